Context: an optimization exercise on an open-source flow, tuned for small area. The choices shown serve that exercise and are no tape-out recipe.
Function was checked by simulation only, so behaviour that the tests miss may differ from the original.
The runs stand in the order in which they began. Some may have run side by side, so a run need not build on the results above it, and the first need not be the original design.
Some runs may be left out. An edit can pass the tests and still lose a function that they never use. The flow treats the clock pin as an ideal source, which a real chip does not have.

[flow/run.sh]
#!/bin/bash
# synth_recipe.tcl (not shown) runs the flow's synth.tcl, then flattens the netlist and writes it again
# the make line also repeats each setting of config.mk as NAME=value (left out here)
make -C /OpenROAD-flow-scripts/flow DESIGN_CONFIG=/design/flow/config.mk WORK_HOME=/design/flow/orfs CLKGATE_MAP_FILE= SYNTH_SCRIPT=/design/flow/synth_recipe.tcl finish
[flow/config.mk]
export PLATFORM = sky130hd
export DESIGN_NAME = router_top
export DESIGN_NICKNAME = router_top
export VERILOG_FILES = /design/flow/design.v
export SDC_FILE = /design/flow/constraint.sdc
export NUM_CORES = 4
export LEC_CHECK = 0
export CAP_MARGIN = 20
export CORE_MARGIN = 2
export CORE_UTILIZATION = 40
export SLEW_MARGIN = 20
[flow/constraint.sdc]
create_clock -name core_clock -period 5.0 [get_ports {clk}]
set_input_delay 1.0000 -clock core_clock [delete_from_list [all_inputs] [get_ports {clk}]]
set_output_delay 1.0000 -clock core_clock [all_outputs]
set_load 0.01 [all_outputs]
[flow/design.v]
module router_fifo(clk,resetn,soft_reset,write_enb,read_enb,lfd_state,data_in,data_out,full,empty);
input clk,resetn,soft_reset,write_enb,read_enb,lfd_state;
input [7:0]data_in;
output reg [7:0]data_out;
output full,empty;
reg [8:0]mem[15:0];
reg [4:0]wr_pt,rd_pt;
reg [6:0]counter;
reg lfd_state_s;
integer i;
always@(posedge clk)
	begin
		if(!resetn)
			lfd_state_s<=0;
		else
			lfd_state_s<=lfd_state;
	end
always@(posedge clk)
begin
   if(!resetn)
   counter<=0;
   else if(soft_reset)
   counter<=0;
   else if(read_enb && !empty)
	begin
		if(mem[rd_pt[3:0]][8]==1'b1)
			counter<=mem[rd_pt[3:0]] [7:2]+1'b1;
	else if(counter!=0)
			counter<=counter-1'b1;
   end
end	
always@(posedge clk)
begin
   if(!resetn)
   data_out<=8'd0;
   else if(soft_reset)
   data_out<=8'd0;  
   else
   begin
     if(counter==7'd0 && data_out!=8'd0)
	 data_out<=8'd0;  
	 else if(read_enb && !empty)
	 data_out<=mem[rd_pt[3:0]][7:0];
	end
end	
always@(posedge clk)
begin
  if(!resetn)
  begin
  for(i=0;i<16;i=i+1)
  mem[i]<=0;
  end
   else if(soft_reset)
   begin
   for(i=0;i<16;i=i+1)
   mem[i]<=0;
   end
   else
   begin
    if(write_enb && !full)
	mem[wr_pt[3:0]]<={lfd_state_s,data_in};
   end
end
always@(posedge clk)
begin
 if(!resetn)
 begin
   wr_pt<=5'd0;
   rd_pt<=5'd0;
 end
  else if(soft_reset)
  begin
   wr_pt<=5'd0;
   rd_pt<=5'd0;
  end
  else
  begin
   if(!full && write_enb)
		wr_pt<=wr_pt+1'b1;
   else
		wr_pt<=wr_pt;
   if(!empty && read_enb)
		rd_pt<=rd_pt+	'b1;
   else
		rd_pt<=rd_pt;
   end
end
assign full=(wr_pt=={~rd_pt[4],rd_pt[3:0]}) ? 1'b1:1'b0;
assign empty=(wr_pt==rd_pt) ? 1'b1:1'b0;
endmodule
module router_sync(clk,reset_in,detect_add,write_en_reg,read_en_0,read_en_1,read_en_2,empty_0,empty_1,empty_2,
full_0,full_1,full_2,data_in,write_en,soft_rst_0,soft_rst_1,soft_rst_2,fifo_full,valid_out_0,valid_out_1,valid_out_2);
input clk,reset_in,detect_add,write_en_reg,read_en_0,read_en_1,read_en_2,empty_0,empty_1,empty_2,full_0,full_1,full_2;
input [1:0]data_in;
output reg [2:0]write_en;
output reg soft_rst_0,soft_rst_1,soft_rst_2;
output reg fifo_full;
output valid_out_0,valid_out_1,valid_out_2;
reg [1:0]temp_reg;  
reg [4:0]timer_0,timer_1,timer_2;  
always@(posedge clk)
	begin
		if(!reset_in)
			temp_reg<=2'b00;
		else if(detect_add)
				temp_reg<=data_in;
	end
always@(*)
	begin
		if(write_en_reg)
			begin
				case(temp_reg)
				2'b00:write_en=3'b001;
				2'b01:write_en=3'b010;
				2'b10:write_en=3'b100;
				default:write_en=3'b000;
				endcase
			end
		else
			write_en=3'b000;
	end
always@(*)
	begin
		case(temp_reg)
		2'b00:fifo_full=full_0;
		2'b01:fifo_full=full_1;
		2'b10:fifo_full=full_2;
		default:fifo_full=1'b0;
		endcase
	end
always@(posedge clk)
	begin
		soft_rst_0<=1'b0;
		timer_0<=5'd0;
		if(!reset_in)
			begin
				soft_rst_0<=1'b0;
				timer_0<=5'd0;
			end
		else if(valid_out_0)
				begin
					if(!read_en_0)
						begin
							if(timer_0==5'd29)
							begin
								soft_rst_0<=1'b1;
								timer_0<=5'd0;
							end
								else
									begin
										soft_rst_0<=1'b0;
										timer_0<=timer_0+5'd1;
									end
						end
				end
	end
always@(posedge clk)
	begin
		soft_rst_1<=1'b0;
		timer_1<=5'd0;
		if(!reset_in)
			begin
				soft_rst_1<=1'b0;
				timer_1<=5'd0;
			end
		else if(valid_out_1)
				begin
					if(!read_en_1)
						begin
							if(timer_1==5'd29)
							begin
								soft_rst_1<=1'b1;
								timer_1<=5'd0;
							end
								else
									begin
										soft_rst_1<=1'b0;
										timer_1<=timer_1+5'd1;
									end
						end
				end
	end
always@(posedge clk)
	begin
		soft_rst_2<=1'b0;
		timer_2<=5'd0;
		if(!reset_in)
			begin
				soft_rst_2<=1'b0;
				timer_2<=5'd0;
			end
		else if(valid_out_2)
				begin
					if(!read_en_2)
						begin
							if(timer_2==5'd29)
							begin
								soft_rst_2<=1'b1;
								timer_2<=5'd0;
							end
								else
									begin
										soft_rst_2<=1'b0;
										timer_2<=timer_2+5'd1;
									end
						end
				end
	end
assign valid_out_0=~empty_0;
assign valid_out_1=~empty_1;
assign valid_out_2=~empty_2;
endmodule						
module router_fsm(clk,resetn,data_in,pkt_valid,parity_done,soft_reset_0,soft_reset_1,soft_reset_2,
fifo_full,low_pkt_valid,fifo_empty_0,fifo_empty_1,fifo_empty_2,detect_add,ld_state,laf_state,full_state,
write_enb_reg,rst_int_reg,lfd_state,busy);
input clk,resetn,pkt_valid,parity_done,soft_reset_0,soft_reset_1,soft_reset_2,fifo_full,low_pkt_valid,
fifo_empty_0,fifo_empty_1,fifo_empty_2;
input [1:0]data_in;
output  busy,detect_add,ld_state,laf_state,full_state,write_enb_reg,rst_int_reg,lfd_state;
reg [1:0]addr;
parameter Decode_address=3'b000,
		  Load_first_data=3'b001,
		  Load_data=3'b010,
		  Fifo_full_state=3'b011,
		  Load_after_full=3'b100,
		  Load_parity=3'b101,
		  Check_parity_error=3'b110,
		  Wait_till_empty=3'b111;
reg [2:0]present_state,next_state;
always@(posedge clk)
	begin
		if(!resetn)
			present_state<=Decode_address;
		else
		begin
			if((soft_reset_0&&(data_in==2'b00))||(soft_reset_1&&(data_in==2'b01))||(soft_reset_2&&(data_in==2'b10)))
				present_state<=Decode_address;
			else
				present_state<=next_state;
		end
	end
always@(posedge clk)
	begin
		if(!resetn)
			addr<=2'b00;
		else
			begin
			if((soft_reset_0&&(data_in==2'b00))||
			   (soft_reset_1&&(data_in==2'b01))||
			   (soft_reset_2&&(data_in==2'b10)))
			     addr<=2'b00;
			else if(detect_add)
					addr<=data_in;
			end
    end
always@(*)
	begin
		next_state=present_state;
			begin
				case(present_state)
					Decode_address : begin
									if(((pkt_valid)&&(data_in==2'b00)&&fifo_empty_0)||
										((pkt_valid)&&(data_in==2'b01)&&fifo_empty_1)||
										((pkt_valid)&&(data_in==2'b10)&&fifo_empty_2))
										next_state=Load_first_data;
									else if(((pkt_valid)&&(data_in==2'b00)&&(~fifo_empty_0))||
										((pkt_valid)&&(data_in==2'b01)&&(~fifo_empty_1))||
										((pkt_valid)&&(data_in==2'b10)&&(~fifo_empty_2)))
											next_state=Wait_till_empty;
									else
										next_state=Decode_address;
									end
					Load_first_data:next_state=Load_data;
					Load_data      :begin
									if(fifo_full)
										next_state=Fifo_full_state;
									else if((!fifo_full)&&!pkt_valid)
										next_state=Load_parity;
									else
										next_state=Load_data;
									end
					Fifo_full_state:begin
									if(!fifo_full)
										next_state=Load_after_full;
									else
										next_state=Fifo_full_state;
									end
					Load_after_full:begin
									if((!parity_done)&&(!low_pkt_valid))
										next_state=Load_data;
									else if((!parity_done)&&(low_pkt_valid))
										next_state=Load_parity;
									else if(parity_done)
										next_state=Decode_address;
									end
					Wait_till_empty:begin
									if((fifo_empty_0 && addr==2'b00 )||
									   (fifo_empty_1 && addr==2'b01 )||
										(fifo_empty_2 && addr==2'b10 ))
										 next_state=Load_first_data;
									else
										next_state=Wait_till_empty;
									end
					Load_parity: next_state=Check_parity_error;
					Check_parity_error:begin
										if(!fifo_full)
										  next_state=Decode_address;
										else
										  next_state=Fifo_full_state;
										 end
					default: next_state=Decode_address;
				endcase
			end
	end
assign detect_add=(present_state==Decode_address)?1'b1:1'b0;
assign lfd_state=(present_state==Load_first_data)?1'b1:1'b0;
assign ld_state=(present_state==Load_data)?1'b1:1'b0;
assign full_state=(present_state==Fifo_full_state)?1'b1:1'b0;
assign laf_state=(present_state==Load_after_full)?1'b1:1'b0;
assign rst_int_reg=(present_state==Check_parity_error)?1'b1:1'b0;
assign write_enb_reg=((present_state==Load_data)||
					(present_state==Load_after_full)||
					(present_state==Load_parity))?1'b1:1'b0;
assign busy=((present_state==Load_first_data)||
			(present_state==Fifo_full_state)||
			(present_state==Load_after_full)||
			(present_state==Load_parity)||
			(present_state==Check_parity_error)||
			(present_state==Wait_till_empty))?1'b1:1'b0;
endmodule
module router_reg(clk,resetn,pkt_valid,data_in,fifo_full,rst_in_reg,detect_add,
ld_state,laf_state,full_state,lfd_state,parity_done,low_pkt_valid,err,d_out);
input clk,resetn,pkt_valid,fifo_full,rst_in_reg,detect_add,ld_state,laf_state,full_state,lfd_state;
input [7:0]data_in;
output reg parity_done,low_pkt_valid,err;
output reg [7:0]d_out;
reg [7:0]Internal_parity,Packet_parity,Header_byte,fifo_full_state_byte;
always@(posedge clk)
	begin
		if(!resetn)
			d_out<=8'd0;
		else if(lfd_state)
			d_out<=Header_byte;
		else if(ld_state && ~fifo_full)
			d_out<=data_in;
		else if(laf_state)
			d_out<=fifo_full_state_byte;
		else
			d_out<=d_out;
	end
always@(posedge clk)
	begin
		if(!resetn)
			{Header_byte,fifo_full_state_byte}<=16'b0;
		else
			begin
				if(pkt_valid && detect_add)
					Header_byte<=data_in;
				else if(ld_state && fifo_full)
					fifo_full_state_byte<=data_in;
			end
	end
always@(posedge clk)
	begin
		if(!resetn)
			Internal_parity<=0;
		else if(detect_add)
			Internal_parity<=0;
		else if(lfd_state)
			Internal_parity<=Header_byte;
		else if(ld_state && pkt_valid && !full_state)
			Internal_parity<=Internal_parity^data_in;
		else if(!pkt_valid && rst_in_reg)
			Internal_parity<=0;
	end
always@(posedge clk)
	begin
		if(!resetn)
			parity_done<=0;
		else begin
			if(ld_state && !pkt_valid && !fifo_full)
				parity_done<=1'b1;
			else if(laf_state && !parity_done && low_pkt_valid)
				parity_done<=1;
			else
				begin
					if(detect_add)
						parity_done<=0;
				end
			end
	end
always@(posedge clk)
	begin
		if(!resetn)
			low_pkt_valid<=0;
		else
			begin
				if(rst_in_reg)
					low_pkt_valid<=0;
				else if(!pkt_valid && ld_state)
					low_pkt_valid<=1'b1;
			end
	end
always@(posedge clk)
	begin
		if(!resetn)
			Packet_parity<=0;
		else if((ld_state && !pkt_valid && !fifo_full)||
				(laf_state && low_pkt_valid && !parity_done))
				Packet_parity<=data_in;
		else if(!pkt_valid && rst_in_reg)
				Packet_parity<=0;
		else
			begin
				if(detect_add)
					Packet_parity<=0;
			end
	end
always@(posedge clk)
	begin
		if(!resetn)
			err<=0;
		else
			begin
				if(parity_done==1'b1 && (Internal_parity != Packet_parity))
					err<=1'b1;
				else
					err<=0;
			end
	end
endmodule
module router_top(
input clk,resetn,read_enb_0,read_enb_1,read_enb_2,pkt_valid,
input [7:0]data_in,
output valid_out_0,valid_out_1,valid_out_2,error,busy,
output [7:0]data_out_0,data_out_1,data_out_2
);
wire w,w1,w2,w3,w4,w5,w6,w7,w8,w9,w10,w11,w12,w13,w14,w15;
wire [2:0]full;
wire [2:0]write_enb;
wire [7:0]data;
router_fsm	fsm1(.clk(clk) ,.resetn(resetn) ,.data_in(data_in[1:0]) ,.pkt_valid(pkt_valid) ,.parity_done(w1) ,.soft_reset_0(w2) ,.soft_reset_1(w3) ,.soft_reset_2(w4)
,.fifo_full(w5) ,.low_pkt_valid(w6) ,.fifo_empty_0(w7) ,.fifo_empty_1(w8) ,.fifo_empty_2(w9) ,.detect_add(w10) ,.ld_state(w11) ,.laf_state(w12) ,.full_state(w13)
,.write_enb_reg(w) ,.rst_int_reg(w14) ,.lfd_state(w15) ,.busy(busy));
router_sync	sync1(.clk(clk) ,.reset_in(resetn) ,.detect_add(w10) ,.write_en_reg(w) ,.read_en_0(read_enb_0) ,.read_en_1(read_enb_1) ,.read_en_2(read_enb_2)
 ,.empty_0(w7) ,.empty_1(w8) ,.empty_2(w9) ,.full_0(full[0]) ,.full_1(full[1]) ,.full_2(full[2]) ,.data_in(data_in[1:0]) ,.write_en(write_enb),
 .soft_rst_0(w2) ,.soft_rst_1(w3) ,.soft_rst_2(w4) ,.fifo_full(w5) ,.valid_out_0(valid_out_0) ,.valid_out_1(valid_out_1) ,.valid_out_2(valid_out_2));
 router_reg	register(.clk(clk) ,.resetn(resetn) ,.pkt_valid(pkt_valid) ,.data_in(data_in) ,.fifo_full(w5) ,.rst_in_reg(w14) ,
 .detect_add(w10) ,.ld_state(w11) ,.laf_state(w12) ,.full_state(w13) ,.lfd_state(w15) ,.parity_done(w1) ,.low_pkt_valid(w6) ,.err(error) ,.d_out(data));
 router_fifo	fifo1(.clk(clk) ,.resetn(resetn) ,.soft_reset(w2) ,.write_enb(write_enb[0]) ,.read_enb(read_enb_0) ,.lfd_state(w15) ,.data_in(data) ,.data_out(data_out_0) ,
 .full(full[0]) ,.empty(w7));
 router_fifo	fifo2(.clk(clk) ,.resetn(resetn) ,.soft_reset(w3) ,.write_enb(write_enb[1]) ,.read_enb(read_enb_1) ,.lfd_state(w15) ,.data_in(data) ,.data_out(data_out_1) ,
 .full(full[1]) ,.empty(w8));
 router_fifo	fifo3(.clk(clk) ,.resetn(resetn) ,.soft_reset(w4) ,.write_enb(write_enb[2]) ,.read_enb(read_enb_2) ,.lfd_state(w15) ,.data_in(data) ,.data_out(data_out_2) ,
 .full(full[2]) ,.empty(w9));
 endmodule
==> results of run 1 <==
[worst max path at each step]
stage / from / end / slack (ps) / depth (start not counted)
after global placement: resetn / fifo1.mem[3][8] / 1510 / 5
after CTS: fifo2.wr_pt[3] / valid_out_1 / 1110 / 4
after global routing: fsm1.present_state[1] / fifo1.mem[3][5] / 930 / 7
after detailed placement: resetn / fifo1.mem[3][4] / 1310 / 5
after floorplan: resetn / fifo1.mem[11][0] / 2100 / 4
final: fifo2.wr_pt[3] / valid_out_1 / 1210 / 4
[per-layer routing]
metal | wire length [um] | GRT usage (%) | vias up
met1 | 28800 | 25.9 | 8506
met4 | 1830 | 6.20 | 0
met5 | 0 | 0 | -
met3 | 3470 | 2.95 | 112
met2 | 31400 | 30.6 | 496
li1 | - | - | 7900
[logic make-up (layout without fill, tap and decap cells)]
family                   count (synthesis)  count (layout)  synth area share, %
AND/OR/NAND/NOR                        906             906                 18.1
flip-flops                             588             588                 59.0
AO/OA/AOI/OAI                          218             218                 5.16
buffers and inverters                  179             254                 2.93
multiplexers                           155             155                 11.4
XOR/XNOR                                65              65                 2.09
adder cells (fa/ha/maj)                 30              30                 1.38
[through the flow]
step                      cell area (um^2)  hold slack (ps)  std cells  util (%)
after global placement               28600              448       2967      42.5
after detailed placement             28600              462       2967      42.5
after CTS                            30900              471       3089      45.8
after global routing                 30900              492       3089      45.8
after floorplan                      27300              433       2141         -
final                                30900              468       3089      45.8
[area by class of cell]
class,count,area [um^2],share of cell area [%]
sequential,588,16100,52.2
multi-input combinational,1374,10400,33.7
clock buffer,92,1930,6.26
tap,873,1090,3.54
timing repair buffer,109,931,3.02
clock inverter,30,312,1.01
inverter,23,86.3,0.280
[cells in the mapped netlist (all sizes together), types with 7 or more instances]
cell type	count
a21boi	15
a21oi	48
a221oi	8
a22oi	30
a31oi	14
and2	295
and3	150
buf	36
clkbuf	118
dfxtp	156
edfxtp	432
ha	30
inv	23
mux2i	31
mux4	123
nand2	169
nand2b	21
nand3	35
nand4	12
nor2	135
nor2b	19
nor3	24
o211ai	10
o21ai	62
or3	9
or4	7
xnor2	15
xor2	50
[worst min-delay path, stage by stage, from the launching register on]
cell and delay (ps):
sky130_fd_sc_hd__dfxtp_1 310, sky130_fd_sc_hd__nand2_1 60, sky130_fd_sc_hd__mux2i_1 50
==> summary.md, run 1 <==
The number of instances in the synthesized netlist was 2141. The HPWL after detailed placement is 42.6 mm. For the pin with the worst max-slew slack, the measured transition is 1120 ps.

The tightest min-delay check is of the reg -> reg type. The number of synthesis warnings came out at 4. The first routing iteration left 1381 violations. Dividing the synthesized area by the synthesized cell count gives 12.7 um^2. The tool flagged a number of max-cap violations equal to 0. OpenSTA, run right after detailed placement, puts the worst setup slack at 1310 ps.

For the first-pass GRT wire length, the log shows 101 mm. The path with the worst hold slack has its endpoint at register.Packet_parity[0]. For this run, design rule violations remaining after detail routing come to 0. The worst setup path is captured at a primary output. Setup violations remaining at the end of the flow were counted as 0. Input and output buffers added on the ports amount to 42. The first detailed-routing pass ran for 5 iterations. The floorplan die height is 265 um, and the register bit total from synthesis is 588.

The tree built by TritonCTS fans out to 588 sinks. Once the clock tree was built, the resizer swapped 0 gates to a different size. Summed over all layers, the global routing overflow is 0. For the count of pins on the block boundary, the log shows 43. The most used flip-flop cell after synthesis is sky130_fd_sc_hd__edfxtp_1. The worst hold path cell count was 2; the routed via count divided by cell count was 5.51. The period utilization works out to 75.7%.

The flow ran to the end and the layout has no timing, DRC or antenna violations. Critical path class: reg -> out. The tools report the initial antenna violation count as 0. The initial standard-cell utilization of the core was 40.5%. Endpoint of the most critical register-to-register path: fifo1.mem[3][4].

The startpoint identified for the worst hold timing path is register.Packet_parity[0]. The buffers plus inverters on the worst setup path works out to 1. The total inserted antenna cells came out at 0. For this design, the CTS-stage hold fixing added 0 buffers. Measured in cells, the most critical reg-to-reg path has a length of 7.

The biggest area contributor in the post-synthesis netlist is sky130_fd_sc_hd__edfxtp_1. The logs give 70300 um^2 for the die area and 95 for the floorplan row count. The tree is rooted in a sky130_fd_sc_hd__clkbuf_16. For the number of global-route vias before repair, the log shows 17000. The logs give 25.5% for the worst slew margin relative to its limit and 2207 for the number of nets in the layout. The floorplan step defined a core boundary enclosing 67400 um^2. The critical path goes through xor2_1 > nor4_2 > nand2_1 > clkdlybuf4s50_1. In this run the cell area of the synthesized design comes to 27300 um^2. In the synthesized netlist the async set-or-reset flop fraction comes to 0%. The post-route netlist has 13.9% of its cells at a drive strength greater than 1. For the number of hold-slack violations in the final timing report, the log shows 0. The synthesized design devotes to its leading area cell type 47.5% of total area. After clock tree synthesis, the clock-pin slew on the worst setup and hold paths is 50 ps. Data on the critical path is required at its endpoint by 4000 ps.

The pin count of the biggest net entering global routing is 49. In this run the critical register-to-register path is launched from fsm1.present_state[1]. Among all stages on the critical path, the largest delay is contributed by sky130_fd_sc_hd__nor4_2. In this run the post-CTS setup repair buffer count came out at 0. Yosys mapped a number of flops with a built-in enable equal to 432. The clock latency on the worst-skew pair was 620 ps; the final worst clock skew was 29.4 ps.

The count of nets left with antenna violations once routing finished came out at 0. For the finished layout, the period the worst path requires is 3790 ps. From left edge to right edge, the die measures 265 um. Relative to the synthesized area, the layout overhead comes to 13.1%.

Leading cell type in the layout, fill and taps excluded: sky130_fd_sc_hd__edfxtp_1. The number of max-slew violations in the final report is 0, and the setup TNS after final layout is 0 ps. The data arrival time at the worst-slack endpoint was 2790 ps. Type of element launching the critical path: a flop. The largest single stage delay on the critical path is 710 ps. Counting the fill cells in the layout gives 5926. In the final layout, the registers with the most flip-flops are fifo1.mem x144, fifo2.mem x144, fifo3.mem x144. The routed wirelength normalized by instance count was 21.2 um.

Yosys attributes the largest share of cell area to sky130_fd_sc_hd__edfxtp_1 (48%), sky130_fd_sc_hd__dfxtp_1 (11%), sky130_fd_sc_hd__mux4_2 (9.7%). The number of different library cells used by synthesis comes to 74. The library cells used most frequently in the layout, excluding fill and tap cells, are sky130_fd_sc_hd__edfxtp_1 (432), sky130_fd_sc_hd__and2_1 (295), sky130_fd_sc_hd__nand2_1 (169).

The gate family responsible for the most delay along the worst path was simple AND/OR/NAND/NOR gates. When the netlist entered floorplanning its net count stood at 2185. After synthesis, flip-flops and latches occupy 59.0% of the total area. TritonCTS built the clock tree. The minimum setup slack among reg-to-reg paths is 1290 ps.

Setup repair after global routing left no endpoint under its margin. The run gives 1210 ps as the slack of the critical path. Buffers inserted during clock tree synthesis total 67. Across all layers, the routed design uses 17000 vias. Along the worst path, the maximum fanout reaches 9. Routability-driven placement finished with a final weighted congestion of 0.832.

The tools report the total track usage as 18.8%. The tools report the overall routed net length as 65.4 mm. The clock passes through at most 3 buffers.

Timing would allow up to 264 MHz. The clock tree synthesis step divided the H-tree into 3 levels.
Power of run 1 is not shown: the default activity estimate is doubtful for this run.
==> inputs of run 2 (changes only) <==
==> flow/design.v (replaced) <==
module router_fifo(clk,resetn,read_enb,write_enb,hdr_load,data_in,data_out,full,empty,soft_reset);
input clk,resetn,read_enb,write_enb,hdr_load;
input [7:0]data_in;
output reg [7:0]data_out;
output full,empty;
output soft_reset;
reg [7:0]mem[15:0];
reg [4:0]last;
reg [6:0]counter;
reg hdr;           
reg [4:0]timer;    
integer i;
assign empty = last[4];
assign full  = (last == 5'd15);
wire rd = read_enb && !empty;
wire wr = write_enb && !full;
wire [7:0] m1[7:0], m2[3:0], m3[1:0];
genvar g;
generate
	for(g=0;g<8;g=g+1) begin : l1
		assign m1[g] = last[0] ? mem[2*g+1] : mem[2*g];
	end
	for(g=0;g<4;g=g+1) begin : l2
		assign m2[g] = last[1] ? m1[2*g+1] : m1[2*g];
	end
	for(g=0;g<2;g=g+1) begin : l3
		assign m3[g] = last[2] ? m2[2*g+1] : m2[2*g];
	end
endgenerate
wire [7:0] head = last[3] ? m3[1] : m3[0];
assign soft_reset = (timer == 5'd30);
always@(posedge clk)
	if(!resetn || empty || read_enb)
		timer <= 5'd0;
	else if(timer == 5'd29)
		timer <= 5'd30;
	else if(timer == 5'd30)
		timer <= 5'd1;
	else
		timer <= timer + 5'd1;
always@(posedge clk)
	if(wr) begin
		mem[0] <= data_in;
		for(i=1;i<16;i=i+1)
			mem[i] <= mem[i-1];
	end
always@(posedge clk)
	if(!resetn || soft_reset) begin
		last <= 5'h1f;
		counter <= 7'd0;
		data_out <= 8'd0;
	end else begin
		if(wr && !rd)
			last <= last + 5'd1;
		else if(rd && !wr)
			last <= last - 5'd1;
		if(rd) begin
			if(hdr)
				counter <= head[7:2] + 7'd1;
			else if(counter != 7'd0)
				counter <= counter - 7'd1;
		end
		if(counter == 7'd0 && data_out != 8'd0)
			data_out <= 8'd0;
		else if(rd)
			data_out <= head;
	end
always@(posedge clk)
	if(!resetn)
		hdr <= 1'b0;
	else if(hdr_load)
		hdr <= 1'b1;
	else if(soft_reset || rd)
		hdr <= 1'b0;
endmodule
module router_fsm(clk,resetn,pkt_valid,data_in,empty,full,soft_rst,write_en,hdr_load,busy,err,d_out);
input clk,resetn,pkt_valid;
input [7:0]data_in;
input [2:0]empty,full,soft_rst;
output [2:0]write_en;
output [2:0]hdr_load;
output busy;
output reg err;
output reg [7:0]d_out;
localparam Decode_address=3'b000,
		  Load_first_data=3'b001,
		  Load_data=3'b010,
		  Fifo_full_state=3'b011,
		  Load_after_full=3'b100,
		  Load_parity=3'b101,
		  Check_parity_error=3'b110,
		  Wait_till_empty=3'b111;
reg [2:0]state,next_state;
reg [1:0]addr;
reg [7:0]full_byte;      
reg [7:0]parity_diff;    
reg parity_done,low_pkt_valid;
wire da  = (state==Decode_address);
wire lfd = (state==Load_first_data);
wire ld  = (state==Load_data);
wire laf = (state==Load_after_full);
wire cpe = (state==Check_parity_error);
wire [2:0] din_dec = {data_in[1:0]==2'd2, data_in[1:0]==2'd1, data_in[1:0]==2'd0};
wire [2:0] addr_dec = {addr==2'd2, addr==2'd1, addr==2'd0};
wire fifo_full = |(full & addr_dec);
wire sr_hit = |(soft_rst & din_dec);
assign hdr_load = lfd ? addr_dec : 3'b000;
assign write_en = (ld || laf || state==Load_parity) ? addr_dec : 3'b000;
assign busy = !(da || ld);
always@(*) begin
	next_state = state;
	case(state)
	Decode_address:
		if(pkt_valid && |din_dec)
			next_state = |(empty & din_dec) ? Load_first_data : Wait_till_empty;
	Load_first_data: next_state = Load_data;
	Load_data:
		if(fifo_full) next_state = Fifo_full_state;
		else if(!pkt_valid) next_state = Load_parity;
	Fifo_full_state:
		if(!fifo_full) next_state = Load_after_full;
	Load_after_full:
		if(parity_done) next_state = Decode_address;
		else if(low_pkt_valid) next_state = Load_parity;
		else next_state = Load_data;
	Load_parity: next_state = Check_parity_error;
	Check_parity_error:
		next_state = fifo_full ? Fifo_full_state : Decode_address;
	Wait_till_empty:
		if(|(empty & addr_dec)) next_state = Load_first_data;
	endcase
end
always@(posedge clk)
	if(!resetn || sr_hit)
		state <= Decode_address;
	else
		state <= next_state;
always@(posedge clk)
	if(da)
		addr <= data_in[1:0];
always@(posedge clk)
	if(da || (ld && !fifo_full))
		d_out <= data_in;
	else if(laf)
		d_out <= full_byte;
always@(posedge clk)
	if(ld)
		full_byte <= data_in;
wire take_parity = (ld && !pkt_valid && !fifo_full) || (laf && low_pkt_valid && !parity_done);
always@(posedge clk)
	if(cpe && !pkt_valid)
		parity_diff <= 8'd0;
	else if(lfd)
		parity_diff <= d_out;
	else if((ld && pkt_valid) || take_parity)
		parity_diff <= parity_diff ^ data_in;
always@(posedge clk)
	if(!resetn)
		parity_done <= 1'b0;
	else if(take_parity)
		parity_done <= 1'b1;
	else if(da)
		parity_done <= 1'b0;
always@(posedge clk)
	if(!resetn || cpe)
		low_pkt_valid <= 1'b0;
	else if(!pkt_valid && ld)
		low_pkt_valid <= 1'b1;
always@(posedge clk)
	if(!resetn)
		err <= 1'b0;
	else
		err <= parity_done && (parity_diff != 8'd0);
endmodule
module router_top(
input clk,resetn,read_enb_0,read_enb_1,read_enb_2,pkt_valid,
input [7:0]data_in,
output valid_out_0,valid_out_1,valid_out_2,error,busy,
output [7:0]data_out_0,data_out_1,data_out_2
);
wire [2:0] empty, full, soft_rst, write_en;
wire [7:0] data;
wire [2:0] hdr_load;
router_fsm fsm1(.clk(clk), .resetn(resetn), .pkt_valid(pkt_valid), .data_in(data_in),
  .empty(empty), .full(full), .soft_rst(soft_rst), .write_en(write_en),
  .hdr_load(hdr_load), .busy(busy), .err(error), .d_out(data));
router_fifo fifo1(.clk(clk), .resetn(resetn), .read_enb(read_enb_0), .write_enb(write_en[0]),
  .hdr_load(hdr_load[0]), .data_in(data), .data_out(data_out_0),
  .full(full[0]), .empty(empty[0]), .soft_reset(soft_rst[0]));
router_fifo fifo2(.clk(clk), .resetn(resetn), .read_enb(read_enb_1), .write_enb(write_en[1]),
  .hdr_load(hdr_load[1]), .data_in(data), .data_out(data_out_1),
  .full(full[1]), .empty(empty[1]), .soft_reset(soft_rst[1]));
router_fifo fifo3(.clk(clk), .resetn(resetn), .read_enb(read_enb_2), .write_enb(write_en[2]),
  .hdr_load(hdr_load[2]), .data_in(data), .data_out(data_out_2),
  .full(full[2]), .empty(empty[2]), .soft_reset(soft_rst[2]));
assign valid_out_0 = ~empty[0];
assign valid_out_1 = ~empty[1];
assign valid_out_2 = ~empty[2];
endmodule
==> run 2 against run 1 <==
Still clean. Via count fell by 32%. First-iteration DRC count fell by 22%. Clock skew fell by 16 ps. Sequential cell count fell by 94. Largest cell class unchanged. Highest routed layer unchanged.
==> summary.md, run 2 <==
The tool flagged a number of max-cap violations equal to 0. At the end of the flow, the number of nets in the layout was 1427. The placed instances occupy a cell area of 21800 um^2. The core region is 51300 um^2. The first-pass GRT wire length came out at 66.0 mm. TritonCTS built the clock tree.

The startpoint identified for the worst register-to-register timing path is fsm1.state[1]. The clock tree buffer depth was 3; the clock sink count was 494. The number of antenna-violating nets in the routed design is 0, and the initial detailed-routing violation count is 1080. In this run the tightest slew margin relative to its limit is 27.1%. Clock tree synthesis inserted a total of 50 buffers.

For this run, the top clock speed supported by timing is 295 MHz. Synthesis inferred 494 register bits. The top cell types in the final layout, fill and taps aside, are sky130_fd_sc_hd__edfxtp_1 (402), sky130_fd_sc_hd__nand2_1 (102), sky130_fd_sc_hd__dfxtp_1 (88). After detailed routing, the number of remaining DRC violations is 0. After clock tree synthesis, the clock-pin slew on the worst setup and hold paths is 60 ps. The minimum setup slack among reg-to-reg paths was 1620 ps; the overall routed net length was 40.8 mm.

Once the floorplan was initialized, standard cells occupied 40.4% of the core. The library cell used as clock root buffer is sky130_fd_sc_hd__clkbuf_16. Type of element launching the critical path: a flop.

Global routing used 15.5% of the available tracks across all layers. In the final routed layout, each cell accounts on average for 19.4 um. Entering global routing, the biggest net connects 73 pins.

At the end of the flow the core is filled with cells to 45.7%. In this run the count of I/O pins placed on the die edge is 43. The repair_antennas step left the layout with diodes totalling 0.

The run gives 83 as the floorplan row count. The most frequent cell after synthesis was sky130_fd_sc_hd__edfxtp_1. The filler cells instantiated in the layout total 4439. The hold-critical path endpoint is fifo1.mem[13][5].

The register area share after synthesis was 67.1%; the number of buffers added to fix hold violations after cts was 0. Yosys mapped the design onto 70 distinct sky130hd cell types. The cell type with the largest total area after synthesis was sky130_fd_sc_hd__edfxtp_1. For the pin with the worst max-slew slack, the measured transition is 1090 ps.

The worst setup path is captured at a flop. Worst hold path cell count: 0. The count of endpoints failing setup in the final report is 0. The period utilization is 67.7%, and the maximum net fanout on the critical path is 72. Yosys mapped a number of flops with a built-in enable equal to 402. Once detailed placement completed, the half-perimeter wirelength came to 25.5 mm. By area the synthesized netlist is led by sky130_fd_sc_hd__edfxtp_1 (58%), sky130_fd_sc_hd__mux4_2 (9.3%), sky130_fd_sc_hd__dfxtp_1 (8.9%). In the synthesized netlist, the cells that appear most often are sky130_fd_sc_hd__edfxtp_1 (402), sky130_fd_sc_hd__nand2_1 (102), sky130_fd_sc_hd__dfxtp_1 (92). The tools report the met3 capacity usage during global routing as 3.01%.

The most used flip-flop cell after synthesis is sky130_fd_sc_hd__edfxtp_1. Required arrival time at the worst endpoint: 5220 ps. After detailed placement, the design holds a cell count of 2007.

Compared with the post-synthesis result, the final layout area differs by 13.2%. Of the post-synthesis cell area, the dominant cell type holds 58.3%. Hold is met by 434 ps. The overall via count from detail_route is 11600. Measured in cells, the most critical reg-to-reg path has a length of 6.

At the end of routability-driven placement, the weighted congestion stood at 0.819. The floorplan step defined a die boundary enclosing 53600 um^2. Setup repair after global routing left no endpoint under its margin. Once layout is done, the placed cells without fillers occupy 23500 um^2.

Subtracting the final worst setup slack from the clock period gives 3380 ps. Counting every net in the synthesized netlist gives 1376. The post-CTS setup buffer count is 0, and the width of the chip is 232 um. After global routing, the most crowded layer is met2. The critical path class is reg -> reg.

The number of max-slew violations in the final report came out at 0. In this run the most critical hold path is launched from fifo1.mem[12][5]. A synthesized cell averages 15.6 um^2. The clock reaches the later pin of the worst-skew pair after 590 ps. The number of detailed-route iterations in the first pass is 5, and the number of synthesis warnings is 3.

The run finished with no timing, DRC or antenna violations. The initial antenna violation count was 0. The clock tree synthesis step divided the H-tree into 2 levels.

The fraction of final layout cells with drive strength greater than 1 is 15.7%, and the met1 track utilization from global routing is 23.2%. Once the clock tree was built, the resizer swapped 0 gates to a different size. For the non-filler instance count after layout, the log shows 2101. Synthesis produced 1328 cells. Leading cell type in the layout, fill and taps excluded: sky130_fd_sc_hd__edfxtp_1. The total overflow left after global routing is 0.

The global-route met2 utilization came out at 23.2%. The tools report the number of hold-slack violations in the final timing report as 0. The logs give 11600 for the number of global-route vias before repair and 13.4 ps for the final worst clock skew. In the final layout, the registers with the most flip-flops are fifo1.mem x128, fifo2.mem x128, fifo3.mem x128.

The data arrival time at the worst-slack endpoint was 3600 ps. The class of the tightest hold or removal check is reg -> reg. The synthesized netlist occupies a cell area of 20700 um^2. In this run the critical register-to-register path is captured at fifo2.mem[12][6].

The number of buffer cells added on primary ports was 42; the proportion of register bits with asynchronous set or reset after synthesis was 0%. After detailed routing, the number of vias per cell comes to 5.51. In this run the vertical extent of the chip is 232 um.
## run 2: kinds of logic after synthesis
group,synth area share [%]
simple gates,6.88
flops,67.1
xor+xnor,1.18
fa+ha+maj,2.16
compound gates,6.88
mux,13.2
buf+inv,2.58
## run 2: worst max-delay path by stage
stage | start | to | depth (start not counted)
after global placement | read_enb_2 | fifo3.last[4] | 13
after CTS | fsm1.state[1] | fifo2.mem[7][6] | 6
after detailed placement | read_enb_2 | fifo3.last[4] | 13
final | fsm1.state[1] | fifo2.mem[12][6] | 6
after global routing | fsm1.state[1] | fifo2.mem[13][6] | 6
after floorplan | fsm1.state[0] | fifo3.last[4] | 13
## run 2: critical path, stage by stage (launching register included)
cell	delay (ps)
sky130_fd_sc_hd__dfxtp_1	640
sky130_fd_sc_hd__nand2b_4	120
sky130_fd_sc_hd__nor2_4	370
sky130_fd_sc_hd__nor2_4	130
sky130_fd_sc_hd__nor3_4	210
sky130_fd_sc_hd__buf_4	710
sky130_fd_sc_hd__buf_4	710
## run 2: area by class of cell
type | count | area, um^2 | share of cell area (%)
Sequential cell | 494 | 13900 | 59.3
Multi-Input combinational cell | 730 | 6350 | 27.1
Clock buffer | 69 | 1390 | 5.94
Tap cell | 680 | 851 | 3.63
Timing Repair Buffer | 64 | 586 | 2.50
Clock inverter | 25 | 214 | 0.912
Inverter | 39 | 146 | 0.624
## run 2: metrics by stage
step | setup TNS [ps] | setup slack [ps]
3_3_place_gp | 0 | 1130
3_5_place_dp | 0 | 1080
4_1_cts | 0 | 1590
5_1_grt | 0 | 1350
6_report | 0 | 1620
2_1_floorplan | -3160 | -814
## run 2: layer usage
metal / vias up / part of all wire, % / wire, um
met5: - / 0 / 0
met4: 0 / 1.7 / 709
met3: 62 / 4.5 / 1830
met2: 240 / 45 / 18500
met1: 5938 / 49 / 19800
li1: 5338 / - / -
Power of run 2 is not shown: the default activity estimate is doubtful for this run.
==> inputs of run 3 (changes only) <==
--- a/flow/design.v
+++ b/flow/design.v
@@ -6,7 +6,8 @@
 output soft_reset;
 reg [7:0]mem[15:0];
 reg [4:0]last;
-reg [6:0]counter;
+reg cnt_zero;      
+reg [5:0]cnt;      
 reg hdr;           
 reg [4:0]timer;    
 integer i;
@@ -28,16 +29,14 @@
 	end
 endgenerate
 wire [7:0] head = last[3] ? m3[1] : m3[0];
-assign soft_reset = (timer == 5'd30);
+assign soft_reset = (timer == 5'b10000);
 always@(posedge clk)
 	if(!resetn || empty || read_enb)
-		timer <= 5'd0;
-	else if(timer == 5'd29)
-		timer <= 5'd30;
-	else if(timer == 5'd30)
-		timer <= 5'd1;
+		timer <= 5'b00000;
+	else if(soft_reset)
+		timer <= 5'b00001;
 	else
-		timer <= timer + 5'd1;
+		timer <= {timer[3:0], ~(timer[4] ^ timer[2])};
 always@(posedge clk)
 	if(wr) begin
 		mem[0] <= data_in;
@@ -47,24 +46,23 @@
 always@(posedge clk)
 	if(!resetn || soft_reset) begin
 		last <= 5'h1f;
-		counter <= 7'd0;
+		cnt_zero <= 1'b1;
 		data_out <= 8'd0;
 	end else begin
 		if(wr && !rd)
 			last <= last + 5'd1;
 		else if(rd && !wr)
 			last <= last - 5'd1;
-		if(rd) begin
-			if(hdr)
-				counter <= head[7:2] + 7'd1;
-			else if(counter != 7'd0)
-				counter <= counter - 7'd1;
-		end
-		if(counter == 7'd0 && data_out != 8'd0)
+		if(rd)
+			cnt_zero <= !hdr && (cnt_zero || cnt == 6'd0);
+		if(cnt_zero && data_out != 8'd0)
 			data_out <= 8'd0;
 		else if(rd)
 			data_out <= head;
 	end
+always@(posedge clk)
+	if(rd)
+		cnt <= hdr ? head[7:2] : cnt - 6'd1;
 always@(posedge clk)
 	if(!resetn)
 		hdr <= 1'b0;
--- a/flow/config.mk
+++ b/flow/config.mk
@@ -8,4 +8,7 @@
 export CAP_MARGIN = 20
 export CORE_MARGIN = 2
 export CORE_UTILIZATION = 40
+export CTS_BUF_LIST = sky130_fd_sc_hd__clkbuf_16
+export CTS_CLUSTER_DIAMETER = 100
+export CTS_CLUSTER_SIZE = 32
 export SLEW_MARGIN = 20
==> run 3 against run 2 <==
Still clean on timing, DRC and antenna. First-iteration DRC count shrank 29%. Core utilization shrank 1.6 points. Register-to-register slack worse by 250 ps. Design area fell by 8.1%. Critical path depth is the same. Critical endpoint is now fifo1.mem[15][4].
==> summary.md, run 3 <==
For the post-CTS setup buffer count, the log shows 0. Global routing used 13.9% of the available tracks. Setup repair after global routing left no endpoint under its margin.

The predominant post-synthesis flop cell was sky130_fd_sc_hd__edfxtp_1. The period utilization works out to 72.7%. The tools report the first-pass GRT wire length as 55.7 mm. In this design, the stage delay of the slowest critical-path cell is 760 ps. The layout-stage area growth over the synthesis result was 9.04%.

For the worst setup path, the data arrival time is 3810 ps. The largest total area in the synthesized netlist belongs to sky130_fd_sc_hd__edfxtp_1. After global routing the overflow that remains totals 0. The number of synthesis warnings is 3, and the depth of the CTS H-tree is 1. In the final routed layout, each cell accounts on average for 19.2 um. By area the synthesized netlist is led by sky130_fd_sc_hd__edfxtp_1 (64%), sky130_fd_sc_hd__mux4_2 (12%), sky130_fd_sc_hd__dfxtp_1 (7.5%). Entering global routing, the biggest net connects 86 pins. The fraction of final layout cells with drive strength greater than 1 works out to 16.2%. The number of nets handed over by synthesis was 1162. After clock tree synthesis, the flow added hold-fix buffers numbering 0. Critical path class: reg -> reg. For this design, the sink count on the clock tree is 494. Traced cell by cell, the critical path runs through or2b_4 > nor2_4 > nor2_4 > nor4_4 > buf_4 > buf_4. Measured on the finished design, the core utilization comes to 44.1%.

Leaving out fill and tap cells, the most frequent cell in the layout is sky130_fd_sc_hd__edfxtp_1. Static timing analysis puts the maximum clock frequency at 275 MHz. The tools report the required arrival time at the worst endpoint as 5180 ps. The largest registers in the layout are fifo1.mem x128, fifo2.mem x128, fifo3.mem x128. The smallest hold slack is 411 ps.

The floorplan row count is 81. STA classifies the critical path startpoint as a flop. The routed via count divided by cell count is 5.27. Most frequent cell after synthesis: sky130_fd_sc_hd__edfxtp_1. Final worst clock skew: 51.0 ps. The path class of the tightest hold or removal check is reg -> reg. The routed length on met2 was 15.4 mm; the initial detailed-routing violation count was 768.

At the end of the flow, the number of nets in the layout was 1183. The flow ran to the end and the layout has no timing, DRC or antenna violations. The tools report the overall routed net length as 35.1 mm.

In this run, placement finished with an instance count of 1790. TritonCTS built the clock tree. The initial antenna violation count is 3.

The worst setup path is captured at a flop. Sequential elements use 71.3% of the synthesized area. The proportion of register bits with asynchronous set or reset after synthesis works out to 0%. Library cell used as clock root buffer: sky130_fd_sc_hd__clkbuf_16. The count of max-cap constraint violations is 0, and the count of flip-flops with a built-in enable after synthesis is 420.

The logs give 22.0 mm for the placed wire-length estimate and 0 for the number of hold-slack violations in the final timing report. The clock passes through at most 3 buffers. Floorplan die height: 226 um.

In this run the cell area of the synthesized design comes to 19800 um^2. The library cells used most frequently in the layout, excluding fill and tap cells, are sky130_fd_sc_hd__edfxtp_1 (420), sky130_fd_sc_hd__mux4_2 (108), sky130_fd_sc_hd__nand2_1 (100). Counting instances in the post-synthesis netlist gives the leading cell types as sky130_fd_sc_hd__edfxtp_1 (420), sky130_fd_sc_hd__mux4_2 (108), sky130_fd_sc_hd__nand2_1 (100). The number of remaining DRC errors was 0. Input and output buffers added on the ports amount to 42. The run gives 9611 as the number of global-route vias before repair. The floorplan step defined a die boundary enclosing 51200 um^2.

Across all layers, the routed design uses 9628 vias. The congestion estimate from routability-driven global placement came to 0.791. The number of max-slew violations in the final report is 0, and the initial standard-cell utilization of the core is 40.5%. The area share of the largest cell type after synthesis works out to 63.8%. The maximum net fanout on the critical path came out at 65.

Post-CTS repair changed the size of 0 cells. The synthesized area per cell is 17.5 um^2, and the clock period minus worst slack is 3640 ps. For the pin with the worst max-slew slack, the measured transition is 1050 ps.

After detailed routing, the met3 layer carries 2.07 mm of wire. In this run, CTS created clock tree buffers numbering 20. Before antenna repair, the detailed router went through 5 iterations. The register bit total from synthesis was 494. Once detail routing completed, the nets flagged for antenna violations numbered 0. In the final routing, the length of wire on met1 measures 17.2 mm. The tools report the count of endpoints failing setup in the final report as 0. The logs give 560 ps for the clock latency on the worst-skew pair and 0 for the total inserted antenna cells. In this run the tightest slew margin relative to its limit is 30.3%. Width of the chip: 226 um. Counting every instance in the synthesized netlist gives 1127.

The clock edge transition at the registers on the reported setup and hold paths was 120 ps; the count of pins on the block boundary was 43. Among all stages on the critical path, the largest delay is contributed by sky130_fd_sc_hd__buf_4. In this run the top signal layer used is met5.

Leaving out filler cells and counting taps, the final layout contains 1826. Yosys mapped the design onto 54 distinct sky130hd cell types. The tools report the area inside the core boundary as 48800 um^2.
[run 3: cell count changes after synthesis, moves of 19 or more]
cell                      change
sky130_fd_sc_hd__nand3_1     -20
sky130_fd_sc_hd__mux4_2      +22
sky130_fd_sc_hd__inv_1       -19
sky130_fd_sc_hd__a21oi_1     -20
sky130_fd_sc_hd__nor2_1      -44
sky130_fd_sc_hd__nor3_1      -22
[run 3: cell families (layout without fill, tap and decap cells)]
| logic type | after synthesis | count (layout) | share of synthesized area (%) |
|---|---|---|---|
| flip-flops | 494 | 494 | 71.3 |
| AND/OR/NAND/NOR | 219 | 219 | 5.73 |
| AO/OA/AOI/OAI | 148 | 148 | 4.32 |
| buffers and inverters | 75 | 110 | 1.94 |
| multiplexers | 138 | 138 | 13.9 |
| XOR/XNOR | 32 | 32 | 1.42 |
| adder cells (fa/ha/maj) | 21 | 21 | 1.44 |
[run 3: final cells by class]
| class | count | area [um^2] |
|---|---|---|
| clock buffers | 21 | 526 |
| clock inverters | 15 | 116 |
| fillers | 4263 | 27300 |
| inverters | 18 | 67.6 |
| multi-input cells | 558 | 5400 |
| flip-flops and latches | 494 | 14100 |
| well taps | 664 | 831 |
| repair buffers | 56 | 526 |
[run 3: final timing paths]
path                    startpoint                to  slack (ps)  depth (start not counted)
hold reg to reg   fifo3.mem[14][7]  fifo3.mem[15][7]         410                          0
setup / recovery     fsm1.state[0]  fifo1.mem[15][4]        1360                          6
hold / removal    fifo3.mem[14][7]  fifo3.mem[15][7]         410                          0
setup reg to reg     fsm1.state[0]  fifo1.mem[15][4]        1360                          6
[run 3: worst max-delay path, delay by kind of cell (launching register included)]
kind	cells	cell delay (ps)
flip-flops	1	540
buffers and inverters	2	1460
AND/OR/NAND/NOR	4	1160
[run 3: stage by stage]
step | TNS (ps) | worst slack [ps] | area, um^2
detailed placement | 0 | 1370 | 20900
global placement | 0 | 1460 | 20900
CTS | 0 | 1340 | 21600
global route | 0 | 1090 | 21600
floorplan | -108560 | -2190 | 19900
finish | 0 | 1360 | 21600
[run 3: layer usage]
layer,global-route usage (%),up-vias
met4,2.70,4
met2,20.4,206
met3,2.80,28
li1,-,4430
met5,0,-
met1,21.4,4960
Power of run 3 is not shown: the default activity estimate is doubtful for this run.
==> inputs of run 4 (changes only) <==
--- a/flow/config.mk
+++ b/flow/config.mk
@@ -9,6 +9,6 @@
 export CORE_MARGIN = 2
 export CORE_UTILIZATION = 40
 export CTS_BUF_LIST = sky130_fd_sc_hd__clkbuf_16
-export CTS_CLUSTER_DIAMETER = 100
-export CTS_CLUSTER_SIZE = 32
+export CTS_CLUSTER_DIAMETER = 80
+export CTS_CLUSTER_SIZE = 25
 export SLEW_MARGIN = 20
==> run 4 against run 3 <==
Still clean. Synthesized cell count is the same. Critical path depth unchanged. Worst setup slack improved by 14 ps. Via count is 0.96% higher. Die area did not move. Wire length up 0.89%. Core utilization is 0.55 points higher. Clock skew is 16 ps lower. Sequential share of layout area down 0.80 points. Count of clock-buffer cells in the layout is 9 higher. Maximum frequency is 0.38% higher. Critical path type unchanged. Critical endpoint is now fifo1.mem[9][7]. Largest cell class unchanged.
==> summary.md, run 4 <==
The run finished with no timing, DRC or antenna violations. The tools report the library cell used as clock root buffer as sky130_fd_sc_hd__clkbuf_16. The area share of the largest cell type after synthesis was 63.8%; the number of buffers created by CTS was 27.

Of the synthesized area, sequential elements account for 71.3%. On the worst path, the slowest cell contributes a delay of 750 ps. Entering global routing, the biggest net connects 86 pins. The number of gates resized after CTS was 0. The tools report the die area as 51200 um^2. The depth of the CTS H-tree was 1; the synthesized area per cell was 17.5 um^2.

The count of endpoints failing setup in the final report is 0. For the worst-skew pair, the clock arrives at the later sink with an insertion delay of 590 ps. The synthesized netlist devotes 5.73% of its cell area to simple gates. The largest registers in the layout are fifo1.mem x128, fifo2.mem x128, fifo3.mem x128. In this run the horizontal extent of the chip is 226 um.

In the layout the commonest cells are sky130_fd_sc_hd__edfxtp_1 (420), sky130_fd_sc_hd__mux4_2 (108), sky130_fd_sc_hd__nand2_1 (100). At the worst endpoint, the arrival time is 3830 ps. The tightest min-delay check is of the reg -> reg type.

The area fraction in compound gates after synthesis works out to 4.32%. The number of distinct library cell variants in the gate-level netlist after synthesis is 54. The most used flip-flop cell after synthesis is sky130_fd_sc_hd__edfxtp_1. The routed wirelength normalized by instance count was 19.2 um. After synthesis, the most frequently instantiated cells are sky130_fd_sc_hd__edfxtp_1 (420), sky130_fd_sc_hd__mux4_2 (108), sky130_fd_sc_hd__nand2_1 (100). Proportion of register bits with asynchronous set or reset after synthesis: 0%.

The post-synthesis share of cell area spent on full adders, half adders and majority gates came out at 1.44%. In this run the core area contains 81 standard-cell rows. Setup total negative slack on the finished layout was measured at 0 ps. The run gives 276 MHz as the achievable frequency. For the pin with the worst max-slew slack, the measured transition is 1050 ps. The post-CTS setup buffer count was 0; the number of hold-slack violations in the final timing report was 0. Of the cells placed in the final design, the portion with a size suffix greater than 1 is 17.4%. The area growth from synthesis to layout is 10.4%. The final worst clock skew came out at 35.0 ps. For this design the top-level I/O count stands at 43. The aggregate global routing overflow was 0. Leading cell type in the layout, fill and taps excluded: sky130_fd_sc_hd__edfxtp_1. After the first detailed-routing iteration, the DRC count stood at 901. Post-synthesis mux area share: 13.9%. The most frequent cell after synthesis is sky130_fd_sc_hd__edfxtp_1. The detail route stage leaves a number of antenna-violating nets equal to 0.

TritonCTS built the clock tree. The routed via count divided by cell count came out at 5.28. For the worst slew margin relative to its limit, the log shows 29.9%. The cell type with the largest total area after synthesis is sky130_fd_sc_hd__edfxtp_1. In this design, the largest share of critical-path delay is due to buffers and inverters.

The maximum net fanout on the critical path was 65. Ranked by total cell area, the synthesized netlist is headed by sky130_fd_sc_hd__edfxtp_1 (64%), sky130_fd_sc_hd__mux4_2 (12%), sky130_fd_sc_hd__dfxtp_1 (7.5%). Summing the areas of all xor and xnor instances in the mapped netlist gives 1.42% of the synthesized area. The register bit total from synthesis is 494. For the first-pass GRT wire length, the log shows 56.3 mm. The HPWL after detailed placement is 22.0 mm.

The worst setup path is launched from a flop. The worst setup path is captured at a flop. Cell with the largest stage delay on the worst path: sky130_fd_sc_hd__buf_4. The number of detailed-route iterations in the first pass is 6, and the required arrival time at the worst endpoint is 5210 ps. The run gives 3 as the clock tree buffer depth.

Count of max-cap constraint violations: 0. The number of max-slew violations in the final report is 0, and the number of global-route vias before repair is 9693. Setup repair after global routing left no endpoint under its margin. The dominant combinational cell family by area after synthesis is multiplexers. Walking the worst path, the cells encountered are or2b_4 > nor2_4 > nor2_4 > nor4_4 > buf_4 > buf_4.

The initial antenna violation count was 3; the floorplan die height was 226 um. The combined area of all synthesized cells came out at 19800 um^2. The Yosys step of the flow raised 3 warnings. For the overall routed net length, the log shows 35.4 mm. After floorplanning, the core was sized to cover 48800 um^2. For this configuration, the core starts out at a cell density of 40.5%. The clock sink count was 494; the period utilization was 72.4%. The logs give 0 for the number of remaining DRC errors and 0 for the number of buffers added to fix hold violations after cts. The tightest hold path in the finished design has a slack of 414 ps. The synthesized design contains 420 enable-type register cells. The final route contains 9720 vias. At the end of the flow, the number of nets in the layout was 1190. The congestion estimate from routability-driven global placement came to 0.791.

For this run, the total global-route usage over all layers was measured as 14.1%. The clock period minus worst slack came out at 3620 ps. Critical path class: reg -> reg. The number of buffer cells added on primary ports was 42; the number of nets produced by synthesis was 1162.

The cell count after synthesis came out at 1127. Buffers plus inverters on the worst setup path: 2. Clock-pin slew was measured on the worst setup and hold paths at 100 ps.
## run 4: changes by cell type in the layout (fill, tap and decap cells not counted), moves of 3 or more
cell                         previous run  this run
sky130_fd_sc_hd__clkbuf_16             21        30
sky130_fd_sc_hd__inv_6                  0         4
sky130_fd_sc_hd__clkinvlp_4             0         3
sky130_fd_sc_hd__inv_1                 27        24
## run 4: path summary, 6_finish.rpt
path | start | endpoint | slack (ps) | cells after the start
max | fsm1.state[0] | fifo1.mem[9][7] | 1380 | 6
min | fifo3.mem[8][7] | fifo3.mem[9][7] | 410 | 0
max reg2reg | fsm1.state[0] | fifo1.mem[9][7] | 1380 | 6
min reg2reg | fifo3.mem[8][7] | fifo3.mem[9][7] | 410 | 0
## run 4: cells by family (layout without fill, tap and decap cells)
family / after synthesis / after routing
buffers and inverters: 75 / 124
other: 0 / 1
AND/OR/NAND/NOR: 219 / 219
adder cells (fa/ha/maj): 21 / 21
multiplexers: 138 / 138
AO/OA/AOI/OAI: 148 / 148
flip-flops: 494 / 494
XOR/XNOR: 32 / 32
## run 4: stage by stage
stage | utilization, % | instances | cell area (um^2) | worst slack, ps
global placement | 42.8 | 1790 | 20900 | 1460
CTS | 44.7 | 1840 | 21800 | 1350
floorplan | - | 1127 | 19900 | -2190
global route | 44.7 | 1840 | 21800 | 1120
detailed placement | 42.8 | 1790 | 20900 | 1370
finish | 44.7 | 1841 | 21800 | 1380
## run 4: final cells by class
type,count,area (um^2)
fillers,4230,27000
flip-flops and latches,494,14100
multi-input cells,558,5400
well taps,664,831
clock buffers,30,751
repair buffers,56,526
clock inverters,20,155
inverters,18,67.6
diodes,1,2.50
## run 4: routing by layer
layer  GRT usage [%]  routed length [um]  vias to the layer above
met5               0                  29                        -
met4            2.70                 527                        4
met3            3.08                2090                       38
met2            20.6               15400                      220
met1            21.7               17300                     4998
li1                -                   -                     4460
Power of run 4 is not shown: the default activity estimate is doubtful for this run.
==> inputs of run 5 (changes only) <==
==> flow/flow/run.sh (new file) <==
#!/bin/bash
# Standard ORFS layout with two changes: the port buffers use the smallest
# buffer, and clock tree synthesis inserts no dummy loads.
set -euo pipefail
export BUFFER_PORTS_ARGS="-buffer_cell sky130_fd_sc_hd__buf_1"
export CTS_ARGS="-sink_clustering_enable -repair_clock_nets -sink_clustering_size 32 -sink_clustering_max_diameter 100 -buf_list sky130_fd_sc_hd__clkbuf_16 -dont_use_dummy_load"
bash standard.sh > standard.log 2>&1
==> flow/standard.sh (new file) <==
#!/bin/bash
# synth_recipe.tcl (not shown) runs the flow's synth.tcl, then flattens the netlist and writes it again
# the make line also repeats each setting of config.mk as NAME=value (left out here)
make -C /OpenROAD-flow-scripts/flow DESIGN_CONFIG=/design/flow/config.mk WORK_HOME=/design/flow/orfs CLKGATE_MAP_FILE= SYNTH_SCRIPT=/design/flow/synth_recipe.tcl "${@:-finish}"
--- a/flow/config.mk
+++ b/flow/config.mk
@@ -9,6 +9,6 @@
 export CORE_MARGIN = 2
 export CORE_UTILIZATION = 40
 export CTS_BUF_LIST = sky130_fd_sc_hd__clkbuf_16
-export CTS_CLUSTER_DIAMETER = 80
-export CTS_CLUSTER_SIZE = 25
+export CTS_CLUSTER_DIAMETER = 100
+export CTS_CLUSTER_SIZE = 32
 export SLEW_MARGIN = 20
removed: flow/run.sh
==> run 5 against run 4 <==
Still clean. Global-route usage hardly changed. Critical path depth unchanged. Cell count decreased by 1.6%. Sequential share of layout area is 2.0 points higher. Hold slack lost 76 ps. Wire length shrank 0.23%. Synthesized cell count is the same. Critical endpoint is now fifo1.mem[8][4].
==> summary.md, run 5 <==
After technology mapping, the gate count stands at 1127. The clock passes through at most 3 buffers. Fill cells in the final layout number 4336.

Summing all flip-flop and latch instances after layout gives 14100 um^2. After synthesis, the mean cell area works out to 17.5 um^2. Minimum setup slack among reg-to-reg paths: 1330 ps. The number of nets in the layout is 1184. The startpoint identified for the worst register-to-register timing path is fsm1.state[0]. In this run, synthesis inferred 420 flip-flops with an integrated enable.

For the number of nets produced by synthesis, the log shows 1162. Data on the critical path is required at its endpoint by 5100 ps. The worst hold path cell count is 0. The tightest min-delay check is of the reg -> reg type. The area of the multi-input gates came out at 5400 um^2. The slew at the pin with the worst max-slew slack is 847 ps, and the floorplan row count is 81. TritonCTS built the clock tree. The initial detailed-routing violation count was 890; the number of cells traversed by the worst register-to-register path was 6.

Routed signal wires occupy layers up through met5. Relative to the synthesized area, the layout overhead comes to 7.09%. By instance count, the leading cell after synthesis is sky130_fd_sc_hd__edfxtp_1. The post-route netlist has 16.0% of its cells at a drive strength greater than 1. The largest individual stage delay along the critical path comes from the cell sky130_fd_sc_hd__buf_4. The logs give 0.789 for the last weighted congestion value of the routability-driven placer and 40.5% for the initial standard-cell utilization of the core. Number of detailed-route iterations in the first pass: 5. The number of buffers added to fix hold violations after cts came out at 0. For the placed wire-length estimate, the log shows 21.8 mm. Across the run, the number of max-cap violations was 0.

Port buffering added 42 buffers. For the number of synthesis warnings, the log shows 3. Library cell used as clock root buffer: sky130_fd_sc_hd__clkbuf_16. The leading cell type in the layout, fill and taps excluded was sky130_fd_sc_hd__edfxtp_1. The cell area that synthesis handed to floorplanning was 19800 um^2. Timing would allow up to 272 MHz. The largest registers in the layout are fifo1.mem x128, fifo2.mem x128, fifo3.mem x128. The routed via count divided by cell count was 5.28. Entering global routing, the biggest net connects 94 pins. Once the clock tree was built, the resizer swapped 0 gates to a different size. In the detailed route, the total length drawn on met3 is 1.50 mm. The floorplan step defined a die boundary enclosing 51200 um^2. In the final timing run, aggregate negative setup slack is 0 ps.

For the area inside the core boundary, the log shows 48800 um^2. At the later pin of the worst-skew pair, clock insertion delay measures 580 ps. After clock tree synthesis, the clock-pin slew on the worst setup and hold paths is 120 ps.

The number of global-route vias before repair was 9479. The tools report the aggregate global routing overflow as 0. The number of max-slew violations in the final report is 0. The routed length on met2 was 15.3 mm; the number of remaining DRC errors was 0. The first global-routing pass estimated 56.4 mm of wire.

Number of antenna-violating nets in the routed design: 0. Data arrives at the worst endpoint at 3780 ps. The initial antenna violation count was 7; the total track usage was 14.1%. For this run, the slowest stage of the critical path takes 740 ps. The register bit total from synthesis works out to 494. The width of the chip is 226 um. sky130_fd_sc_hd__edfxtp_1 takes more of the synthesized area than any other cell. The maximum net fanout on the critical path came out at 65. The run finished with no timing, DRC or antenna violations. The floorplan die height was 226 um. The depth of the CTS H-tree was 1; the period utilization was 73.5%. The count of pins on the block boundary was 43; the routed wirelength normalized by instance count was 19.5 um. The final worst clock skew came out at 102 ps. After detailed routing, the total wire length is 35.3 mm. For the clock sink count, the log shows 494.

Predominant post-synthesis flop cell: sky130_fd_sc_hd__edfxtp_1. The clock period could shrink to 3670 ps. The number of distinct library cell variants in the gate-level netlist after synthesis came out at 54. The endpoint identified for the worst register-to-register timing path is fifo1.mem[8][4].

The hold-critical path endpoint was fifo3.mem[5][1]. For the number of hold-slack violations in the final timing report, the log shows 0. The type of element launching the critical path is a flop. Sequential cells were found to cover 71.3% of the synthesized design area. Setup repair after global routing left no endpoint under its margin. The routed layout has 9565 vias. Headroom to the max-slew limit came out at 43.5%. Buffers inserted during clock tree synthesis total 20. Ranked by total cell area, the synthesized netlist is headed by sky130_fd_sc_hd__edfxtp_1 (64%), sky130_fd_sc_hd__mux4_2 (12%), sky130_fd_sc_hd__dfxtp_1 (7.5%).

The number of setup buffers added after CTS is 0. Setup violations remaining at the end of the flow were counted as 0. Traced cell by cell, the critical path runs through or2b_4 > nor2_4 > nor2_4 > nor4_4 > buf_4 > buf_4. The critical path is of the reg -> reg type. By count the netlist is led by sky130_fd_sc_hd__edfxtp_1 (420), sky130_fd_sc_hd__mux4_2 (108), sky130_fd_sc_hd__nand2_1 (100). In this run the most critical hold path is launched from fifo3.mem[4][1]. STA classifies the critical path endpoint as a flop.

After synthesis, the largest area contributor takes up 63.8% of total cell area. Proportion of register bits with asynchronous set or reset after synthesis: 0%. For this block, wires on met1 add up to 17.9 mm. Leaving out fill and tap cells, the most frequent cells in the layout are sky130_fd_sc_hd__edfxtp_1 (420), sky130_fd_sc_hd__mux4_2 (108), sky130_fd_sc_hd__nand2_1 (100).
[run 5: how the worst max path moves through the flow]
stage | startpoint | end | slack (ps)
2_1_floorplan | fsm1.state[1] | fifo1.last[4] | -2190
5_1_grt | fsm1.state[0] | fifo1.mem[7][4] | 1050
3_5_place_dp | fsm1.state[0] | fifo1.mem[8][7] | 1420
6_report | fsm1.state[0] | fifo1.mem[8][4] | 1330
4_1_cts | fsm1.state[0] | fifo1.mem[8][4] | 1310
3_3_place_gp | fsm1.state[0] | fifo1.mem[6][7] | 1500
[run 5: worst max-delay path: cells and delay by family, from the launching register on]
family / cells / cell delay, ps
buf+inv: 2 / 1450
flops: 1 / 560
simple gates: 4 / 1160
[run 5: final cells by class]
| class | instances | share of cell area, % |
|---|---|---|
| sequential | 494 | 66.6 |
| inverter | 18 | 0.319 |
| tap | 664 | 3.92 |
| clock buffer | 20 | 2.36 |
| timing repair buffer | 57 | 1.31 |
| antenna | 1 | 0.0118 |
| multi-input combinational | 558 | 25.5 |
[run 5: stage by stage]
stage          instances  hold WS, ps  area, um^2  util [%]  setup slack, ps
6_report            1812          338       21200      43.3             1330
5_1_grt             1811          333       21200      43.3             1050
4_1_cts             1811          334       21200      43.3             1310
3_5_place_dp        1791          428       20700      42.3             1420
3_3_place_gp        1791          424       20700      42.3             1500
2_1_floorplan       1127          421       19900         -            -2190
[run 5: logic make-up after synthesis]
logic type               Yosys count  synth area share (%)
multiplexers                     138                  13.9
adder cells (fa/ha/maj)           21                  1.44
AO/OA/AOI/OAI                    148                  4.32
AND/OR/NAND/NOR                  219                  5.73
buffers and inverters             75                  1.94
XOR/XNOR                          32                  1.42
flip-flops                       494                  71.3
[run 5: layer usage]
layer / up-vias / global-route usage, %
met5: - / 0
met4: 10 / 2.31
met3: 37 / 2.84
met2: 137 / 20.4
met1: 4965 / 22.2
li1: 4416 / -
Power of run 5 is not shown: the default activity estimate is doubtful for this run.
==> inputs of run 6 (changes only) <==
--- a/flow/design.v
+++ b/flow/design.v
@@ -148,8 +148,8 @@
 always@(posedge clk)
 	if(cpe && !pkt_valid)
 		parity_diff <= 8'd0;
-	else if(lfd)
-		parity_diff <= d_out;
+	else if(da)
+		parity_diff <= data_in;
 	else if((ld && pkt_valid) || take_parity)
 		parity_diff <= parity_diff ^ data_in;
 always@(posedge clk)
==> flow/flow/run.sh (replaced) <==
#!/bin/bash
# The standard ORFS layout with three changes:
#  - synthesis maps logic with an area-oriented ABC script (flow/area.abc);
#  - the port buffers are the smallest buffer, buf_1;
#  - clock tree synthesis clusters up to 32 sinks and inserts no dummy loads.
set -euo pipefail
HERE=$(pwd)
export OWN_ABC_SCRIPT="$HERE/flow/area.abc"
export BUFFER_PORTS_ARGS="-buffer_cell sky130_fd_sc_hd__buf_1"
export CTS_ARGS="-sink_clustering_enable -repair_clock_nets -sink_clustering_size 32 -sink_clustering_max_diameter 100 -buf_list sky130_fd_sc_hd__clkbuf_16 -dont_use_dummy_load"
cat flow/synth_head.tcl synth_recipe.tcl > own_synth.tcl
sed "s|SYNTH_SCRIPT=[^ ]*|SYNTH_SCRIPT=$HERE/own_synth.tcl|" standard.sh > own_standard.sh
grep -q "SYNTH_SCRIPT=$HERE/own_synth.tcl" own_standard.sh
bash own_standard.sh > standard.log 2>&1
==> flow/flow/area.abc (new file) <==
strash
dch -f
amap -m -F 4 -A 8
==> flow/flow/synth_head.tcl (new file) <==
# Prepended to synth_recipe.tcl: the technology mapping uses flow/area.abc
# (area-oriented mapping) in place of ORFS's speed script. Nothing else in
# the synthesis changes.
proc abc {args} {
  set i [lsearch -exact $args -script]
  if { $i >= 0 } { lset args [expr {$i + 1}] $::env(OWN_ABC_SCRIPT) }
  yosys abc {*}$args
}
==> run 6 against run 5 <==
Die area fell by 3.8%. Area after synthesis fell by 3.8%. Non-clock buffer count rose by 9. Clock skew fell by 59 ps. First-iteration DRC count rose by 53%. Worst setup slack improved by 200 ps. Design area fell by 1.7%. Global-route usage rose by 1.4 points. Sequential cell count did not move. Cell count rose by 6.8%. Hold slack improved by 75 ps. Critical endpoint is now fsm1.d_out[4]. Largest cell class unchanged.
==> summary.md, run 6 <==
The proportion of register bits with asynchronous set or reset after synthesis came out at 0%. The total inserted antenna cells is 0, and the clock sink count is 494. The number of max-slew violations in the final report came out at 0. The run gives 23.8 mm as the placed wire-length estimate. The initialized floorplan defines 79 standard-cell rows. The number of setup buffers added after CTS is 0. The post-route netlist has 5.34% of its cells at a drive strength greater than 1. The first global-routing pass estimated 62.5 mm of wire. On the critical path, the stage with the largest delay is an instance of sky130_fd_sc_hd__dfxtp_4. After Yosys synthesis, full adders, half adders and majority gates account for 1.50% of the synthesized area. In this run, distinct cell masters in the synthesized netlist total 39. By area the synthesized netlist is led by sky130_fd_sc_hd__edfxtp_1 (66%), sky130_fd_sc_hd__dfxtp_1 (7.8%), sky130_fd_sc_hd__o221ai_1 (4.2%). The Yosys step of the flow raised 3 warnings.

When the netlist entered floorplanning its net count stood at 1278. The congestion estimate from routability-driven global placement came to 0.809. The share of synthesized area in the top cell type comes to 66.3%. The number of remaining DRC errors was 0; the count of endpoints failing setup in the final report was 0. After clock tree synthesis, the clock-pin slew on the worst setup and hold paths is 120 ps. Data on the critical path is required at its endpoint by 5290 ps.

After synthesis, the most frequently instantiated cells are sky130_fd_sc_hd__edfxtp_1 (420), sky130_fd_sc_hd__o221ai_1 (92), sky130_fd_sc_hd__o21ai_0 (86). Setup slack on the critical path of the routed design comes to 1530 ps. The tools report the endpoint class of the critical path as a flop.

The run finished with no timing, DRC or antenna violations. The run gives 560 ps as the clock latency on the worst-skew pair. Of the total synthesized cell area, the portion taken by AND, OR, NAND and NOR gates is 3.64%. For this run, the total global-route usage over all layers was measured as 15.5%. Max-cap violations in this run came to 0. The run gives 40.4% as the worst slew margin relative to its limit. For this configuration, the core starts out at a cell density of 40.7%. The width of the chip is 222 um. The largest stage delay on the critical path came out at 740 ps.

The synthesized design contains 494 register bits. In the routed layout, each cell is associated on average with a via count of 5.98. The library cell used most frequently in the layout, excluding fill and tap cells, is sky130_fd_sc_hd__edfxtp_1.

The average instance in the mapped netlist occupies 15.3 um^2. The layout-stage area growth over the synthesis result was 9.40%. Traced cell by cell, the critical path runs through clkinv_8 > nor4_1 > a222oi_1 > clkinv_1 > nor2_1 > nor2_1 > clkinv_1 > o22a_1. The most frequent cell after synthesis was sky130_fd_sc_hd__edfxtp_1. Overall routed net length: 39.2 mm. Buffers placed on the I/O ports in this run total 42. The post-synthesis mux area share works out to 0%.

The tools report the achievable frequency as 288 MHz. The critical path is of the reg -> reg type. On the final layout, the worst clock skew is 42.2 ps. In this run the remaining antenna-violating nets after routing total 0. The run gives 74.1% as the register area share after synthesis. By area, the combinational part of the netlist is dominated by compound AO/OA/AOI/OAI gates. For the pin with the worst max-slew slack, the measured transition is 894 ps.

The predominant post-synthesis flop cell is sky130_fd_sc_hd__edfxtp_1. Counting along the longest clock path gives a buffer depth of 3. After clock tree synthesis, the flow added hold-fix buffers numbering 0. After the first detailed-routing iteration, the DRC count stood at 1363. For the number of global-route vias before repair, the log shows 11000. The number of clock buffers added by TritonCTS is 20. The synthesized netlist devotes 19.3% of its cell area to compound gates.

Setup repair after global routing left no endpoint under its margin. From bottom edge to top edge, the die measures 222 um. The number of hold-slack violations in the final timing report came out at 0. The post-synthesis share of cell area spent on xor and xnor gates works out to 0.138%. The initial antenna violation count is 0. STA puts the critical path data arrival time at 3760 ps. The library cells used most frequently in the layout, excluding fill and tap cells, are sky130_fd_sc_hd__edfxtp_1 (420), sky130_fd_sc_hd__o221ai_1 (92), sky130_fd_sc_hd__o21ai_0 (84). For this block, the via count after detailed routing is 11600.

The synthesized netlist occupies a cell area of 19000 um^2. Post-placement setup slack: 1480 ps. 43 I/O pins were placed. The number of nets in the layout is 1366. Routed wirelength normalized by instance count: 20.3 um. The tree is rooted in a sky130_fd_sc_hd__clkbuf_16. The worst path in the final design needs a cycle of 3470 ps, including I/O delays and setup. Post-CTS repair changed the size of 0 cells.

Along the worst path, the maximum fanout reaches 47. The biggest area contributor in the post-synthesis netlist is sky130_fd_sc_hd__edfxtp_1. TritonCTS built the clock tree. The first detailed-routing pass took 5 iterations. The type of element launching the critical path is a flop. The depth of the CTS H-tree was 1; the number of instances in the synthesized netlist was 1243. The total overflow left after global routing is 0. Entering global routing, the biggest net connects 92 pins. The largest registers in the layout are fifo1.mem x128, fifo2.mem x128, fifo3.mem x128. After layout, the worst path uses 69.5% of the clock period.

The die covers 49300 um^2. The area inside the core boundary was 46800 um^2. The class of the tightest hold or removal check was reg -> reg. In this run, synthesis inferred 420 flip-flops with an integrated enable.
[run 6: changes by cell type after synthesis, sizes merged, moves of 37 or more]
cell | previous run | this run
o22a | 0 | 49
mux4 | 108 | 0
nor2 | 19 | 56
a22oi | 0 | 61
clkinv | 0 | 69
nand2 | 100 | 42
o221ai | 2 | 92
[run 6: logic make-up (layout without fill, tap and decap cells)]
kind of cell    Yosys count  count (layout)
xor+xnor                  3               3
simple gates            154             154
flops                   494             494
compound gates          502             502
fa+ha+maj                21              21
buf+inv                  69             155
[run 6: cell type report]
type | instances | area (um^2)
Fill cell | 4148 | 25900
Sequential cell | 494 | 14100
Multi-Input combinational cell | 680 | 4750
Tap cell | 607 | 759
Clock buffer | 20 | 500
Timing Repair Buffer | 66 | 362
Inverter | 69 | 318
[run 6: worst paths after layout]
check | startpoint | end | slack [ps] | cells after the start
max | fifo1.last[1] | fsm1.d_out[4] | 1530 | 8
min | fifo3.mem[13][6] | fifo3.mem[14][6] | 410 | 0
max reg2reg | fifo1.last[1] | fsm1.d_out[4] | 1530 | 8
min reg2reg | fifo3.mem[13][6] | fifo3.mem[14][6] | 410 | 0
[run 6: stage by stage]
stage               std cells  hold WS [ps]  instance area (um^2)  setup TNS (ps)  util, %
finish                   1936           413                 20800               0     44.5
global route             1936           431                 20800               0     44.5
CTS                      1935           425                 20800               0     44.4
detailed placement       1915           419                 20300               0     43.4
global placement         1915           410                 20300               0     43.4
floorplan                1243           403                 19200           -5170        -
[run 6: critical path, delay by kind of cell (launching register included)]
family	cells	cell delay [ps]
buf+inv	3	780
compound gates	2	570
flops	1	740
simple gates	3	1070
[run 6: metal layers]
layer / GRT usage (%) / wire, um
met4: 3.75 / 665
met5: 0 / 0
met2: 22.8 / 17400
met1: 24.3 / 19000
met3: 2.03 / 2240
Power of run 6 is not shown: the default activity estimate is doubtful for this run.
==> inputs of run 7 (changes only) <==
--- a/flow/flow/run.sh
+++ b/flow/flow/run.sh
@@ -2,11 +2,14 @@
 # The standard ORFS layout with three changes:
 #  - synthesis maps logic with an area-oriented ABC script (flow/area.abc);
 #  - the port buffers are the smallest buffer, buf_1;
+#  - floorplan removes synthesis buffers instead of repairing timing on
+#    wire-load estimates;
 #  - clock tree synthesis clusters up to 32 sinks and inserts no dummy loads.
 set -euo pipefail
 HERE=$(pwd)
 export OWN_ABC_SCRIPT="$HERE/flow/area.abc"
 export BUFFER_PORTS_ARGS="-buffer_cell sky130_fd_sc_hd__buf_1"
+export REMOVE_ABC_BUFFERS=1
 export CTS_ARGS="-sink_clustering_enable -repair_clock_nets -sink_clustering_size 32 -sink_clustering_max_diameter 100 -buf_list sky130_fd_sc_hd__clkbuf_16 -dont_use_dummy_load"
 cat flow/synth_head.tcl synth_recipe.tcl > own_synth.tcl
 sed "s|SYNTH_SCRIPT=[^ ]*|SYNTH_SCRIPT=$HERE/own_synth.tcl|" standard.sh > own_standard.sh
==> run 7 against run 6 <==
Critical path depth decreased by 1. Global-route usage rose by 0.22 points. Worst setup slack got worse by 210 ps. Design area shrank 0.94%. Clock skew grew 4.9 ps. Area after synthesis is the same. Non-clock buffer count did not move.
==> summary.md, run 7 <==
The run finished with no timing, DRC or antenna violations. The number of different library cells used by synthesis comes to 39. Before antenna repair, the detailed router went through 7 iterations. In the final layout, the share of cells above drive strength 1 is 3.69%. The slack of the critical path came out at 1310 ps. The clock period minus worst slack was 3690 ps. TritonCTS built the clock tree. Measured in cells, the most critical reg-to-reg path has a length of 7.

The number of synthesis warnings came out at 3. The routed via count divided by cell count was 6.02. The tools report the endpoint class of the critical path as a flop. The clock latency on the worst-skew pair was 570 ps; the period utilization was 73.7%. The min-delay analysis places its worst path in the category reg -> reg.

The proportion of register bits with asynchronous set or reset after synthesis is 0%, and the cell area after layout is 20600 um^2. Across the run, the number of max-cap violations was 0. Setup violations remaining at the end of the flow were counted as 0. After clock tree synthesis, the flow added hold-fix buffers numbering 0.

For this run, the post-layout net count is 1365. Of the synthesized area, sequential elements account for 74.1%. The tools report the number of max-slew violations in the final report as 0. The worst hold path terminates at fifo3.timer[4]. The largest registers in the layout are fifo1.mem x128, fifo2.mem x128, fifo3.mem x128. The worst setup path is launched from a flop. In this run the worst path has a maximum fanout of 80. CTS saw 494 sinks. The startpoint of the most critical hold path was fifo3.timer[3]. The number of remaining DRC errors came out at 0. The number of buffer cells added on primary ports works out to 42. The worst register-to-register path begins at fsm1.state[0]. Number of buffers created by CTS: 19. The last weighted congestion value of the routability-driven placer is 0.847. The clock edge transition at the registers on the reported setup and hold paths came out at 120 ps.

Final hold analysis gives a worst-case slack of 428 ps. Placed wire-length estimate: 24.2 mm. By count the netlist is led by sky130_fd_sc_hd__edfxtp_1 (420), sky130_fd_sc_hd__o221ai_1 (92), sky130_fd_sc_hd__o21ai_0 (86). The number of global-route vias before repair is 11100. Leaving out fill and tap cells, the most frequent cells in the layout are sky130_fd_sc_hd__edfxtp_1 (420), sky130_fd_sc_hd__o221ai_1 (92), sky130_fd_sc_hd__o21ai_0 (86).

Setup TNS after final layout: 0 ps. The run gives 79 as the floorplan row count. Relative to the synthesized area, the layout overhead comes to 8.37%.

The depth of the CTS H-tree was 1. The first-pass GRT wire length was 63.3 mm; the number of antenna-violating nets in the routed design was 0. The slew at the pin with the worst max-slew slack was 1020 ps. The run gives 0 as the number of hold-slack violations in the final timing report. The area share of the largest cell type after synthesis works out to 66.3%.

Data on the critical path is required at its endpoint by 5180 ps. The die area came out at 49300 um^2. The count of flip-flops with a built-in enable after synthesis was 420; the achievable frequency was 271 MHz. The worst register-to-register path has a setup slack of 1310 ps.

The run gives 15.7% as the total track usage. Cell type with the largest total area after synthesis: sky130_fd_sc_hd__edfxtp_1. The floorplan step defined a core boundary enclosing 46800 um^2. The logs give 39.7 mm for the overall routed net length and 43 for the count of pins on the block boundary. The library cell used as clock root buffer was sky130_fd_sc_hd__clkbuf_16. The library cell used most frequently in the layout, excluding fill and tap cells, is sky130_fd_sc_hd__edfxtp_1.

For the final worst clock skew, the log shows 47.1 ps. Sorting the synthesized cells by area gives the leading types as sky130_fd_sc_hd__edfxtp_1 (66%), sky130_fd_sc_hd__dfxtp_1 (7.8%), sky130_fd_sc_hd__o221ai_1 (4.2%). The logs give 0 for the number of cells upsized or downsized after cts and 0 for the post-CTS setup buffer count. The overall via count from detail_route is 11600, and the floorplan die height is 222 um. In the final routed layout, each cell accounts on average for 20.5 um. At the placement stage, the worst setup path has a slack of 1330 ps. The data arrival time at the worst-slack endpoint was 3860 ps. Counting along the longest clock path gives a buffer depth of 3. The first routing iteration left 1461 violations. The run gives 40.7% as the initial standard-cell utilization of the core. For the aggregate global routing overflow, the log shows 0. The tools report the endpoint of the most critical register-to-register path as fifo3.mem[15][0]. Measured along the x axis, the die boundary spans 222 um. The synthesized area per cell is 15.3 um^2. The critical path is of the reg -> reg type. Setup repair after global routing left no endpoint under its margin. For the combined area of all synthesized cells, the log shows 19000 um^2. Among all flip-flop cells after synthesis, the most frequent one is sky130_fd_sc_hd__edfxtp_1. Entering global routing, the biggest net connects 81 pins. The run gives 0 as the initial antenna violation count. The worst hold path cell count is 2, and the worst slew margin relative to its limit is 31.8%. The number of antenna diodes in the final layout is 0. Synthesis produced 1243 cells. In the post-synthesis netlist, the cell with the most instances is sky130_fd_sc_hd__edfxtp_1.

The register bit total from synthesis was 494. The placed instances occupy a cell area of 20100 um^2.
## run 7: worst max-delay path, cell delays in order, from the launching register on
cell and delay (ps):
sky130_fd_sc_hd__dfxtp_1 350, sky130_fd_sc_hd__clkinv_1 120, sky130_fd_sc_hd__nand2_1 80, sky130_fd_sc_hd__nor2_1 610, sky130_fd_sc_hd__a21oi_1 290, sky130_fd_sc_hd__nor3_2 380
sky130_fd_sc_hd__buf_4 570, sky130_fd_sc_hd__buf_4 870
## run 7: routing by layer
| layer | part of all wire [%] | wire (um) | global-route usage, % | vias to the layer above |
|---|---|---|---|---|
| met5 | 0 | 0 | 0 | - |
| met2 | 45 | 17900 | 23.7 | 374 |
| met1 | 48 | 19100 | 24.6 | 5843 |
| li1 | - | - | - | 5394 |
| met3 | 5.4 | 2140 | 1.55 | 38 |
| met4 | 1.5 | 609 | 3.57 | 0 |
## run 7: worst max-delay path by stage
stage	start	end	slack, ps	cells after the start
3_5_place_dp	fsm1.state[0]	fifo3.mem[15][0]	1330	7
6_report	fsm1.state[0]	fifo3.mem[15][0]	1310	7
3_3_place_gp	fsm1.state[0]	fifo3.mem[5][6]	1440	7
2_1_floorplan	fifo1.last[0]	fifo1.last[4]	-7780	12
5_1_grt	fsm1.state[0]	fifo3.mem[12][0]	1010	7
4_1_cts	fsm1.state[0]	fifo3.mem[15][0]	1350	7
## run 7: stage by stage
stage               util [%]  std cells
finish                  44.1       1935
global route            44.1       1935
CTS                     44.1       1935
detailed placement      43.1       1916
global placement        43.1       1916
floorplan                  -       1243
## run 7: cells by family after synthesis
family | count (synthesis) | share of synthesized area [%]
xor+xnor | 3 | 0.138
compound gates | 502 | 19.3
simple gates | 154 | 3.64
flops | 494 | 74.1
buf+inv | 69 | 1.36
fa+ha+maj | 21 | 1.50
## run 7: cell type report
type	count	area, um^2
Clock buffer	19	475
Timing Repair Buffer	66	338
Tap cell	607	759
Fill cell	4157	26100
Multi-Input combinational cell	680	4680
Inverter	69	259
Sequential cell	494	14100
Power of run 7 is not shown: the default activity estimate is doubtful for this run.
==> inputs of run 8 (changes only) <==
--- a/flow/design.v
+++ b/flow/design.v
@@ -81,13 +81,13 @@
 output reg err;
 output reg [7:0]d_out;
 localparam Decode_address=3'b000,
-		  Load_first_data=3'b001,
-		  Load_data=3'b010,
-		  Fifo_full_state=3'b011,
-		  Load_after_full=3'b100,
-		  Load_parity=3'b101,
-		  Check_parity_error=3'b110,
-		  Wait_till_empty=3'b111;
+		  Load_first_data=3'b011,
+		  Load_data=3'b101,
+		  Fifo_full_state=3'b100,
+		  Load_after_full=3'b110,
+		  Load_parity=3'b111,
+		  Check_parity_error=3'b010,
+		  Wait_till_empty=3'b001;
 reg [2:0]state,next_state;
 reg [1:0]addr;
 reg [7:0]full_byte;      
==> flow/config.mk (replaced) <==
export PLATFORM = sky130hd
export DESIGN_NAME = router_top
export DESIGN_NICKNAME = router_top
export VERILOG_FILES = /design/flow/design.v
export SDC_FILE = /design/flow/constraint.sdc
export NUM_CORES = 4
export LEC_CHECK = 0
export CAP_MARGIN = 10
export CORE_MARGIN = 2
export CORE_UTILIZATION = 60
export CTS_BUF_LIST = sky130_fd_sc_hd__clkbuf_16
export CTS_CLUSTER_DIAMETER = 100
export CTS_CLUSTER_SIZE = 32
export SLEW_MARGIN = 10
==> run 8 against run 7 <==
Still clean. Sequential share of layout area is 1.0 points higher. Worst setup slack improved by 70 ps. Register-to-register slack improved by 70 ps. Sequential cell count did not move. Maximum frequency grew 1.9%. Critical path type unchanged.
==> summary.md, run 8 <==
Ranked by instance count, the synthesized netlist is headed by sky130_fd_sc_hd__edfxtp_1 (420), sky130_fd_sc_hd__o221ai_1 (116), sky130_fd_sc_hd__a21oi_1 (92). Once the clock tree was built, the setup fixing pass inserted 0 buffers. In the global route stage, overall resource usage came out at 23.3%.

Summing all flip-flop and latch instances after layout gives 14100 um^2. The worst hold path belongs to the class reg -> reg. Counting cells, the worst reg-to-reg path comes to 6. The logs give 1361 for the number of nets in the layout and 3 for the clock tree buffer depth. For this run, the top clock speed supported by timing is 277 MHz. The worst setup path is launched from a flop. Floorplan die height: 182 um. The worst setup path is captured at a flop. After detailed routing, no signal wire sits above met5.

The routed length on met3 is 2.32 mm, and the maximum net fanout on the critical path is 17. Headroom to the max-slew limit came out at 23.6%. The worst hold path cell count is 1. The largest total area in the synthesized netlist belongs to sky130_fd_sc_hd__edfxtp_1. In this run the critical register-to-register path is launched from fifo1.last[1]. Hold repair after CTS inserted 0 buffers. Last weighted congestion value of the routability-driven placer: 0.784. The first global-routing pass estimated 61.4 mm of wire.

In this run the count of I/O pins placed on the die edge is 43. Area of the multi-input gates: 4610 um^2. Setup slack on the worst reg-to-reg path comes out at 1380 ps. The layout-stage area growth over the synthesis result is 7.29%. The routed layout has 11600 vias. Yosys attributes the largest share of cell area to sky130_fd_sc_hd__edfxtp_1 (67%), sky130_fd_sc_hd__dfxtp_1 (7.8%), sky130_fd_sc_hd__o221ai_1 (5.4%). TritonCTS built the clock tree. The final critical path takes up 72.3% of the cycle. The run gives 10900 as the number of global-route vias before repair. The routed via count divided by cell count is 6.71, and the placed wire-length estimate is 23.0 mm. The combined area of all synthesized cells was 18900 um^2; the depth of the CTS H-tree was 1. In this run, CTS created clock tree buffers numbering 19. The worst setup path is of the reg -> reg kind. At the pin with the least slew margin, the transition time is 1150 ps.

Setup violations remaining at the end of the flow were counted as 0. The root buffer cell chosen for the clock tree is sky130_fd_sc_hd__clkbuf_16. The run gives 60.4% as the initial standard-cell utilization of the core.

The largest registers in the layout are fifo1.mem x128, fifo2.mem x128, fifo3.mem x128. The tools report the endpoint of the most critical register-to-register path as fsm1.d_out[1]. Initial antenna violation count: 1. Between clock sinks in the finished design, the worst skew comes to 57.6 ps.

The initialized floorplan defines 65 standard-cell rows. The path with the worst hold slack has its endpoint at fifo2.timer[1]. The tools report the number of max-slew violations in the final report as 0. The area share of the largest cell type after synthesis came out at 66.6%. The detailed router put a total of 18.4 mm of wire on met1.

In this run, post-CTS repair resized a total of 0 instances. In this run the standard cell core region covers 31300 um^2. Cells with a size suffix above 1 make up 4.16% of the layout. Entering global routing, the biggest net connects 91 pins.

The share of the Yosys chip area taken by registers is 74.5%. The synthesized area per cell is 15.4 um^2. After detailed routing, the average wire length per cell comes to 22.2 um. After technology mapping, the gate count stands at 1232.

Counting flops with an async set or reset pin after synthesis yields a share of 0%. The die is 182 um wide. The clock sink count was 494. Setup repair after global routing left no endpoint under its margin. Number of antenna-violating nets in the routed design: 0. The startpoint of the most critical hold path is fifo2.timer[0]. The most frequent cell after synthesis was sky130_fd_sc_hd__edfxtp_1.

The die covers 33000 um^2. The number of hold-slack violations in the final timing report is 0, and the number of synthesis warnings is 3. The logs give 0 for the count of max-cap constraint violations and 5220 ps for the required arrival time at the worst endpoint.

Clock edge transition at the registers on the reported setup and hold paths: 120 ps. Subtracting the final worst setup slack from the clock period gives 3620 ps. Input and output buffers added on the ports amount to 42. For the worst setup path, the data arrival time is 3830 ps.

Wire segments on met2 add up to 16.9 mm in the final route. The fraction of the core area covered by cells at the end of the flow was 64.8%. The number of antenna diodes in the final layout is 0. In this run, the number of DRC markers left after iteration 0 of detailed routing was 1149.

The flow ran to the end and the layout has no timing, DRC or antenna violations. For this block, the routed nets add up to 38.4 mm of wire. The library cell used most frequently in the layout, excluding fill and tap cells, is sky130_fd_sc_hd__edfxtp_1.

The register bit total from synthesis was 494; the number of detailed-route iterations in the first pass was 5. The aggregate global routing overflow was 0; the number of remaining DRC errors was 0. Leaving out fill and tap cells, the most frequent cells in the layout are sky130_fd_sc_hd__edfxtp_1 (420), sky130_fd_sc_hd__o221ai_1 (116), sky130_fd_sc_hd__a21oi_1 (92).

Counting the fill cells in the layout gives 2284. The synthesized design contains 420 enable-type register cells. In the synthesized netlist the dominant register cell turns out to be sky130_fd_sc_hd__edfxtp_1. The number of distinct library cell variants in the gate-level netlist after synthesis was 41. The clock latency on the worst-skew pair came out at 550 ps.
## run 8: cell types whose count changed in the layout (fill, tap and decap cells not counted), moves of 5 or more
cell / delta
sky130_fd_sc_hd__o22a_1: -34
sky130_fd_sc_hd__a22oi_1: -25
sky130_fd_sc_hd__o221ai_1: +24
sky130_fd_sc_hd__a21oi_1: +21
sky130_fd_sc_hd__a221oi_1: +14
sky130_fd_sc_hd__nand2_1: -12
sky130_fd_sc_hd__o22ai_1: -11
sky130_fd_sc_hd__a31oi_1: +10
sky130_fd_sc_hd__buf_4: +5
sky130_fd_sc_hd__clkinv_1: -5
## run 8: worst max-delay path by stage
| stage | from | endpoint | slack [ps] |
|---|---|---|---|
| floorplan | fifo2.last[0] | fifo2.last[4] | -7890 |
| global placement | fifo1.last[1] | fsm1.d_out[6] | 1510 |
| detailed placement | fifo1.last[1] | fsm1.d_out[6] | 1470 |
| CTS | fifo1.last[1] | fsm1.d_out[6] | 1430 |
| global route | fifo1.last[1] | fsm1.d_out[1] | 1100 |
| finish | fifo1.last[1] | fsm1.d_out[1] | 1380 |
## run 8: layout make-up
type	instances	area share, %
Tap cell	402	2.48
Inverter	64	1.18
Timing Repair Buffer	71	1.85
Sequential cell	494	69.4
Clock buffer	19	2.34
Multi-Input combinational cell	674	22.7
## run 8: metal layers
| metal | GRT usage (%) | vias to the layer above |
|---|---|---|
| met5 | 0 | - |
| met4 | 4.88 | 2 |
| met2 | 34.3 | 380 |
| met1 | 37.6 | 5762 |
| li1 | - | 5380 |
| met3 | 3.17 | 44 |
## run 8: worst max-delay path, stage by stage (launching register included)
cell and delay (ps):
sky130_fd_sc_hd__dfxtp_1 790, sky130_fd_sc_hd__clkinv_1 190, sky130_fd_sc_hd__nor3_1 510, sky130_fd_sc_hd__a222oi_1 330
sky130_fd_sc_hd__a21oi_1 510, sky130_fd_sc_hd__clkinv_1 440, sky130_fd_sc_hd__or2_0 510
## run 8: metrics by stage
step	area (um^2)	hold slack [ps]	TNS, ps	setup slack (ps)	std cells
floorplan	18900	403	-2519860	-7890	1232
global placement	19800	407	0	1510	1705
detailed placement	19800	413	0	1470	1705
CTS	20300	415	0	1430	1724
global route	20300	415	0	1100	1724
finish	20300	416	0	1380	1724
## run 8: logic make-up (layout without fill, tap and decap cells)
group	after synthesis	after routing	share of synthesized area, %
AO/OA/AOI/OAI	503	503	19.1
XOR/XNOR	3	3	0.139
adder cells (fa/ha/maj)	23	23	1.64
AND/OR/NAND/NOR	145	145	3.43
flip-flops	494	494	74.5
buffers and inverters	64	154	1.27
Power of run 8 is not shown: the default activity estimate is doubtful for this run.
==> inputs of run 9 (changes only) <==
--- a/flow/flow/run.sh
+++ b/flow/flow/run.sh
@@ -10,7 +10,7 @@
 export OWN_ABC_SCRIPT="$HERE/flow/area.abc"
 export BUFFER_PORTS_ARGS="-buffer_cell sky130_fd_sc_hd__buf_1"
 export REMOVE_ABC_BUFFERS=1
-export CTS_ARGS="-sink_clustering_enable -repair_clock_nets -sink_clustering_size 32 -sink_clustering_max_diameter 100 -buf_list sky130_fd_sc_hd__clkbuf_16 -dont_use_dummy_load"
+export CTS_ARGS="-sink_clustering_enable -repair_clock_nets -sink_clustering_size 20 -sink_clustering_max_diameter 60 -buf_list sky130_fd_sc_hd__clkbuf_8 -dont_use_dummy_load"
 cat flow/synth_head.tcl synth_recipe.tcl > own_synth.tcl
 sed "s|SYNTH_SCRIPT=[^ ]*|SYNTH_SCRIPT=$HERE/own_synth.tcl|" standard.sh > own_standard.sh
 grep -q "SYNTH_SCRIPT=$HERE/own_synth.tcl" own_standard.sh
==> run 9 against run 8 <==
Core utilization increased by 0.064 points. Count of clock-buffer cells in the layout increased by 17. Sequential share of layout area decreased by 0.068 points. Non-clock buffer count unchanged. Maximum frequency decreased by 0.55%. First-iteration DRC count increased by 3.6%. Global-route usage increased by 0.35 points. Critical endpoint is now fsm1.d_out[4]. Largest cell class unchanged. Highest routed layer unchanged.
==> summary.md, run 9 <==
For the initial antenna violation count, the log shows 1. STA classifies the critical path startpoint as a flop. Measured against its own limit, the worst slew margin works out to 22.1%. The tools report the placed wire-length estimate as 23.0 mm. The leading cell type in the layout, fill and taps excluded is sky130_fd_sc_hd__edfxtp_1. The die covers 33000 um^2. The number of global-route vias before repair came out at 11200.

Entering global routing, the biggest net connects 91 pins. The count of pins on the block boundary was 43. The run finished with no timing, DRC or antenna violations. Filler cell count in the final layout: 2284. The predominant post-synthesis flop cell is sky130_fd_sc_hd__edfxtp_1. The slew at the pin with the worst max-slew slack is 1170 ps, and the number of distinct library cell variants in the gate-level netlist after synthesis is 41. The routed via count divided by cell count was 6.71; the routed wirelength normalized by instance count was 22.4 um. After detailed routing, the number of remaining DRC violations is 0. Global routing used 23.7% of the available tracks. Clock-pin slew was measured on the worst setup and hold paths at 120 ps.

The tools report the overall routed net length as 39.0 mm. The run gives 11700 as the overall via count from detail_route. The critical path class is reg -> reg.

A synthesized cell averages 15.4 um^2. The tools report the number of nets in the layout as 1378. The path class of the tightest hold or removal check is reg -> reg. The count of max-cap constraint violations is 0. The tools report the number of max-slew violations in the final report as 0. Ranked by total cell area, the synthesized netlist is headed by sky130_fd_sc_hd__edfxtp_1 (67%), sky130_fd_sc_hd__dfxtp_1 (7.8%), sky130_fd_sc_hd__o221ai_1 (5.4%).

In the final layout, the registers with the most flip-flops are fifo1.mem x128, fifo2.mem x128, fifo3.mem x128. The initial detailed-routing violation count was 1190. In this run the cell area measured after placement is 19800 um^2. The post-placement cell count is 1705, and the register bit total from synthesis is 494. The period utilization came out at 72.7%. STA puts the critical path data arrival time at 3830 ps.

The number of antenna-violating nets in the routed design was 0; the combined area of all synthesized cells was 18900 um^2. Counting instances in the post-synthesis netlist gives the leading cell types as sky130_fd_sc_hd__edfxtp_1 (420), sky130_fd_sc_hd__o221ai_1 (116), sky130_fd_sc_hd__a21oi_1 (92). CTS built an H-tree with a depth of 2. The tools report the endpoint class of the critical path as a flop.

From left edge to right edge, the die measures 182 um. Of all nets on the critical path, the largest fanout is 17. Yosys printed 3 warnings. The top cell types in the final layout, fill and taps aside, are sky130_fd_sc_hd__edfxtp_1 (420), sky130_fd_sc_hd__o221ai_1 (116), sky130_fd_sc_hd__a21oi_1 (92). Static timing analysis puts the maximum clock frequency at 275 MHz. The number of hold buffers added after CTS was 0. In this run the standard cell core region covers 31300 um^2. Row generation in the floorplan step produced 65 rows. The last weighted congestion value of the routability-driven placer is 0.784, and the clock sink count is 494. The most common cell in the synthesized netlist is sky130_fd_sc_hd__edfxtp_1.

The clock arrives with 58.7 ps of skew. The floorplan die height is 182 um, and the area share of the largest cell type after synthesis is 66.6%. The clock latency on the worst-skew pair was 570 ps.

Setup repair after global routing left no endpoint under its margin. The tools report the number of detailed-route iterations in the first pass as 5. The library cell used as clock root buffer is sky130_fd_sc_hd__clkbuf_8. The tools report the number of hold-slack violations in the final timing report as 0. In this run the tool buffered the top-level ports with 42 buffer cells. The initial utilization of the core area, before any placement, comes to 60.4%. Counting along the longest clock path gives a buffer depth of 3. The non-filler instance count after layout is 1741, and the count of flip-flops with a built-in enable after synthesis is 420. The run gives 36 as the number of buffers created by CTS. The logs give 0 for the aggregate global routing overflow and 62.1 mm for the first-pass GRT wire length. In this run the post-CTS setup repair buffer count came out at 0. The cell type with the largest total area after synthesis was sky130_fd_sc_hd__edfxtp_1.

The count of endpoints failing setup in the final report is 0, and the fraction of final layout cells with drive strength greater than 1 is 5.38%. The logs give 5190 ps for the required arrival time at the worst endpoint and 74.5% for the register area share after synthesis. The total inserted antenna cells was 0; the cell area after layout was 20300 um^2.

TritonCTS built the clock tree. Counting flops with an async set or reset pin after synthesis yields a share of 0%. Relative to the synthesized area, the layout overhead comes to 7.39%.

The number of instances in the synthesized netlist is 1232. The worst path in the final design needs a cycle of 3640 ps, including I/O delays and setup. The number of cells upsized or downsized after cts was 0.
## run 9: cell counts after synthesis
No cell type changed its count.
## run 9: cell families after synthesis
| family | Yosys count | synth area share (%) |
|---|---|---|
| flops | 494 | 74.5 |
| compound gates | 503 | 19.1 |
| buf+inv | 64 | 1.27 |
| xor+xnor | 3 | 0.139 |
| fa+ha+maj | 23 | 1.64 |
| simple gates | 145 | 3.43 |
## run 9: final timing paths
check	start	end	slack, ps	cells past startpoint
worst max-delay path	fifo1.last[1]	fsm1.d_out[4]	1360	6
worst min-delay path	fifo2.mem[14][6]	fifo2.mem[15][6]	420	0
worst max register to register	fifo1.last[1]	fsm1.d_out[4]	1360	6
worst min register to register	fifo2.mem[14][6]	fifo2.mem[15][6]	420	0
## run 9: worst max-delay path, stage by stage, from the launching register on
cell                       delay, ps
sky130_fd_sc_hd__dfxtp_1         780
sky130_fd_sc_hd__clkinv_1        190
sky130_fd_sc_hd__nor3_1          500
sky130_fd_sc_hd__a222oi_1        320
sky130_fd_sc_hd__a21oi_1         510
sky130_fd_sc_hd__clkinv_1        450
sky130_fd_sc_hd__or2_0           510
## run 9: metal layers
metal | routed length [um] | vias up | track usage [%]
met5 | 10 | - | 0
met4 | 805 | 2 | 6.11
met3 | 2250 | 53 | 3.65
met2 | 17200 | 361 | 34.3
met1 | 18700 | 5852 | 37.8
li1 | - | 5406 | -
## run 9: area by class of cell
type,count,area [um^2],area share [%]
clock buffer,36,495,2.44
multi-input combinational,674,4610,22.7
timing repair buffer,71,375,1.85
sequential,494,14100,69.4
tap,402,503,2.47
inverter,64,240,1.18
## run 9: through the flow
step,worst slack (ps),hold slack [ps],utilization (%),TNS [ps]
final,1360,419,64.9,0
after global placement,1510,407,63.3,0
after detailed placement,1470,413,63.3,0
after global routing,1050,433,64.9,0
after floorplan,-7890,403,-,-2519860
after CTS,1370,415,64.9,0
Power of run 9 is not shown: the default activity estimate is doubtful for this run.
==> inputs of run 10 (changes only) <==
--- a/flow/flow/run.sh
+++ b/flow/flow/run.sh
@@ -10,7 +10,7 @@
 export OWN_ABC_SCRIPT="$HERE/flow/area.abc"
 export BUFFER_PORTS_ARGS="-buffer_cell sky130_fd_sc_hd__buf_1"
 export REMOVE_ABC_BUFFERS=1
-export CTS_ARGS="-sink_clustering_enable -repair_clock_nets -sink_clustering_size 20 -sink_clustering_max_diameter 60 -buf_list sky130_fd_sc_hd__clkbuf_8 -dont_use_dummy_load"
+export CTS_ARGS="-sink_clustering_enable -repair_clock_nets -sink_clustering_size 40 -sink_clustering_max_diameter 60 -buf_list sky130_fd_sc_hd__clkbuf_16 -dont_use_dummy_load"
 cat flow/synth_head.tcl synth_recipe.tcl > own_synth.tcl
 sed "s|SYNTH_SCRIPT=[^ ]*|SYNTH_SCRIPT=$HERE/own_synth.tcl|" standard.sh > own_standard.sh
 grep -q "SYNTH_SCRIPT=$HERE/own_synth.tcl" own_standard.sh
==> run 10 against run 9 <==
Count of clock-buffer cells in the layout is the same. Design area grew 2.0%. Still clean on timing, DRC and antenna. Worst setup slack lost 3.2 ps. Largest cell class unchanged. Die area is the same. Highest routed layer unchanged.
==> summary.md, run 10 <==
The flow ran to the end and the layout has no timing, DRC or antenna violations. The aggregate global routing overflow was 0. The data arrival time at the worst-slack endpoint was 3820 ps; the number of antenna-violating nets in the routed design was 0. The run gives 11700 as the overall via count from detail_route. In the layout the commonest cells are sky130_fd_sc_hd__edfxtp_1 (420), sky130_fd_sc_hd__o221ai_1 (116), sky130_fd_sc_hd__a21oi_1 (92). The tool flagged a number of max-cap violations equal to 0. Gates resized during post-CTS repair numbered 0. Routability-driven placement finished with a final weighted congestion of 0.784. Setup violations remaining at the end of the flow were counted as 0. At the pin with the least slew margin, the transition time is 1140 ps.

Counting along the longest clock path gives a buffer depth of 3. Critical path class: reg -> reg. Minimum setup slack among reg-to-reg paths: 1360 ps.

After clock tree synthesis, the clock-pin slew on the worst setup and hold paths is 100 ps. The core region is 31300 um^2. The tools report the number of hold-slack violations in the final timing report as 0. The worst register-to-register path begins at fifo1.last[1]. The number of synthesis warnings is 3. The floorplan has 65 rows.

Leaving out fill and tap cells, the most frequent cell in the layout is sky130_fd_sc_hd__edfxtp_1. For this run, the total global-route usage over all layers was measured as 23.7%. The initial detailed-routing violation count is 1281, and the clock sink count is 494.

The area share of the largest cell type after synthesis was 66.6%. The endpoint class of the critical path is a flop. The post-CTS setup buffer count is 0. For the area of the multi-input gates, the log shows 4610 um^2.

Layout-stage area growth over the synthesis result: 9.53%. The floorplan die height was 182 um; the non-filler instance count after layout was 1741. The worst hold path cell count was 0; the number of buffers added to fix hold violations after cts was 0.

0 antenna diodes ended up in the layout. Counting cells, the worst reg-to-reg path comes to 6. The worst setup path is launched from a flop. In this run the worst path has a maximum fanout of 17.

For this run, design rule violations remaining after detail routing come to 0. The clock period could shrink to 3640 ps. The largest registers in the layout are fifo1.mem x128, fifo2.mem x128, fifo3.mem x128. The number of global-route vias before repair is 11200. The width of the chip is 182 um.

Headroom to the max-slew limit came out at 23.8%. The tools report the number of buffers created by CTS as 36. Of the available clock period, the critical path in the final layout requires 72.8%. The first detailed-routing pass ran for 5 iterations. Achievable frequency: 275 MHz.

Summed over all layers, the routed wires come to 38.9 mm. By area the synthesized netlist is led by sky130_fd_sc_hd__edfxtp_1 (67%), sky130_fd_sc_hd__dfxtp_1 (7.8%), sky130_fd_sc_hd__o221ai_1 (5.4%). Once routing completed, OpenROAD measured the worst setup slack at 1360 ps. The number of nets in the layout was 1378; the synthesized area per cell was 15.4 um^2.

The initial antenna violation count came out at 1. The fraction of final layout cells with drive strength greater than 1 came out at 5.38%. Buffers placed on the I/O ports in this run total 42. The tools report the number of max-slew violations in the final report as 0. Yosys mapped the design onto 41 distinct sky130hd cell types. In the synthesized netlist, the cells that appear most often are sky130_fd_sc_hd__edfxtp_1 (420), sky130_fd_sc_hd__o221ai_1 (116), sky130_fd_sc_hd__a21oi_1 (92). The count of flip-flops with a built-in enable after synthesis came out at 420. For this run, the register share of the synthesized area comes to 74.5%.

The proportion of register bits with asynchronous set or reset after synthesis is 0%. For the number of instances in the synthesized netlist, the log shows 1232. Endpoint of the most critical register-to-register path: fsm1.d_out[5]. Counting the fill cells in the layout gives 2252. The first global-routing pass estimated 62.1 mm of wire.

The startpoint of the most critical hold path was fifo2.mem[0][7]. The synthesized netlist occupies a cell area of 18900 um^2. The depth of the CTS H-tree came out at 2. Routed wirelength normalized by instance count: 22.4 um. Library cell used as clock root buffer: sky130_fd_sc_hd__clkbuf_16. Setup repair after global routing left no endpoint under its margin.

The synthesized design contains 494 register bits. The most frequent cell after synthesis is sky130_fd_sc_hd__edfxtp_1. In this run the worst hold path is classified as reg -> reg. The required arrival time at the worst endpoint came out at 5180 ps. In this run, placement finished with an instance count of 1705. Cell type with the largest total area after synthesis: sky130_fd_sc_hd__edfxtp_1. Clock skew on the completed layout was measured at 48.1 ps. Once detailed placement completed, the half-perimeter wirelength came to 23.0 mm. The die covers 33000 um^2. The sequential cells in the finished layout cover a total of 14100 um^2. Predominant post-synthesis flop cell: sky130_fd_sc_hd__edfxtp_1. Clock latency on the worst-skew pair, taken at its later pin, is 540 ps.

The count of pins on the block boundary came out at 43. The run gives 1470 ps as the post-placement setup slack. In the routed layout, each cell is associated on average with a via count of 6.70. The hold-critical path endpoint was fifo2.mem[1][7].

For the pin count of the biggest net entering global routing, the log shows 91. TritonCTS built the clock tree. The run gives 60.4% as the initial standard-cell utilization of the core.
## run 10: cell counts after synthesis
Identical to the previous run, type by type.
## run 10: critical path, stage by stage (launching register included)
cell and delay (ps):
sky130_fd_sc_hd__dfxtp_1 770, sky130_fd_sc_hd__clkinv_1 190, sky130_fd_sc_hd__nor3_1 530, sky130_fd_sc_hd__a222oi_1 330
sky130_fd_sc_hd__a21oi_1 520, sky130_fd_sc_hd__clkinv_1 440, sky130_fd_sc_hd__or2_0 520
## run 10: logic make-up after synthesis
group,after synthesis,share of synthesized area (%)
AO/OA/AOI/OAI,503,19.1
flip-flops,494,74.5
AND/OR/NAND/NOR,145,3.43
buffers and inverters,64,1.27
adder cells (fa/ha/maj),23,1.64
XOR/XNOR,3,0.139
## run 10: layout make-up
cell class	count	area share, %
Inverter	64	1.16
Sequential cell	494	68.0
Multi-Input combinational cell	674	22.3
Timing Repair Buffer	71	1.81
Tap cell	402	2.43
Clock buffer	36	4.35
## run 10: per-layer routing
metal	wire (um)	global-route usage [%]
met5	10	0
met2	17100	34.2
met1	18600	38.1
met3	2330	3.55
met4	814	6.41
## run 10: metrics by stage
stage	setup TNS [ps]	utilization (%)	hold WS, ps	instance area (um^2)
2_1_floorplan	-2519860	-	403	18900
3_3_place_gp	0	63.3	407	19800
3_5_place_dp	0	63.3	413	19800
4_1_cts	0	66.2	409	20700
5_1_grt	0	66.2	424	20700
6_report	0	66.2	410	20700
## run 10: how the worst max path moves through the flow
stage,slack (ps),endpoint,startpoint
5_1_grt,1080,fsm1.d_out[5],fifo1.last[1]
3_5_place_dp,1470,fsm1.d_out[6],fifo1.last[1]
2_1_floorplan,-7890,fifo2.last[4],fifo2.last[0]
6_report,1360,fsm1.d_out[5],fifo1.last[1]
3_3_place_gp,1510,fsm1.d_out[6],fifo1.last[1]
4_1_cts,1420,fsm1.d_out[5],fifo1.last[1]
Power of run 10 is not shown: the default activity estimate is doubtful for this run.
==> inputs of run 11 (changes only) <==
==> flow/flow/run.sh (replaced) <==
#!/bin/bash
# The standard ORFS layout with these changes:
#  - synthesis maps logic with an area-oriented ABC script (flow/area.abc);
#  - the port buffers are the smallest buffer, buf_1;
#  - floorplan removes synthesis buffers instead of repairing timing on
#    wire-load estimates;
#  - clock tree synthesis clusters up to 32 sinks and inserts no dummy loads.
set -euo pipefail
HERE=$(pwd)
export OWN_ABC_SCRIPT="$HERE/flow/area.abc"
export BUFFER_PORTS_ARGS="-buffer_cell sky130_fd_sc_hd__buf_1"
export REMOVE_ABC_BUFFERS=1
export CTS_ARGS="-sink_clustering_enable -repair_clock_nets -sink_clustering_size 32 -sink_clustering_max_diameter 100 -buf_list sky130_fd_sc_hd__clkbuf_16 -dont_use_dummy_load"
cat flow/synth_head.tcl synth_recipe.tcl > own_synth.tcl
sed "s|SYNTH_SCRIPT=[^ ]*|SYNTH_SCRIPT=$HERE/own_synth.tcl|" standard.sh > own_standard.sh
grep -q "SYNTH_SCRIPT=$HERE/own_synth.tcl" own_standard.sh
bash own_standard.sh > standard.log 2>&1
==> run 11 against run 10 <==
Clock skew is 9.5 ps higher. Design area fell by 2.1%. Area after synthesis unchanged. Critical path type unchanged. Critical endpoint is now fsm1.d_out[1]. Highest routed layer unchanged.
==> summary.md, run 11 <==
Leaving out fill and tap cells, the most frequent cell in the layout is sky130_fd_sc_hd__edfxtp_1. The maximum net fanout on the critical path was 17; the register area share after synthesis was 74.5%. In this run, CTS created clock tree buffers numbering 19. The first detailed-routing pass took 5 iterations. For the post-placement setup slack, the log shows 1470 ps.

The aggregate global routing overflow was 0; the routed via count divided by cell count was 6.71. The type of element launching the critical path is a flop. The min-delay analysis places its worst path in the category reg -> reg. STA puts the critical path data arrival time at 3830 ps. The synthesized netlist devotes 19.1% of its cell area to compound gates. For this run, the share of the core covered by cells in the final layout is 64.8%. The count of pins on the block boundary came out at 43. After synthesis, the netlist uses 41 different library cells. The number of hold-slack violations in the final timing report came out at 0.

By area, the combinational part of the netlist is dominated by compound AO/OA/AOI/OAI gates. In this run the cell area of the synthesized design comes to 18900 um^2. The tool flagged a number of max-cap violations equal to 0.

The post-synthesis mux area share works out to 0%. For the number of max-slew violations in the final report, the log shows 0. No sink is reached through more buffers than the 3 on the longest clock path.

The logs give 61.4 mm for the first-pass GRT wire length and 1149 for the initial detailed-routing violation count. Clock edge transition at the registers on the reported setup and hold paths: 120 ps. The worst setup path is of the reg -> reg kind.

The fraction of final layout cells with drive strength greater than 1 is 4.16%. Endpoint class of the critical path: a flop. From bottom edge to top edge, the die measures 182 um.

Cell type with the largest total area after synthesis: sky130_fd_sc_hd__edfxtp_1. The die area is 33000 um^2, and the floorplan row count is 65. In the finished design, the share of the clock period the worst path needs comes to 72.3%.

During placement, the flow inserted port buffers numbering 42. Data on the critical path is required at its endpoint by 5220 ps. TritonCTS built the clock tree. By count the netlist is led by sky130_fd_sc_hd__edfxtp_1 (420), sky130_fd_sc_hd__o221ai_1 (116), sky130_fd_sc_hd__a21oi_1 (92). At the end of routability-driven placement, the weighted congestion stood at 0.784. The count of flip-flops with a built-in enable after synthesis was 420.

For the number of buffers added to fix hold violations after cts, the log shows 0. By instance count, the leading cell after synthesis is sky130_fd_sc_hd__edfxtp_1. In the layout the commonest cells are sky130_fd_sc_hd__edfxtp_1 (420), sky130_fd_sc_hd__o221ai_1 (116), sky130_fd_sc_hd__a21oi_1 (92).

The synthesized netlist devotes 3.43% of its cell area to simple gates. Of the total synthesized cell area, the portion taken by XOR and XNOR cells is 0.139%. The area share of the largest cell type after synthesis works out to 66.6%. The largest registers in the layout are fifo1.mem x128, fifo2.mem x128, fifo3.mem x128. After synthesis, the cell types taking the most area are sky130_fd_sc_hd__edfxtp_1 (67%), sky130_fd_sc_hd__dfxtp_1 (7.8%), sky130_fd_sc_hd__o221ai_1 (5.4%).

The achievable frequency was 277 MHz; the proportion of register bits with asynchronous set or reset after synthesis was 0%. In this run the mean area of a mapped cell was 15.4 um^2. The depth of the CTS H-tree is 1, and the worst slew margin relative to its limit is 23.6%.

The initial utilization of the core area, before any placement, comes to 60.4%. The width of the chip is 182 um. Non-filler instance count after layout: 1724.

After Yosys synthesis, full adders, half adders and majority gates account for 1.64% of the synthesized area. The cell count after synthesis came out at 1232. In this run, synthesis produced a sequential element count of 494. The run gives 10900 as the number of global-route vias before repair. Area inside the core boundary: 31300 um^2.

Entering global routing, the biggest net connects 91 pins. The logs give 1 for the initial antenna violation count and 0 for the number of cells upsized or downsized after cts. Global routing used 23.3% of the available tracks across all layers. The logs give 38.4 mm for the overall routed net length and 3 for the number of synthesis warnings. The routed wirelength normalized by instance count came out at 22.2 um.

Clock period minus worst slack: 3620 ps. After detailed routing, the number of remaining DRC violations is 0. Summed over all failing endpoints, the final setup total negative slack is 0 ps. The slack of the critical path came out at 1380 ps.

Layout-stage area growth over the synthesis result: 7.29%. For the post-CTS setup buffer count, the log shows 0. Counting every sink on the clock net gives 494.

For the final database, setup skew stands at 57.6 ps. Predominant post-synthesis flop cell: sky130_fd_sc_hd__edfxtp_1. The run finished with no timing, DRC or antenna violations. The post-placement cell count came out at 1705. Setup violations remaining at the end of the flow were counted as 0. The overall via count from detail_route is 11600. Detailed placement ended at an HPWL of 23.0 mm. For the total inserted antenna cells, the log shows 0.

The number of antenna-violating nets in the routed design was 0. Library cell used as clock root buffer: sky130_fd_sc_hd__clkbuf_16. At the pin with the least slew margin, the transition time is 1150 ps. The number of nets in the layout was 1361. Setup repair after global routing left no endpoint under its margin.

The run gives 550 ps as the clock latency on the worst-skew pair.
run 11: cell counts after synthesis:
Identical to the previous run, type by type.
run 11: stage by stage:
stage	cell area (um^2)	hold slack (ps)
after floorplan	18900	403
after global placement	19800	407
after detailed placement	19800	413
after CTS	20300	415
after global routing	20300	415
final	20300	416
run 11: metal layers:
layer	up-vias	global-route usage [%]	routed length, um
met2	380	34.3	16900
met4	2	4.88	713
li1	5380	-	-
met3	44	3.17	2320
met5	-	0	10
met1	5762	37.6	18400
run 11: final timing paths:
path / from / to / slack [ps] / cells past startpoint
worst max-delay path: fifo1.last[1] / fsm1.d_out[1] / 1380 / 6
worst min-delay path: fifo2.timer[0] / fifo2.timer[1] / 420 / 1
worst min register to register: fifo2.timer[0] / fifo2.timer[1] / 420 / 1
worst max register to register: fifo1.last[1] / fsm1.d_out[1] / 1380 / 6
run 11: critical path, stage by stage, from the launching register on:
cell                       delay [ps]
sky130_fd_sc_hd__dfxtp_1          790
sky130_fd_sc_hd__clkinv_1         190
sky130_fd_sc_hd__nor3_1           510
sky130_fd_sc_hd__a222oi_1         330
sky130_fd_sc_hd__a21oi_1          510
sky130_fd_sc_hd__clkinv_1         440
sky130_fd_sc_hd__or2_0            510
run 11: kinds of logic (layout without fill, tap and decap cells):
family	count (synthesis)	in the layout
flip-flops	494	494
XOR/XNOR	3	3
buffers and inverters	64	154
adder cells (fa/ha/maj)	23	23
AO/OA/AOI/OAI	503	503
AND/OR/NAND/NOR	145	145
run 11: area by class of cell:
cell class,instances,area (um^2)
multi-input combinational,674,4610
tap,402,503
timing repair buffer,71,375
inverter,64,240
clock buffer,19,475
sequential,494,14100
fill,2284,11000
Power of run 11 is not shown: the default activity estimate is doubtful for this run.
==> inputs of run 12 (changes only) <==
--- a/flow/config.mk
+++ b/flow/config.mk
@@ -11,4 +11,6 @@
 export CTS_BUF_LIST = sky130_fd_sc_hd__clkbuf_16
 export CTS_CLUSTER_DIAMETER = 100
 export CTS_CLUSTER_SIZE = 32
+export GPL_ROUTABILITY_DRIVEN = 0
+export GPL_TIMING_DRIVEN = 0
 export SLEW_MARGIN = 10
==> run 12 against run 11 <==
Register-to-register slack got worse by 970 ps. Core utilization increased by 1.0 points. Global-route usage increased by 0.31 points. Area after synthesis unchanged. Non-clock buffer count increased by 17. First-iteration DRC count decreased by 3.4%. Count of clock-buffer cells in the layout unchanged. Wire length increased by 1.1%. Synthesized cell count unchanged. Clock skew decreased by 7.1 ps. Highest routed layer is now met4.
==> summary.md, run 12 <==
Once placement completed, the tool counted placed cells totaling 1722. Measured against its own limit, the worst slew margin works out to 14.8%. The initial detailed-routing violation count was 1110.

For this run, the post-layout net count is 1378. In the final layout, the share of cells above drive strength 1 is 6.05%. Data on the critical path arrives at its endpoint at 4980 ps.

After detailed routing, the number of remaining DRC violations is 0. Together, buffers and inverters on the worst path number 5. The number of detailed-route iterations in the first pass is 8.

The count of flip-flops with a built-in enable after synthesis came out at 420. The later pin in the worst-skew pair is clocked with a latency of 550 ps. TritonCTS built the clock tree. Number of antenna-violating nets in the routed design: 0. Predominant post-synthesis flop cell: sky130_fd_sc_hd__edfxtp_1. After routing the design area is 20600 um^2. The number of hold-slack violations in the final timing report came out at 0. The slowest stage of the critical path belongs to the cell sky130_fd_sc_hd__dfxtp_1. In the global route stage, overall resource usage came out at 23.6%. Traced cell by cell, the critical path runs through clkinv_1 > nor3_1 > nor3_2 > buf_4 > buf_4 > buf_6 > ha_1 > clkinv_1 > ha_1 > a21o_1 > a31oi_1 > nor2_1 > a21oi_1 > o221ai_1. The leading cell type in the layout, fill and taps excluded was sky130_fd_sc_hd__edfxtp_1. The aggregate global routing overflow is 0. The count of endpoints failing setup in the final report was 0.

Slew at the pin with the worst max-slew slack: 1270 ps. The tools report the library cell used as clock root buffer as sky130_fd_sc_hd__clkbuf_16. 0 antenna diodes ended up in the layout. The logs give 31300 um^2 for the area inside the core boundary and 0 for the number of max-slew violations in the final report. The combined area of all synthesized cells came out at 18900 um^2.

The gate family responsible for the most delay along the worst path was buffers and inverters. The setup check on the worst reg-to-reg path leaves a slack of 410 ps. For the achievable frequency, the log shows 218 MHz.

In the finished design, the share of the clock period the worst path needs comes to 91.8%. For this design the top-level I/O count stands at 43. The slack of the critical path was 410 ps; the proportion of register bits with asynchronous set or reset after synthesis was 0%.

In this run the worst setup path begins at fifo1.last[1]. The tools report the floorplan row count as 65. Floorplan die height: 182 um. Max-cap violations in this run came to 0. The area of placed instances was 20100 um^2; the routed via count divided by cell count was 6.69. The number of global-route vias before repair is 11100, and the post-placement setup slack is 424 ps. The tools report the initial antenna violation count as 0. The clock tree buffer depth is 3. Entering global routing, the biggest net connects 56 pins.

After layout, the minimum clock period comes to 4590 ps. From synthesis to final layout, the design area changed by 8.94%. The tools report the startpoint of the most critical register-to-register path as fifo1.last[1]. The final layout contains routed wiring with a total length of 38.8 mm. Once detailed placement completed, the half-perimeter wirelength came to 24.3 mm. Measured along the x axis, the die boundary spans 182 um. After synthesis, the netlist uses 41 different library cells. The tools report the fraction of the core area covered by cells at the end of the flow as 65.9%.

The type of element launching the critical path is a flop. Overall via count from detail_route: 11600. Ranked by total cell area, the synthesized netlist is headed by sky130_fd_sc_hd__edfxtp_1 (67%), sky130_fd_sc_hd__dfxtp_1 (7.8%), sky130_fd_sc_hd__o221ai_1 (5.4%).

The number of hold buffers added after CTS was 0. Critical path class: reg -> reg. The floorplan step defined a die boundary enclosing 33000 um^2. The run gives 5390 ps as the required arrival time at the worst endpoint. In the final layout, flip-flops and latches occupy 14100 um^2. The largest registers in the layout are fifo1.mem x128, fifo2.mem x128, fifo3.mem x128. Counting the fill cells in the layout gives 2262. For the non-filler instance count after layout, the log shows 1741. Between clock sinks in the finished design, the worst skew comes to 50.4 ps. Synthesis inferred 494 register bits. The run finished with no timing, DRC or antenna violations.

The number of instances in the synthesized netlist came out at 1232. Leaving out fill and tap cells, the most frequent cells in the layout are sky130_fd_sc_hd__edfxtp_1 (420), sky130_fd_sc_hd__o221ai_1 (116), sky130_fd_sc_hd__a21oi_1 (92). Yosys instantiated no cell more often than sky130_fd_sc_hd__edfxtp_1. Counting instances in the post-synthesis netlist gives the leading cell types as sky130_fd_sc_hd__edfxtp_1 (420), sky130_fd_sc_hd__o221ai_1 (116), sky130_fd_sc_hd__a21oi_1 (92).

The first global-routing pass estimated 62.1 mm of wire. On the worst path, the slowest cell contributes a delay of 840 ps. The run gives 3 as the number of synthesis warnings. Setup repair after global routing left no endpoint under its margin. The tree built by TritonCTS fans out to 494 sinks. The cell type with the largest total area after synthesis is sky130_fd_sc_hd__edfxtp_1. The class of the tightest hold or removal check is reg -> reg. The depth of the CTS H-tree was 1. For this run, the register share of the synthesized area comes to 74.5%. The routed wirelength normalized by instance count was 22.3 um.

Dividing the synthesized area by the synthesized cell count gives 15.4 um^2. For this configuration, the core starts out at a cell density of 60.4%. The number of buffer cells added on primary ports is 42, and the clock edge transition at the registers on the reported setup and hold paths is 120 ps. The run gives 4620 um^2 as the area of the multi-input gates. The number of clock buffers added by TritonCTS is 19. In this run the worst path has a maximum fanout of 18. The endpoint class of the critical path was a flop. The tools report the startpoint of the most critical hold path as fifo2.timer[3]. The area share of the largest cell type after synthesis is 66.6%.
==> run 12: cell counts after synthesis <==
Identical to the previous run, type by type.
==> run 12: layout make-up <==
type	instances	share of cell area, %
Clock buffer	19	2.31
Tap cell	402	2.44
Timing Repair Buffer	88	3.25
Sequential cell	494	68.4
Inverter	64	1.19
Multi-Input combinational cell	674	22.4
==> run 12: metrics by stage <==
step           setup TNS (ps)  hold WS (ps)
5_1_grt                     0           433
2_1_floorplan        -2519860           403
3_5_place_dp                0           416
3_3_place_gp         -4334540           409
6_report                    0           408
4_1_cts                     0           414
==> run 12: routing by layer <==
layer	part of all wire [%]	global-route usage, %
met1	49	38.4
met2	45	35.1
met3	5.1	2.77
met4	1.6	4.10
met5	0	0
==> run 12: final timing paths <==
| check | depth (start not counted) | endpoint |
|---|---|---|
| max | 14 | fifo1.last[3] |
| min | 1 | fifo2.timer[4] |
| max reg2reg | 14 | fifo1.last[3] |
| min reg2reg | 1 | fifo2.timer[4] |
==> run 12: logic make-up (layout without fill, tap and decap cells) <==
| family | after synthesis | after routing | synth area share (%) |
|---|---|---|---|
| AOI/OAI and AO/OA | 503 | 503 | 19.1 |
| DFF | 494 | 494 | 74.5 |
| and+or+nand+nor | 145 | 145 | 3.43 |
| buffers and inverters | 64 | 171 | 1.27 |
| adders and majority gates | 23 | 23 | 1.64 |
| xor gates and xnor gates | 3 | 3 | 0.139 |
==> run 12: timing repair <==
action | in CTS | in global routing
gates resized for setup | 0 | 1
setup endpoints to repair | 0 | 8
buffers inserted | 0 | 0
Power of run 12 is not shown: the default activity estimate is doubtful for this run.
==> inputs of run 13 (changes only) <==
==> flow/config.mk (replaced) <==
export PLATFORM = sky130hd
export DESIGN_NAME = router_top
export DESIGN_NICKNAME = router_top
export VERILOG_FILES = /design/flow/design.v
export SDC_FILE = /design/flow/constraint.sdc
export NUM_CORES = 4
export LEC_CHECK = 0
export CAP_MARGIN = 0
export CORE_MARGIN = 2
export CORE_UTILIZATION = 70
export CTS_BUF_LIST = sky130_fd_sc_hd__clkbuf_16
export CTS_CLUSTER_DIAMETER = 100
export CTS_CLUSTER_SIZE = 32
export SLEW_MARGIN = 0
==> run 13 against run 12 <==
Synthesized cell count stayed put. Via count shrank 0.15%. Register-to-register slack gained 850 ps. Maximum frequency is 23% higher. Critical path depth decreased by 5. Count of clock-buffer cells in the layout unchanged. Hold slack better by 12 ps. First-iteration DRC count rose by 35%. Area after synthesis did not move. Design area is 2.1% lower. Sequential cell count is the same. Core utilization up 9.6 points. Critical endpoint is now fsm1.parity_diff[7]. Highest routed layer unchanged.
==> summary.md, run 13 <==
After detailed routing, the number of remaining DRC violations is 0. The repair_antennas step left the layout with diodes totalling 0. The most frequent cell after synthesis was sky130_fd_sc_hd__edfxtp_1. The tools report the pin count of the biggest net entering global routing as 98. The clock drives 494 sinks. For the data arrival time at the worst-slack endpoint, the log shows 4120 ps. For the initial standard-cell utilization of the core, the log shows 70.8%. The width of the chip works out to 168 um. The number of antenna-violating nets in the routed design came out at 0.

The synthesized area per cell was 15.4 um^2; the fraction of the core area covered by cells at the end of the flow was 75.5%. The tools report the floorplan row count as 60. The share of the Yosys chip area taken by registers is 74.5%.

Buffers inserted to repair hold after CTS numbered 0. The number of cells upsized or downsized after cts is 0. The initial antenna violation count is 0, and the depth of the CTS H-tree is 1. The number of setup buffers added after CTS is 0.

Proportion of register bits with asynchronous set or reset after synthesis: 0%. Along the worst path, the maximum fanout reaches 57. The floorplan die height works out to 168 um. The synthesized netlist contains 41 unique library cells. The period utilization was 74.7%; the aggregate global routing overflow was 0.

The run gives 0.833 as the last weighted congestion value of the routability-driven placer. The wire-length estimate of the detail-placed layout is 23.2 mm. The detailed router finished its first iteration with 1495 violations. In the final design database the tool counted 1355 nets.

The largest registers in the layout are fifo1.mem x128, fifo2.mem x128, fifo3.mem x128. Timing analysis after detailed placement gives a worst setup slack of 1300 ps. The area share of the largest cell type after synthesis is 66.6%, and the combined area of all synthesized cells is 18900 um^2.

Across the routed clock network, the largest skew measured is 48.5 ps. Leading cell type in the layout, fill and taps excluded: sky130_fd_sc_hd__edfxtp_1. After detailed routing, the total wire length is 37.6 mm. For the required arrival time at the worst endpoint, the log shows 5390 ps. The worst setup path is launched from a flop. The library cells used most frequently in the layout, excluding fill and tap cells, are sky130_fd_sc_hd__edfxtp_1 (420), sky130_fd_sc_hd__o221ai_1 (116), sky130_fd_sc_hd__a21oi_1 (92). Setup repair after global routing left no endpoint under its margin.

The worst pin sits at a relative slew slack of 21.1%. The number of hold-slack violations in the final timing report is 0, and the layout-stage area growth over the synthesis result is 6.61%. By startpoint and endpoint, the worst setup path is classified as reg -> reg. The post-route netlist has 3.65% of its cells at a drive strength greater than 1.

In the final timing run, aggregate negative setup slack is 0 ps. The first global-routing pass estimated 60.2 mm of wire. Port buffering added 42 buffers.

In this run the worst hold path is classified as reg -> reg. Predominant post-synthesis flop cell: sky130_fd_sc_hd__edfxtp_1. The overall via count from detail_route is 11600. Counting I/O delays and the setup requirement, the final critical path takes 3740 ps. No sink is reached through more buffers than the 3 on the longest clock path. The run finished with no timing, DRC or antenna violations.

Setup slack closes at 1260 ps. Clock tree synthesis selected as its root buffer the cell sky130_fd_sc_hd__clkbuf_16. The floorplan step defined a die boundary enclosing 28400 um^2. The synthesized design contains 420 enable-type register cells.

Using the TritonRoute via totals, the vias-per-cell ratio works out to 7.02. Endpoint class of the critical path: a flop. The number of instances in the synthesized netlist is 1232, and the count of pins on the block boundary is 43. The count of max-cap constraint violations is 0, and the number of buffers created by CTS is 19.

The slew at the pin with the worst max-slew slack works out to 1180 ps. The achievable frequency is 268 MHz, and the routed wirelength normalized by instance count is 22.7 um. Counting instances in the post-synthesis netlist gives the leading cell types as sky130_fd_sc_hd__edfxtp_1 (420), sky130_fd_sc_hd__o221ai_1 (116), sky130_fd_sc_hd__a21oi_1 (92). Across every metal layer, demand over resource in global routing totals 26.6%.

By area the synthesized netlist is led by sky130_fd_sc_hd__edfxtp_1 (67%), sky130_fd_sc_hd__dfxtp_1 (7.8%), sky130_fd_sc_hd__o221ai_1 (5.4%). The register bit total from synthesis is 494, and the clock edge transition at the registers on the reported setup and hold paths is 120 ps. sky130_fd_sc_hd__edfxtp_1 takes more of the synthesized area than any other cell.

Number of max-slew violations in the final report: 0. During synthesis, Yosys emitted a total of 3 warnings. The area inside the core boundary was 26700 um^2; the number of global-route vias before repair was 11000.

The clock reaches the later pin of the worst-skew pair after 550 ps. Count of endpoints failing setup in the final report: 0. TritonCTS built the clock tree. The tools report the number of detailed-route iterations in the first pass as 5.
run 13: layer usage:
| layer | part of all wire (%) | vias up | wire [um] | track usage, % |
|---|---|---|---|---|
| met5 | 0 | - | 0 | 0 |
| met4 | 2.1 | 0 | 801 | 5.92 |
| met3 | 6.4 | 51 | 2400 | 2.63 |
| met2 | 46 | 441 | 17300 | 41.1 |
| met1 | 45 | 5756 | 17000 | 42.3 |
| li1 | - | 5377 | - | - |
run 13: path summary, 6_finish.rpt:
kind | start | to | slack, ps | cells past startpoint
worst min-delay path | fifo2.timer[0] | fifo2.timer[1] | 420 | 1
worst max-delay path | fifo1.last[0] | fsm1.parity_diff[7] | 1260 | 9
worst max register to register | fifo1.last[0] | fsm1.parity_diff[7] | 1260 | 9
worst min register to register | fifo2.timer[0] | fifo2.timer[1] | 420 | 1
run 13: stage by stage:
stage	std cells	hold slack [ps]	area [um^2]
4_1_cts	1657	421	20200
3_5_place_dp	1638	419	19700
5_1_grt	1657	433	20200
2_1_floorplan	1232	403	18900
3_3_place_gp	1638	408	19700
6_report	1657	420	20200
run 13: critical path: stages (launching register included):
cell and delay (ps):
sky130_fd_sc_hd__dfxtp_2 330, sky130_fd_sc_hd__buf_4 490, sky130_fd_sc_hd__clkinv_1 180, sky130_fd_sc_hd__nor3_1 510
sky130_fd_sc_hd__a222oi_1 330, sky130_fd_sc_hd__nand2_1 120, sky130_fd_sc_hd__nand2_1 80, sky130_fd_sc_hd__nor3_1 740
sky130_fd_sc_hd__clkinv_1 460, sky130_fd_sc_hd__o221a_1 330
run 13: logic make-up after synthesis:
| kind of cell | Yosys count | share of synthesized area, % |
|---|---|---|
| buffers and inverters | 64 | 1.27 |
| adder cells (fa/ha/maj) | 23 | 1.64 |
| XOR/XNOR | 3 | 0.139 |
| AO/OA/AOI/OAI | 503 | 19.1 |
| AND/OR/NAND/NOR | 145 | 3.43 |
| flip-flops | 494 | 74.5 |
run 13: layout make-up:
| cell class | instances | area [um^2] |
|---|---|---|
| Sequential cell | 494 | 14100 |
| Fill cell | 1651 | 6550 |
| Multi-Input combinational cell | 674 | 4610 |
| Clock buffer | 19 | 475 |
| Tap cell | 341 | 427 |
| Timing Repair Buffer | 65 | 330 |
| Inverter | 64 | 240 |
Power of run 13 is not shown: the default activity estimate is doubtful for this run.

[re-timing with driven ports]
How much do the figures lean on ideal ports? The routed layouts below were timed once more, with nothing changed but the port constraints.
Step 1 sets driving cells, clkbuf_16 on the clock port and buf_2 on the other inputs (assumed; they add their load-dependent delay and slew).
Step 2 adds t to the input delays and takes it off the output delays; t is the mean of the earliest and latest rising clock arrival at the registers after step 1. Input paths then give back, and output paths get back, about the clock's delay inside the block.
Slacks: no drivers / after step 1 / after step 2; pairs: no drivers / after step 1.
run | t (ns) | setup slack, ns | worst setup path after step 2 | worst data-port slew with drivers (ns) | pins driven straight from the clock port
run 1 | 0.669 | 1.213 / 1.154 / 1.271 | input to register | 0.07 | 1
run 2 | 0.638 | 1.616 / 1.616 / 1.023 | input to register | 0.12 | 1
run 3 | 0.589 | 1.364 / 1.364 / 1.364 | register to register | 0.08 | 1
run 4 | 0.628 | 1.378 / 1.378 / 1.378 | register to register | 0.08 | 1
run 5 | 0.577 | 1.325 / 1.325 / 1.325 | register to register | 0.08 | 1
run 6 | 0.595 | 1.526 / 1.526 / 1.526 | register to register | 0.04 | 1
run 7 | 0.601 | 1.315 / 1.315 / 1.299 | input to register | 0.04 | 1
run 8 | 0.573 | 1.384 / 1.384 / 1.384 | register to register | 0.04 | 1
run 9 | 0.593 | 1.364 / 1.364 / 1.364 | register to register | 0.04 | 1
run 10 | 0.574 | 1.361 / 1.361 / 1.361 | register to register | 0.04 | 1
run 11 | 0.573 | 1.384 / 1.384 / 1.384 | register to register | 0.04 | 1
run 12 | 0.576 | 0.410 / 0.410 / 0.410 | register to register | 0.06 | 1
run 13 | 0.571 | 1.263 / 1.263 / 1.263 | register to register | 0.05 | 1
After both steps setup and hold are still met in every run listed. For run 2, which loses most, drivers alone change the setup slack by 0.000 ns; drivers and shift together by -0.593 ns.
